Background: an optimization exercise with open tools, aiming at small area. Do not read the settings as production practice.
Function was checked by simulation only, so behaviour that the tests miss may differ from the original.
Runs are listed by start time; runs that overlapped did not see each other's results, and the first one shown may already differ from the original design.
The series may have gaps, and a smaller design here may also do less where the tests do not look.
No activity file was given, so power comes from the tool's default toggle rates.

==> flow/design.v <==
module ProgramCounter(
    outPCNext,
    PCNext,
    reset,
    clock
);
    output reg[31:0] outPCNext;  
    input[31:0] PCNext;          
    input reset;                 
    input clock;                 
    always @(posedge clock)
        begin
            if (reset)  
                begin
                    outPCNext <= 32'b0;
                end
            else
                begin
                    outPCNext <= PCNext;
                end
        end
endmodule
module PCAdder(
    outPCAdder,
    outPCNext
);
    output [31:0] outPCAdder;     
    input[31:0] outPCNext;        
    assign outPCAdder = outPCNext + 32'd4;
endmodule
module PCAdderShift(
    PCAddShift,
    outPCNext,
    immediate
);
    output [31:0] PCAddShift;     
    input[31:0] outPCNext;        
    input[31:0] immediate;        
    assign PCAddShift = outPCNext + {immediate[30:0], 1'b0};
endmodule
module Controller(
    ALUOp,
    branch,
    rWrite,
    memoryToRegister,
    ALUSrc,
    memoryRead,
    memoryWrite,
    opcode
);
    output reg branch;               
    output reg rWrite;               
    output reg memoryToRegister;     
    output reg ALUSrc;               
    output reg memoryRead;           
    output reg memoryWrite;          
    output reg[1:0] ALUOp;           
    input[6:0] opcode;               
    always @(*)
        begin
            ALUSrc = 1'b0;
            memoryToRegister = 1'b0;
            rWrite = 1'b0;
            memoryRead = 1'b0;
            memoryWrite = 1'b0;
            branch = 1'b0;
            ALUOp = 2'b00;
            case (opcode)
                7'b0110011:  
                    begin
                        rWrite = 1'b1;
                        ALUOp = 2'b10;
                    end
                7'b0000011:  
                    begin
                        ALUSrc = 1'b1;
                        memoryToRegister = 1'b1;
                        rWrite = 1'b1;
                        memoryRead = 1'b1;
                        ALUOp = 2'b00;
                    end
                7'b0100011:  
                    begin
                        ALUSrc = 1'b1;
                        memoryWrite = 1'b1;
                        ALUOp = 2'b00;
                    end
                7'b1100011:  
                    begin
                        branch = 1'b1;
                        ALUOp = 2'b01;
                    end
                default: ;
            endcase
        end
endmodule
module ImmediateGenerator(
    outImmediate,
    immediate
);
    output reg[31:0] outImmediate;   
    input[31:0] immediate;           
    always @(*)
        begin
            case (immediate[6:0])
                7'b0100011: outImmediate = {{20{immediate[31]}}, immediate[31:25], immediate[11:7]};              
                7'b0000011: outImmediate = {{20{immediate[31]}}, immediate[31:20]};                               
                7'b1100011: outImmediate = {{21{immediate[31]}}, immediate[7], immediate[30:25], immediate[11:8]};  
                default:    outImmediate = 32'b0;
            endcase
        end
endmodule
module ALUControl(
    outALUControl,
    funct7,
    funct3,
    ALUOp
);
    output reg[3:0] outALUControl;   
    input[6:0] funct7;           
    input[2:0] funct3;           
    input[1:0] ALUOp;            
    always @(*)
        begin
            if (ALUOp == 2'b00)       
                outALUControl = 4'b0010;
            else if (ALUOp == 2'b01)  
                outALUControl = 4'b0110;
            else if (ALUOp == 2'b10 && funct7 == 7'b0000000 && funct3 == 3'b000)  
                outALUControl = 4'b0010;
            else if (ALUOp == 2'b10 && funct7 == 7'b0100000 && funct3 == 3'b000)  
                outALUControl = 4'b0110;
            else if (ALUOp == 2'b10 && funct7 == 7'b0000000 && funct3 == 3'b111)  
                outALUControl = 4'b0000;
            else if (ALUOp == 2'b10 && funct7 == 7'b0000000 && funct3 == 3'b110)  
                outALUControl = 4'b0001;
            else
                outALUControl = 4'b1111;  
        end
endmodule
module ALU(
    ALUOut,
    zero,
    ALUControl,
    input1,
    input2
);
    output reg[31:0] ALUOut;     
    output zero;                 
    input[31:0] input1;          
    input[31:0] input2;          
    input[3:0] ALUControl;       
    always @(*)
        begin
            case (ALUControl)
                4'b0000: ALUOut = input1 & input2;    
                4'b0001: ALUOut = input1 | input2;    
                4'b0010: ALUOut = input1 + input2;    
                4'b0110: ALUOut = input1 - input2;    
                4'b0111: ALUOut = input1 & input2;
                4'b1100: ALUOut = ~(input1 | input2);
                default: ALUOut = 32'b0;              
            endcase
        end
    assign zero = (ALUOut == 32'b0);
endmodule
module MUX_32_2_1(
    out,
    input1,
    input2,
    selector
);
    output [31:0] out;       
    input[31:0] input1;      
    input[31:0] input2;      
    input selector;          
    assign out = selector ? input2 : input1;
endmodule
module MUX_32_2_1_2(
    out,
    input1,
    input2,
    selector
);
    output [31:0] out;       
    input[31:0] input1;      
    input[31:0] input2;      
    input selector;          
    assign out = selector ? input2/4 : input1;
endmodule
module MUX32_2_1_and(
    PCNext,
    addPC,
    addPCShift,
    zero,
    branch
);
    output [31:0] PCNext;        
    input[31:0] addPC;           
    input[31:0] addPCShift;      
    input zero;                  
    input branch;                
    assign PCNext = (zero && branch) ? addPCShift : addPC;
endmodule
module RegisterMemory(
    outRS1,
    outRS2,
    rs1,
    rs2,
    rsWrite,
    dataWrite,
    rWrite,
    clock,
    reset
);
    output [31:0] outRS1;                    
    output [31:0] outRS2;                    
    reg[31:0] registerArray[31:0];
    input[4:0] rs1;                          
    input[4:0] rs2;                          
    input[4:0] rsWrite;                      
    input[31:0] dataWrite;                   
    input rWrite;                            
    input reset;                             
    input clock;                             
    integer i;
    assign outRS1 = registerArray[rs1];
    assign outRS2 = registerArray[rs2];
    always @(posedge clock)
        begin
            if (reset)
                begin
                    for (i = 0; i < 32; i = i + 1)
                        registerArray[i] <= (i == 29) ? 32'd252 : i;
                end
            else if (rWrite == 1'b1 && rsWrite != 5'd0)
                begin
                    registerArray[rsWrite] <= dataWrite;
                end
        end
endmodule
module DataMemory(
    readData,
    position,
    writeData,
    memWrite,
    memRead,
    clock,
    reset
);
    output [31:0] readData;      
    input[4:0] position;         
    input[31:0] writeData;       
    input reset;                 
    input clock;                 
    input memWrite;              
    input memRead;               
    reg[31:0] dataArray[31:0];   
    integer i;
    assign readData = dataArray[position];
    always @(posedge clock)
        begin
            if (reset)
                begin
                    for (i = 0; i < 32; i = i + 1)
                        dataArray[i] <= i;
                end
            else if (memWrite)
                begin
                    dataArray[position] <= writeData;
                end
        end
endmodule
module Datapath(
    clock,
    reset,
    instr,
    pc,
    rf_we,
    rf_waddr,
    rf_wdata,
    dm_we,
    dm_addr,
    dm_wdata
);
    input reset, clock;
    input [31:0] instr;          
    output [31:0] pc;            
    output rf_we;                
    output [4:0] rf_waddr;
    output [31:0] rf_wdata;
    output dm_we;                
    output [4:0] dm_addr;        
    output [31:0] dm_wdata;
    wire[31:0] PCSel,
               instruction,
               PCpsadd,
               writeData,
               data1,
               data2,
               PCNext,
               ALUout,
               immediate,
               auxiliarData,
               PCshift,
               readData;
    wire branch,
         memRead,
         memtoReg,
         memWrite,
         ALUSrc,
         zero,
         rWrite;  
    wire[1:0] ALUOp;  
    wire[3:0] ALUCrt;
    assign instruction = instr;
    assign pc = PCNext;
    assign rf_we = rWrite;
    assign rf_waddr = instruction[11:7];
    assign rf_wdata = writeData;
    assign dm_we = memWrite;
    assign dm_addr = ALUout[4:0];
    assign dm_wdata = data2;
    ProgramCounter programCounter(
        .outPCNext(PCNext),
        .PCNext(PCSel),
        .reset(reset),
        .clock(clock)
    );
    PCAdder pcAdd(
        .outPCAdder(PCpsadd),
        .outPCNext(PCNext)
    );
    Controller control(
        .ALUOp(ALUOp),
        .branch(branch),
        .rWrite(rWrite),
        .memoryToRegister(memtoReg),
        .ALUSrc(ALUSrc),
        .memoryRead(memRead),
        .memoryWrite(memWrite),
        .opcode(instruction[6:0])
    );
    ImmediateGenerator immGen(
        .outImmediate(immediate),
        .immediate(instruction)
    );
    RegisterMemory registerMem(
        .outRS1(data1),
        .outRS2(data2),
        .rs1(instruction[19:15]),
        .rs2(instruction[24:20]),
        .rsWrite(instruction[11:7]),
        .dataWrite(writeData),
        .rWrite(rWrite),
        .clock(clock),
        .reset(reset)
    );
    ALUControl aluCrt(
        .outALUControl(ALUCrt),
        .funct7(instruction[31:25]),
        .funct3(instruction[14:12]),
        .ALUOp(ALUOp)
    );
    MUX_32_2_1_2 mux1(
        .out(auxiliarData),
        .input1(data2),
        .input2(immediate),
        .selector(ALUSrc)
    );
    ALU alu(
        .ALUOut(ALUout),
        .zero(zero),
        .ALUControl(ALUCrt),
        .input1(data1),
        .input2(auxiliarData)
    );
    DataMemory dataMem(
        .readData(readData),
        .position(ALUout[4:0]),
        .writeData(data2),
        .memWrite(memWrite),
        .memRead(memRead),
        .clock(clock),
        .reset(reset)
    );
    MUX_32_2_1 mux2(
        .out(writeData),
        .input1(ALUout),
        .input2(readData),
        .selector(memtoReg)
    );
    MUX32_2_1_and mux32And(
        .PCNext(PCSel),
        .addPC(PCpsadd),
        .addPCShift(PCshift),
        .zero(zero),
        .branch(branch)
    );
    PCAdderShift pcAdderShift(
        .PCAddShift(PCshift),
        .outPCNext(PCNext),
        .immediate(immediate)
    );
endmodule
==> flow/run.sh <==
#!/bin/bash
# synth_recipe.tcl (not shown) runs the flow's synth.tcl, then flattens the netlist and writes it again
# the make line also repeats each setting of config.mk as NAME=value (left out here)
make -C /OpenROAD-flow-scripts/flow DESIGN_CONFIG=/design/flow/config.mk WORK_HOME=/design/flow/orfs CLKGATE_MAP_FILE= SYNTH_SCRIPT=/design/flow/synth_recipe.tcl finish
==> flow/config.mk <==
export PLATFORM = sky130hd
export DESIGN_NAME = Datapath
export DESIGN_NICKNAME = Datapath
export VERILOG_FILES = /design/flow/design.v
export SDC_FILE = /design/flow/constraint.sdc
export NUM_CORES = 4
export LEC_CHECK = 0
export CAP_MARGIN = 20
export CORE_MARGIN = 2
export CORE_UTILIZATION = 40
export SLEW_MARGIN = 20
==> flow/constraint.sdc <==
create_clock -name core_clock -period 12.0 [get_ports {clock}]
set_input_delay 2.4000 -clock core_clock [delete_from_list [all_inputs] [get_ports {clock}]]
set_output_delay 2.4000 -clock core_clock [all_outputs]
set_load 0.01 [all_outputs]
==> results of run 1 <==
[worst paths after layout]
| path | from | slack [ns] | cells past startpoint | end |
|---|---|---|---|---|
| setup / recovery | instr[23] | 0.28 | 24 | rf_wdata[22] |
| hold reg to reg | programCounter.outPCNext[1]$_SDFFE_PP0P_ | 0.55 | 2 | programCounter.outPCNext[1]$_SDFFE_PP0P_ |
| setup reg to reg | registerMem.registerArray[23][0]$_SDFFCE_PN1P_ | 3.89 | 29 | programCounter.outPCNext[31]$_SDFF_PP0_ |
| hold / removal | programCounter.outPCNext[1]$_SDFFE_PP0P_ | 0.55 | 2 | programCounter.outPCNext[1]$_SDFFE_PP0P_ |
[metal layers]
metal,vias to the layer above,share of wire
li1,33382,-
met3,1446,0.13
met2,6429,0.44
met4,20,0.072
met1,41612,0.35
met5,-,0.00029
[flip-flops by register name (all words and copies together) (netlist names)]
| register | cells |
|---|---|
| dataMem.dataArray | 1024 |
| registerMem.registerArray | 1024 |
| programCounter.outPCNext | 31 |
[cell usage after synthesis, types with 67 or more instances]
master and n:
a21oi_1 111, a22oi_1 193, a31oi_1 129, and3_1 155
buf_1 86, buf_2 124, clkbuf_1 632, edfxtp_1 2048
inv_1 87, mux2i_1 364, mux4_2 372, nand2_1 1388
nand2b_1 79, nand3_1 461, nor2_1 2040, xnor2_1 67
[per-stage QoR]
step / setup slack [ns] / hold WS [ns] / util / setup TNS [ns]
finish: 0.284 / 0.547 / 0.453 / 0
global route: 0.0182 / 0.586 / 0.453 / 0
CTS: 0.00431 / 0.541 / 0.453 / 0
detailed placement: -0.0182 / 0.527 / 0.427 / -0.0182
global placement: -0.0602 / 0.522 / 0.427 / -0.0602
floorplan: 0.582 / 0.540 / - / 0
[power groups by stage]
stage | Combinational (mW) | Sequential [mW] | Clock, mW
2_1_floorplan | 3.17 | 8.40 | 0
3_3_place_gp | 6.29 | 8.42 | 0
3_5_place_dp | 6.31 | 8.43 | 0
4_1_cts | 6.34 | 8.28 | 6.59
5_1_grt | 6.74 | 8.30 | 6.85
6_report | 6.55 | 8.28 | 6.59
[kinds of logic after synthesis]
kind of cell               Yosys count
other                                1
DFF                               2079
adders and majority gates           87
and+or+nand+nor                   4370
muxes                              753
buffers and inverters              985
AOI/OAI and AO/OA                  894
xor gates and xnor gates           105
[critical path, stage by stage]
cell and delay [ns]:
buf_2 0.26, buf_4 0.45, buf_4 0.34, or2_2 0.16, nor2_1 0.19, a22oi_1 0.31
and4_2 0.43, buf_4 0.34, buf_4 0.53, a21oi_1 0.19, xor2_1 0.20, ha_1 0.42
a21o_1 0.22, a31o_2 0.21, a21oi_1 0.11, o31ai_1 0.19, o21a_1 0.29, or3_1 0.40
xor2_1 0.16, a22o_1 0.24, nor2_1 0.13, a41o_1 0.50, inv_1 0.09, clkdlybuf4s50_1 0.50
[timing repair]
action / CTS / global route
endpoints found under the setup margin: 1 / 10
pin swaps: 0 / 4
resized for setup: 1 / 15
setup buffers: 0 / 0
[placed cells by master (no fill, tap or decap), types with 43 or more instances in the layout]
master	netlist	final
nand2_1	1388	1354
nor2_1	2040	2033
clkbuf_1	632	50
ha_1	66	66
a211oi_1	50	48
xnor2_1	67	67
a22oi_1	193	191
nand3_1	461	461
and3_1	155	152
nand4_1	49	49
a21oi_1	111	110
o21ai_0	65	65
inv_1	87	86
mux4_2	372	372
mux2i_1	364	363
nand2b_2	0	43
buf_4	35	416
clkbuf_16	0	217
clkinv_1	1	56
clkdlybuf4s50_1	0	127
a31oi_1	129	128
edfxtp_1	2048	2048
a32oi_1	65	65
[final cells by class]
cell class / instances / area, µm² / area share
clock buffers: 267 / 5620 / 0.0473
flip-flops and latches: 2079 / 62100 / 0.523
inverters: 99 / 387 / 0.00326
multi-input cells: 6242 / 39800 / 0.336
diodes: 12 / 30.0 / 0.000253
well taps: 3515 / 4400 / 0.0371
clock inverters: 127 / 1080 / 0.00913
repair buffers: 589 / 5220 / 0.0439
==> summary.txt, run 1 <==
Place
  • # port buffers: 140
  • Final GP Congestion: 0.956
  • DP Wirelength: 268000 µm
  • DP Area: 112000 µm²
  • Cells after DPL: 12523

Clock network
  • CTS max path bufs: 3
  • Clock Latency Late Sink: 0.91 ns
  • Clock Sinks: 2079
  • Worst-path clk slew: 0.06 ns
  • Hold-fix buffers, CTS: 0
  • CTS tree: yes
  • Root buffer cell: clkbuf_16
  • TritonCTS buffer count: 214
  • H-Tree Depth: 4

Floorplanning
  • Initial Util: 0.401
  • Die area: 267000 µm²
  • Die Y: 516 µm
  • Die width: 516 µm
  • Core Region: 262000 µm²
  • Number of I/O pins: 142
  • Row cnt: 188

Final layout
  • Layout cell share with drive strength beyond 1: 0.145
  • Non-Filler Instances: 12930
  • # fillers: 23907
  • NumNets Final: 9327
  • Area grow syn2layout: 13.0%
  • Design area: 119000 µm²

Drt
  • Initial DRC Count: 13284
  • Pre-antenna DRT Iters: 9
  • Drt via density: 6.41
  • Final WL: 438000 µm
  • Wirelength per Cell: 33.9 µm
  • Drc violations: 0
  • ANT nets after route: 0
  • Routed vias: 82889

Yosys
  • Most area-consuming cells after synthesis: edfxtp_1 (59%), mux4_2 (8.0%), nor2_1 (7.3%)
  • Ys flop type: edfxtp_1
  • Yosys reg bits: 2079
  • Dominant cell type by area after synthesis: edfxtp_1
  • Post-synth EDFFs: 2048
  • Mapped Area: 105000 µm²
  • Synth Area in Compound Gates: 0.0607
  • Async S/R FF share, synth: 0
  • Synth top area share: 0.586
  • Adder-cell share of the synthesized area: 0.0101
  • Multiplexer area fraction after synthesis: 0.116
  • Syn Area/Cell: 11.3 µm²
  • Synth Warn #: 7
  • Largest family of logic cells by synthesized area: simple AND/OR/NAND/NOR gates
  • Post-synthesis sequential area ratio: 0.592
  • Post-Synth Simple-Gate Area: 0.174
  • Synth unique cells: 89
  • Synth Area in XOR/XNOR: 0.00876
  • Post-Syn Instances: 9274

Status
  • Status: finished clean

STA
  • Max Fclk: 85.4 MHz
  • Fin crit period: 11.72 ns
  • Fin. max-slew vios: 0
  • Fin crit share: 0.976
  • Slew HR: 0.156
  • Final hold vios: 0
  • Clock skew: 0.0386 ns
  • Final setup violating endpoints: 0
  • RSZ-0062 raised after global routing: no
  • Slew @ Worst Pin: 1.26 ns

Worst hold path
  • HP Class: reg -> reg

Global route
  • Global-route wire length before repair: 608000 µm
  • Busiest layer in global routing: met2
  • Vias in the first global route: 78685
  • Antenna violations before repair: 19
  • Congestion Overflow GR: 0
  • M1 GR Usage: 0.404
  • GR Util met2: 0.493
  • GRT met3 Usage: 0.0961
  • Global Route Usage Sum: 0.322
  • Pin count of the biggest net entering global routing: 141

Pwr
  • Overall power: 21.4 mW
  • Sequential Power Share: 0.387
  • P_sw: 7.85 mW
  • Gate power share: 0.306
  • Leakage power: 43.7 nW
  • Sw Share: 0.366
  • Clk network pwr share: 0.308
  • Cell Pwr Density: 181 nW/µm²
  • Internal power: 13.6 mW
  • Worst IR Drop VDD: 0.175 mV

Worst setup path
  • Crit path max fanout: 27
  • Data arrival, critical path: 9.32 ns
  • Crit Path Class: in -> out
  • WP data required: 9.60 ns
  • Crit path launch type: input pin
  • Crit. End Element: primary output

Job
  • Max-cap viol count: 0
==> run 2: changes to the inputs <==
==> flow/design.v (replaced) <==
module Datapath(
    clock,
    reset,
    instr,
    pc,
    rf_we,
    rf_waddr,
    rf_wdata,
    dm_we,
    dm_addr,
    dm_wdata
);
    input reset, clock;
    input [31:0] instr;
    output [31:0] pc;
    output rf_we;
    output [4:0] rf_waddr;
    output [31:0] rf_wdata;
    output dm_we;
    output [4:0] dm_addr;
    output [31:0] dm_wdata;
    wire [6:0] op = instr[6:0];
    wire [4:0] rd = instr[11:7];
    wire [4:0] rs1 = instr[19:15];
    wire [4:0] rs2 = instr[24:20];
    wire [2:0] f3 = instr[14:12];
    wire [6:0] f7 = instr[31:25];
    wire is_r  = (op == 7'b0110011);
    wire is_ld = (op == 7'b0000011);
    wire is_st = (op == 7'b0100011);
    wire is_br = (op == 7'b1100011);
    reg [31:1] pcq;
    assign pc = {pcq, 1'b0};
    reg [31:0] rf [1:31];
    reg [31:0] dm [0:31];
    reg [31:0] a, b;
    integer k;
    always @(*) begin
        a = 32'd0;
        b = 32'd0;
        for (k = 1; k < 32; k = k + 1) begin
            a = a | ({32{rs1 == k}} & rf[k]);
            b = b | ({32{rs2 == k}} & rf[k]);
        end
    end
    wire f7z = (f7 == 7'b0000000);
    wire f7s = (f7 == 7'b0100000);
    wire op_as  = (f7z | f7s) & (f3 == 3'b000);
    wire op_and = f7z & (f3 == 3'b111);
    wire op_or  = f7z & (f3 == 3'b110);
    wire inv = instr[30] | ~instr[4];        
    wire [31:0] bb = b ^ {32{inv}};
    wire [31:0] p = a ^ bb;
    wire [31:0] g = a & bb;
    wire [32:0] s2 = {a, 1'b1} + {bb, inv};
    wire [31:0] sum = s2[32:1];
    genvar n;
    wire [31:0] alu = ({32{op_as}} & sum) |
                      ({32{op_and}} & g) |
                      ({32{op_or}} & (p | g));
    wire [4:0] ioff = is_st ? {instr[26:25], instr[11:9]} : instr[26:22];
    wire [4:0] ip = a[4:0] ^ ioff;
    wire [4:0] ig = a[4:0] & ioff;
    wire [5:0] ic;
    assign ic[0] = 1'b0;
    generate
        for (n = 0; n < 5; n = n + 1) begin : g_idx
            assign ic[n+1] = ig[n] | (ip[n] & ic[n]);
        end
    endgenerate
    wire [4:0] idx = ip ^ ic[4:0];
    reg [31:0] mrd;
    always @(*) begin
        mrd = 32'd0;
        for (k = 0; k < 32; k = k + 1)
            mrd = mrd | ({32{idx == k}} & dm[k]);
    end
    wire [31:0] wd = is_ld ? mrd : alu;
    assign rf_we = is_r | is_ld;
    assign rf_waddr = rd;
    assign rf_wdata = wd;
    assign dm_we = is_st;
    assign dm_addr = idx;
    assign dm_wdata = b;
    wire taken = is_br & (&p);
    wire [10:0] boff = taken ? {instr[7], instr[30:25], instr[11:8]} : 11'd2;
    wire bs = taken & instr[31];
    wire [30:0] pa = {{20{bs}}, boff};
    wire [31:1] pcn = pcq + pa;
    always @(posedge clock)
        if (reset) pcq <= 31'd0;
        else pcq <= pcn;
    wire [31:0] wd0 = wd & {32{~reset}};
    wire [31:0] wd1 = wd | {32{reset}};
    wire [31:0] bd0 = b & {32{~reset}};
    wire [31:0] bd1 = b | {32{reset}};
    genvar i, j;
    generate
        for (i = 1; i < 32; i = i + 1) begin : g_rf
            wire en = reset | (rf_we & (rd == i));
            wire [31:0] rv = (i == 29) ? 32'd252 : i;
            wire [31:0] d;
            for (j = 0; j < 32; j = j + 1) begin : g_b
                assign d[j] = rv[j] ? wd1[j] : wd0[j];
            end
            always @(posedge clock)
                if (en) rf[i] <= d;
        end
        for (i = 0; i < 32; i = i + 1) begin : g_dm
            wire en = reset | (is_st & (idx == i));
            wire [31:0] d;
            for (j = 0; j < 32; j = j + 1) begin : g_b
                assign d[j] = (i >> j) & 1 ? bd1[j] : bd0[j];
            end
            always @(posedge clock)
                if (en) dm[i] <= d;
        end
    endgenerate
endmodule
--- a/flow/config.mk
+++ b/flow/config.mk
@@ -8,4 +8,5 @@
 export CAP_MARGIN = 20
 export CORE_MARGIN = 2
-export CORE_UTILIZATION = 40
+export CORE_UTILIZATION = 60
+export CTS_BUF_LIST = sky130_fd_sc_hd__clkbuf_4
 export SLEW_MARGIN = 20
==> summary.txt, run 2 <==
Final layout
  • Most common cell after layout, fill and taps aside: edfxtp_1 (unchanged)
  • NumNets Final: 6517 (was 9327)
  • Reg with most FFs: dm
  • Regs by FF count: dm: 1024 flops, rf: 992 flops, pcq: 31 flops (was dataMem.dataArray: 1024 flops, registerMem.registerArray: 1024 flops, programCounter.outPCNext: 31 flops)
  • Area grow syn2layout: 16.3% (was 13.0%)
  • Max reg flops: 1024
  • Most frequent cells in the layout: edfxtp_1 (2016), clkbuf_4 (739), a22oi_1 (729) (was edfxtp_1 (2048), nor2_1 (2033), nand2_1 (1354))
  • Layout cell share with drive strength beyond 1: 0.218 (was 0.145)
  • Final core utilization: 0.703 (was 0.453)

Floorplanning
  • Number of I/O pins: 142 (unchanged)
  • Row cnt: 138 (was 188)
  • Initial Util: 0.604 (was 0.401)
  • Die area: 145000 µm² (was 267000 µm²)
  • Core Region: 141000 µm² (was 262000 µm²)
  • Die Y: 381 µm (was 516 µm)
  • Die width: 381 µm (was 516 µm)

Global route
  • Global Route Usage Sum: 0.498 (was 0.322)
  • Antenna violations before repair: 18 (was 19)
  • Pin count of the biggest net entering global routing: 81 (was 141)
  • Global-route wire length before repair: 497000 µm (was 608000 µm)
  • Congestion Overflow GR: 0 (unchanged)
  • Vias in the first global route: 64469 (was 78685)

Place
  • DP Wirelength: 213000 µm (was 268000 µm)
  • Final GP Congestion: 0.986 (was 0.956)
  • # port buffers: 140 (unchanged)

Clock network
  • CTS max path bufs: 4 (was 3)
  • Clock Sinks: 2047 (was 2079)
  • CTS tree: yes (unchanged)
  • Worst-path clk slew: 0.06 ns (about the same)
  • H-Tree Depth: 6 (was 4)
  • Post_cts resized: 0 (was 1)
  • Clock Latency Late Sink: 1.38 ns (was 0.91 ns)
  • TritonCTS buffer count: 531 (was 214)
  • Root buffer cell: clkbuf_4 (was clkbuf_16)
  • Hold-fix buffers, CTS: 0 (unchanged)
  • Setup bufs post-CTS: 0 (unchanged)

STA
  • Clock skew: 0.0880 ns (was 0.0386 ns)
  • Slew @ Worst Pin: 1.28 ns (was 1.26 ns)
  • Fin crit period: 12.01 ns (was 11.72 ns)
  • RSZ-0062 raised after global routing: no (unchanged)
  • Slew HR: 0.144 (was 0.156)
  • Max Fclk: 83.3 MHz (was 85.4 MHz)
  • Final hold vios: 0 (unchanged)
  • Fin. max-slew vios: 0 (unchanged)
  • Hold slack: 0.641 ns (was 0.547 ns)
  • Final worst setup slack: -0.00556 ns (was 0.284 ns)
  • Fin Setup TNS: -0.00556 ns (was 0 ns)
  • Fin crit share: 1.00 (was 0.976)
  • Final setup violating endpoints: 1 (was 0)

Pwr
  • Worst IR Drop VDD: 0.128 mV (was 0.175 mV)
  • Leakage power: 35.8 nW (was 43.7 nW)
  • Overall power: 17.0 mW (was 21.4 mW)
  • Cell Pwr Density: 171 nW/µm² (was 181 nW/µm²)

Yosys
  • Post-synthesis sequential area ratio: 0.716 (was 0.592)
  • Async S/R FF share, synth: 0 (unchanged)
  • Yosys reg bits: 2047 (was 2079)
  • Most area-consuming cells after synthesis: edfxtp_1 (71%), a22oi_1 (6.4%), a221oi_1 (3.0%) (was edfxtp_1 (59%), mux4_2 (8.0%), nor2_1 (7.3%))
  • Post-Syn Instances: 5653 (was 9274)
  • Mapped Area: 85400 µm² (was 105000 µm²)
  • Syn Area/Cell: 15.1 µm² (was 11.3 µm²)
  • Synth top area share: 0.709 (was 0.586)
  • Cell with the most instances after synthesis: edfxtp_1 (unchanged)
  • Synth Warn #: 3 (was 7)
  • Ys flop type: edfxtp_1 (unchanged)
  • Post-synth EDFFs: 2016 (was 2048)
  • Synth unique cells: 91 (was 89)
  • Commonest cells in the netlist: edfxtp_1 (2016), a22oi_1 (729), clkbuf_1 (298), a221oi_1 (294), a22o_1 (280) (was edfxtp_1 (2048), nor2_1 (2040), nand2_1 (1388), clkbuf_1 (632), nand3_1 (461))
  • Dominant cell type by area after synthesis: edfxtp_1 (unchanged)

Worst setup path
  • Worst reg2reg setup slack: 4.75 ns (was 3.89 ns)
  • Slowest stage cell, crit path: nor3_2 (was buf_4)
  • Data arrival, critical path: 9.61 ns (was 9.32 ns)
  • CP Cell Sequence: clkdlybuf4s50_1, buf_4, nand2_1, buf_4, nor2_4, buf_4, a22o_1, a221oi_1, nand3_1, or4_1, fa_1, inv_1, fa_1, buf_4, nor3_2, buf_12, a22oi_1, and3_1, nand4_1, o311ai_1, buf_4, o41a_1, nand2_1, clkdlybuf4s50_1 (was buf_2, buf_4, buf_4, or2_2, nor2_1, a22oi_1, and4_2, buf_4, buf_4, a21oi_1, xor2_1, ha_1, a21o_1, a31o_2, a21oi_1, o31ai_1, o21a_1, or3_1, xor2_1, a22o_1, nor2_1, a41o_1, inv_1, clkdlybuf4s50_1)
  • WP data required: 9.60 ns (about the same)
  • Crit path launch type: input pin (unchanged)
  • CP most frequent cell: buf_4 (unchanged)
  • Crit-path max cell delay: 0.83 ns (was 0.53 ns)
  • Crit path max fanout: 29 (was 27)
  • Crit. End Element: primary output (unchanged)
  • Crit Path Class: in -> out (unchanged)

Drt
  • Highest metal used: met5 (unchanged)
  • Drc violations: 0 (unchanged)
  • Wl on met1: 115000 µm (was 153000 µm)
  • Final WL: 369000 µm (was 438000 µm)
  • ANT nets after route: 0 (unchanged)
  • Wirelength per Cell: 42.8 µm (was 33.9 µm)
  • Pre-antenna DRT Iters: 12 (was 9)
  • Routed length on met2: 155000 µm (was 195000 µm)
  • Drt via density: 7.85 (was 6.41)
  • Routed vias: 67737 (was 82889)
  • Initial DRC Count: 14112 (was 13284)
  • Met3 wire len: 65600 µm (was 58800 µm)

Status
  • Layout check failures: setup timing
  • Status: complete, but fails checks (was finished clean)

Worst hold path
  • HP Class: reg -> reg (unchanged)

Job
  • Max-cap viol count: 0 (unchanged)
[run 2: changes by cell type after synthesis, moves of 96 or more]
cell      previous run  this run
mux4_2             372         1
a22o_1              16       280
a221oi_1            21       294
clkbuf_1           632       298
buf_2              124        22
mux2i_1            364        51
nor2_1            2040       174
a31oi_1            129        33
nand3_1            461       188
nand2_1           1388       183
nand4_1             49       154
and3_1             155        36
a22oi_1            193       729
[run 2: cell type report]
| class | instances | area (µm²) |
|---|---|---|
| Clock buffer | 739 | 5550 |
| Inverter | 103 | 389 |
| Tap cell | 1890 | 2360 |
| Clock inverter | 127 | 669 |
| Multi-Input combinational cell | 3119 | 23800 |
| Antenna cell | 19 | 47.5 |
| Timing Repair Buffer | 582 | 5420 |
| Sequential cell | 2047 | 61200 |
| Fill cell | 9571 | 42000 |
[run 2: logic make-up after synthesis]
| group | Yosys count | synth area share |
|---|---|---|
| simple gates | 1044 | 0.0643 |
| buf+inv | 487 | 0.0225 |
| mux | 59 | 0.00716 |
| fa+ha+maj | 99 | 0.0148 |
| flops | 2047 | 0.716 |
| compound gates | 1841 | 0.168 |
| xor+xnor | 75 | 0.00769 |
| other cells | 1 | 0.0000439 |
[run 2: stage by stage]
step	cells	worst slack [ns]	instance area, µm²
floorplan	5653	1.98	85400
global placement	7737	0.00366	92900
detailed placement	7740	0.0538	93000
CTS	8606	0.0228	99200
global route	8613	0.0120	99400
finish	8626	-0.00556	99400
[run 2: per-layer routing]
metal	GRT usage	vias to the layer above
met5	0.00231	-
met4	0.338	33
met3	0.216	2119
met2	0.721	7611
met1	0.605	32554
li1	-	25420
[run 2: final timing paths]
check,startpoint,endpoint,cells after the start
max,instr[16],rf_wdata[21],24
min reg2reg,pcq[31]$_SDFF_PP0_,pcq[31]$_SDFF_PP0_,3
max reg2reg,rf[18][0]$_DFFE_PP_,rf[23][22]$_DFFE_PP_,23
min,pcq[31]$_SDFF_PP0_,pcq[31]$_SDFF_PP0_,3
[run 2: where the power goes]
part	total, mW	switching, mW	leakage [nW]	internal [mW]
registers	8.54	0.175	20.8	8.36
logic	2.63	1.85	11.2	0.781
clock network	5.79	2.84	3.76	2.96
[run 2: worst max-delay path: cells and delay by family]
kind	cells	cell delay (ns)
AOI/OAI and AO/OA	5	1.03
buffers and inverters	9	2.83
adders and majority gates	2	0.88
and+or+nand+nor	8	2.39
==> run 3: changes to the inputs <==
==> flow/flow/run.sh (new file) <==
#!/bin/bash
# Layout flow: the standard ORFS flow (standard synthesis unchanged),
# with a leaner clock tree (larger sink clusters, no dummy loads) and
# plain buf_2 port buffers. Each tool's output goes to a log in this folder.
set -euo pipefail
CTS="-sink_clustering_enable -repair_clock_nets -dont_use_dummy_load"
CTS="$CTS -sink_clustering_size 24 -sink_clustering_max_diameter 80"
CTS="$CTS -buf_list {sky130_fd_sc_hd__clkbuf_8 sky130_fd_sc_hd__clkbuf_16}"
bash standard.sh "CTS_ARGS=$CTS" \
    "BUFFER_PORTS_ARGS=-buffer_cell sky130_fd_sc_hd__buf_2" \
    finish > standard_flow.log 2>&1
==> flow/standard.sh (new file) <==
#!/bin/bash
# synth_recipe.tcl (not shown) runs the flow's synth.tcl, then flattens the netlist and writes it again
# the make line also repeats each setting of config.mk as NAME=value (left out here)
make -C /OpenROAD-flow-scripts/flow DESIGN_CONFIG=/design/flow/config.mk WORK_HOME=/design/flow/orfs CLKGATE_MAP_FILE= SYNTH_SCRIPT=/design/flow/synth_recipe.tcl "${@:-finish}"
--- a/flow/config.mk
+++ b/flow/config.mk
@@ -8,5 +8,4 @@
 export CAP_MARGIN = 20
 export CORE_MARGIN = 2
-export CORE_UTILIZATION = 60
-export CTS_BUF_LIST = sky130_fd_sc_hd__clkbuf_4
+export CORE_UTILIZATION = 40
 export SLEW_MARGIN = 20
removed: flow/run.sh
==> summary.txt, run 3 <==
Drt
  • Final WL: 374000 µm (was 369000 µm)
  • ANT nets after route: 0 (unchanged)
  • Routed vias: 63599 (was 67737)
  • Drt via density: 7.29 (was 7.85)
  • Pre-antenna DRT Iters: 13 (was 12)
  • Initial DRC Count: 14036 (was 14112)
  • Drc violations: 0 (unchanged)
  • Wirelength per Cell: 42.9 µm (was 42.8 µm)

STA
  • Fin crit share: 0.970 (was 1.00)
  • Fin. max-slew vios: 0 (unchanged)
  • Fin crit period: 11.64 ns (was 12.01 ns)
  • Final hold vios: 0 (unchanged)
  • Max Fclk: 85.9 MHz (was 83.3 MHz)
  • Slew HR: 0.176 (was 0.144)
  • Clock skew: 0.120 ns (was 0.0880 ns)
  • Slew @ Worst Pin: 1.22 ns (was 1.28 ns)
  • Fin Setup TNS: 0 ns (was -0.00556 ns)
  • RSZ-0062 raised after global routing: no (unchanged)
  • Final worst setup slack: 0.361 ns (was -0.00556 ns)
  • Final setup violating endpoints: 0 (was 1)

Worst hold path
  • Hold path cells: 2 (was 3)
  • HP Class: reg -> reg (unchanged)
  • WHS Endpoint: pcq[1]$_SDFF_PP0_ (was pcq[31]$_SDFF_PP0_)
  • Hold path start: pcq[1]$_SDFF_PP0_ (was pcq[31]$_SDFF_PP0_)

Worst setup path
  • WP data required: 9.60 ns (about the same)
  • Reg2reg start: rf[13][0]$_DFFE_PP_ (was rf[18][0]$_DFFE_PP_)
  • Slowest stage cell, crit path: fa_1 (was nor3_2)
  • Crit. End Element: primary output (unchanged)
  • Data arrival, critical path: 9.24 ns (was 9.61 ns)
  • CP Cell Sequence: buf_2, nand3b_1, nor2_4, buf_4, a22oi_1, nand4_1, or4_1, inv_1, fa_1, buf_4, nor3_2, buf_4, buf_4, a22o_1, a221oi_1, and3_1, nand4_1, a21oi_1, a21oi_1, buf_2 (was clkdlybuf4s50_1, buf_4, nand2_1, buf_4, nor2_4, buf_4, a22o_1, a221oi_1, nand3_1, or4_1, fa_1, inv_1, fa_1, buf_4, nor3_2, buf_12, a22oi_1, and3_1, nand4_1, o311ai_1, buf_4, o41a_1, nand2_1, clkdlybuf4s50_1)
  • Crit-path max cell delay: 0.84 ns (was 0.83 ns)
  • RR Endpoint: rf[15][12]$_DFFE_PP_ (was rf[23][22]$_DFFE_PP_)
  • Worst reg2reg setup slack: 4.49 ns (was 4.75 ns)
  • Crit path max fanout: 21 (was 29)
  • Crit Path Class: in -> out (unchanged)
  • CP most frequent cell: buf_4 (unchanged)
  • R2r worst-path depth: 24 (was 23)
  • Crit path launch type: input pin (unchanged)

Pwr
  • Leakage power: 33.1 nW (was 35.8 nW)
  • Overall power: 14.8 mW (was 17.0 mW)
  • Cell Pwr Density: 155 nW/µm² (was 171 nW/µm²)
  • Worst IR Drop VDD: 0.142 mV (was 0.128 mV)

Global route
  • Congestion Overflow GR: 0 (unchanged)
  • Vias in the first global route: 58916 (was 64469)
  • Global-route wire length before repair: 499000 µm (was 497000 µm)
  • Pin count of the biggest net entering global routing: 75 (was 81)
  • Antenna violations before repair: 25 (was 18)
  • Global Route Usage Sum: 0.332 (was 0.498)

Floorplanning
  • Row cnt: 169 (was 138)
  • Die Y: 466 µm (was 381 µm)
  • Die area: 217000 µm² (was 145000 µm²)
  • Die width: 466 µm (was 381 µm)
  • Number of I/O pins: 142 (unchanged)
  • Initial Util: 0.402 (was 0.604)
  • Core Region: 212000 µm² (was 141000 µm²)

Clock network
  • Clock Latency Late Sink: 0.84 ns (was 1.38 ns)
  • Worst-path clk slew: 0.04 ns (was 0.06 ns)
  • CTS tree: yes (unchanged)
  • Root buffer cell: clkbuf_16 (was clkbuf_4)
  • CTS max path bufs: 3 (was 4)
  • Setup bufs post-CTS: 0 (unchanged)
  • Hold-fix buffers, CTS: 0 (unchanged)
  • TritonCTS buffer count: 106 (was 531)
  • H-Tree Depth: 3 (was 6)
  • Post_cts resized: 0 (unchanged)
  • Clock Sinks: 2047 (unchanged)

Yosys
  • Post-synth EDFFs: 2016 (unchanged)
  • Synth top area share: 0.709 (unchanged)
  • Mapped Area: 85400 µm² (unchanged)
  • Ys flop type: edfxtp_1 (unchanged)
  • Multiplexer area fraction after synthesis: 0.00716 (unchanged)
  • Cell with the most instances after synthesis: edfxtp_1 (unchanged)
  • Synth Area in XOR/XNOR: 0.00769 (unchanged)
  • Post-Synth Simple-Gate Area: 0.0643 (unchanged)
  • Commonest cells in the netlist: edfxtp_1 (2016), a22oi_1 (729), clkbuf_1 (298), a221oi_1 (294), a22o_1 (280) (unchanged)
  • Synth Area in Compound Gates: 0.168 (unchanged)
  • Synth unique cells: 91 (unchanged)
  • Adder-cell share of the synthesized area: 0.0148 (unchanged)
  • Async S/R FF share, synth: 0 (unchanged)
  • Most area-consuming cells after synthesis: edfxtp_1 (71%), a22oi_1 (6.4%), a221oi_1 (3.0%) (unchanged)
  • Largest family of logic cells by synthesized area: compound AO/OA/AOI/OAI gates (unchanged)
  • Synth Warn #: 3 (unchanged)
  • Yosys reg bits: 2047 (unchanged)
  • Dominant cell type by area after synthesis: edfxtp_1 (unchanged)
  • Post-Syn Instances: 5653 (unchanged)
  • Post-synthesis sequential area ratio: 0.716 (unchanged)
  • Syn Area/Cell: 15.1 µm² (unchanged)

Final layout
  • Max reg flops: 1024 (unchanged)
  • Layout cell share with drive strength beyond 1: 0.147 (was 0.218)
  • Most frequent cells in the layout: edfxtp_1 (2016), a22oi_1 (729), buf_4 (343) (was edfxtp_1 (2016), clkbuf_4 (739), a22oi_1 (729))
  • Area grow syn2layout: 11.9% (was 16.3%)
  • # fillers: 18551 (was 9571)
  • Most common cell after layout, fill and taps aside: edfxtp_1 (unchanged)
  • Multi-input gate area in the final layout: 23900 µm² (was 23800 µm²)
  • Regs by FF count: dm: 1024 flops, rf: 992 flops, pcq: 31 flops (unchanged)
  • NumNets Final: 6025 (was 6517)
  • Register area: 61200 µm² (unchanged)
  • Non-Filler Instances: 8722 (was 8626)
  • Reg with most FFs: dm (unchanged)

Place
  • Pre-CTS setup slack: 0.448 ns (was 0.0538 ns)
  • # port buffers: 140 (unchanged)
  • Cells after DPL: 8601 (was 7740)
  • Final GP Congestion: 0.975 (was 0.986)
  • DP Wirelength: 221000 µm (was 213000 µm)

Status
  • Status: finished clean (was complete, but fails checks)

Job
  • Max-cap viol count: 0 (unchanged)
-- run 3: layout make-up --
cell class                 count  area share
sequential                  2047       0.640
multi-input combinational   3119       0.250
timing repair buffer         515      0.0414
tap                         2821      0.0369
clock buffer                 106      0.0278
inverter                     103     0.00407
antenna                       11    0.000288
-- run 3: critical path, delay by kind of cell --
family,cells,cell delay (ns)
AND/OR/NAND/NOR,7,1.93
buffers and inverters,7,2.14
AO/OA/AOI/OAI,5,1.86
adder cells (fa/ha/maj),1,0.84
-- run 3: kinds of logic (layout without fill, tap and decap cells) --
| logic type | after synthesis | after routing |
|---|---|---|
| other cells | 1 | 12 |
| flops | 2047 | 2047 |
| fa+ha+maj | 99 | 99 |
| mux | 59 | 59 |
| compound gates | 1841 | 1841 |
| xor+xnor | 75 | 75 |
| simple gates | 1044 | 1044 |
| buf+inv | 487 | 724 |
-- run 3: routing by layer --
metal / GRT usage / vias to the layer above / part of all wire
met4: 0.186 / 30 / 0.076
met1: 0.416 / 31564 / 0.34
met2: 0.501 / 6422 / 0.43
met5: 0.00110 / - / 0.00061
met3: 0.118 / 1686 / 0.15
li1: - / 23897 / -
-- run 3: how the worst max path moves through the flow --
stage               startpoint      endpoint  slack [ns]  cells after the start
floorplan            instr[18]  rf_wdata[25]        1.98                     26
global placement     instr[18]  rf_wdata[12]        0.50                     25
detailed placement   instr[18]  rf_wdata[12]        0.45                     25
CTS                  instr[18]  rf_wdata[12]        0.44                     25
global route         instr[18]  rf_wdata[12]        0.18                     25
finish               instr[17]  rf_wdata[12]        0.36                     20
-- run 3: through the flow --
| step | hold slack (ns) | util | area [µm²] |
|---|---|---|---|
| floorplan | 0.629 | - | 85400 |
| global placement | 0.618 | 0.436 | 92600 |
| detailed placement | 0.627 | 0.437 | 92700 |
| CTS | 0.642 | 0.449 | 95300 |
| global route | 0.676 | 0.450 | 95500 |
| finish | 0.648 | 0.450 | 95600 |
-- run 3: power breakdown --
group | leakage, nW | total [mW] | switching [mW] | internal (mW)
Sequential | 20.8 | 8.52 | 0.174 | 8.35
Combinational | 11.0 | 2.54 | 1.84 | 0.700
Clock | 1.31 | 3.78 | 2.21 | 1.57
Total | 33.1 | 14.8 | 4.23 | 10.6
==> run 4: changes to the inputs <==
--- a/flow/design.v
+++ b/flow/design.v
@@ -60,14 +60,5 @@
                       ({32{op_or}} & (p | g));
     wire [4:0] ioff = is_st ? {instr[26:25], instr[11:9]} : instr[26:22];
-    wire [4:0] ip = a[4:0] ^ ioff;
-    wire [4:0] ig = a[4:0] & ioff;
-    wire [5:0] ic;
-    assign ic[0] = 1'b0;
-    generate
-        for (n = 0; n < 5; n = n + 1) begin : g_idx
-            assign ic[n+1] = ig[n] | (ip[n] & ic[n]);
-        end
-    endgenerate
-    wire [4:0] idx = ip ^ ic[4:0];
+    wire [4:0] idx = a[4:0] + ioff;
     reg [31:0] mrd;
     always @(*) begin
==> summary.txt, run 4 <==
Status
  • Status: finished clean (unchanged)

Final layout
  • Most frequent cells in the layout: edfxtp_1 (2016), a22oi_1 (715), buf_4 (370) (was edfxtp_1 (2016), a22oi_1 (729), buf_4 (343))
  • Most common cell after layout, fill and taps aside: edfxtp_1 (unchanged)
  • Layout cell share with drive strength beyond 1: 0.144 (was 0.147)
  • Design area: 96900 µm² (was 95600 µm²)
  • Reg with most FFs: dm (unchanged)
  • Area grow syn2layout: 11.8% (was 11.9%)
  • # fillers: 18722 (was 18551)
  • Regs by FF count: dm: 1024 flops, rf: 992 flops, pcq: 31 flops (unchanged)
  • Multi-input gate area in the final layout: 24900 µm² (was 23900 µm²)
  • NumNets Final: 6333 (was 6025)
  • Max reg flops: 1024 (unchanged)
  • Register area: 61200 µm² (unchanged)

Drt
  • ANT nets after route: 0 (unchanged)
  • Final WL: 401000 µm (was 374000 µm)
  • Drt via density: 7.38 (was 7.29)
  • Drc violations: 0 (unchanged)
  • Wirelength per Cell: 44.3 µm (was 42.9 µm)
  • Routed vias: 66854 (was 63599)
  • Pre-antenna DRT Iters: 12 (was 13)
  • Initial DRC Count: 15014 (was 14036)

Yosys
  • Ys flop type: edfxtp_1 (unchanged)
  • Mapped Area: 86700 µm² (was 85400 µm²)
  • Synth top area share: 0.698 (was 0.709)
  • Most area-consuming cells after synthesis: edfxtp_1 (70%), a22oi_1 (6.2%), a221oi_1 (2.1%) (was edfxtp_1 (71%), a22oi_1 (6.4%), a221oi_1 (3.0%))
  • Async S/R FF share, synth: 0 (unchanged)
  • Cell with the most instances after synthesis: edfxtp_1 (unchanged)
  • Synth Warn #: 3 (unchanged)
  • Synth unique cells: 91 (unchanged)
  • Yosys reg bits: 2047 (unchanged)
  • Dominant cell type by area after synthesis: edfxtp_1 (unchanged)
  • Post-synth EDFFs: 2016 (unchanged)
  • Syn Area/Cell: 14.6 µm² (was 15.1 µm²)
  • Post-Syn Instances: 5952 (was 5653)
  • Commonest cells in the netlist: edfxtp_1 (2016), a22oi_1 (715), nand2_1 (337), clkbuf_1 (297), nand3_1 (231) (was edfxtp_1 (2016), a22oi_1 (729), clkbuf_1 (298), a221oi_1 (294), a22o_1 (280))
  • Post-synthesis sequential area ratio: 0.706 (was 0.716)

Place
  • DP Area: 94100 µm² (was 92700 µm²)
  • # port buffers: 140 (unchanged)
  • Pre-CTS setup slack: 0.412 ns (was 0.448 ns)
  • DP Wirelength: 241000 µm (was 221000 µm)
  • Final GP Congestion: 0.989 (was 0.975)

Clock network
  • Clock Latency Late Sink: 0.84 ns (about the same)
  • CTS tree: yes (unchanged)
  • Clock Sinks: 2047 (unchanged)
  • Setup bufs post-CTS: 0 (unchanged)
  • Hold-fix buffers, CTS: 0 (unchanged)
  • Worst-path clk slew: 0.06 ns (was 0.04 ns)
  • Root buffer cell: clkbuf_16 (unchanged)
  • CTS max path bufs: 3 (unchanged)
  • TritonCTS buffer count: 107 (was 106)
  • H-Tree Depth: 3 (unchanged)

Pwr
  • Gate power share: 0.191 (was 0.171)
  • Sequential Power Share: 0.558 (was 0.574)
  • Sw Share: 0.299 (was 0.285)
  • P_sw: 4.56 mW (was 4.23 mW)
  • Overall power: 15.2 mW (was 14.8 mW)
  • Clk network pwr share: 0.250 (was 0.255)
  • Internal power: 10.7 mW (was 10.6 mW)
  • Worst IR Drop VDD: 0.139 mV (was 0.142 mV)
  • Leakage power: 33.8 nW (was 33.1 nW)
  • Cell Pwr Density: 157 nW/µm² (was 155 nW/µm²)

Worst setup path
  • Data arrival, critical path: 9.43 ns (was 9.24 ns)
  • Reg2reg start: rf[11][24]$_DFFE_PP_ (was rf[13][0]$_DFFE_PP_)
  • RR Endpoint: pcq[30]$_SDFF_PP0_ (was rf[15][12]$_DFFE_PP_)
  • Worst reg2reg setup slack: 4.13 ns (was 4.49 ns)
  • R2r worst-path depth: 22 (was 24)
  • Crit path max fanout: 19 (was 21)
  • Crit path launch type: input pin (unchanged)
  • Crit Path Class: in -> out (unchanged)
  • Crit. End Element: primary output (unchanged)
  • WP data required: 9.60 ns (about the same)

Global route
  • GR Util met2: 0.521 (was 0.501)
  • Global-route wire length before repair: 534000 µm (was 499000 µm)
  • Vias in the first global route: 62104 (was 58916)
  • M1 GR Usage: 0.436 (was 0.416)
  • Antenna violations before repair: 17 (was 25)
  • Busiest layer in global routing: met2 (unchanged)
  • GRT met3 Usage: 0.128 (was 0.118)
  • Pin count of the biggest net entering global routing: 77 (was 75)
  • Global Route Usage Sum: 0.351 (was 0.332)
  • Congestion Overflow GR: 0 (unchanged)

STA
  • Final hold vios: 0 (unchanged)
  • Final setup violating endpoints: 0 (unchanged)
  • Slew @ Worst Pin: 1.23 ns (was 1.22 ns)
  • Fin. max-slew vios: 0 (unchanged)
  • Hold slack: 0.590 ns (was 0.648 ns)
  • Max Fclk: 84.6 MHz (was 85.9 MHz)
  • Fin crit period: 11.83 ns (was 11.64 ns)
  • RSZ-0062 raised after global routing: no (unchanged)
  • Clock skew: 0.106 ns (was 0.120 ns)
  • Fin Setup TNS: 0 ns (unchanged)
  • Slew HR: 0.176 (about the same)
  • Fin crit share: 0.986 (was 0.970)
  • Final worst setup slack: 0.173 ns (was 0.361 ns)

Floorplanning
  • Initial Util: 0.403 (was 0.402)
  • Number of I/O pins: 142 (unchanged)
  • Die area: 220000 µm² (was 217000 µm²)
  • Die Y: 470 µm (was 466 µm)
  • Die width: 470 µm (was 466 µm)
  • Core Region: 215000 µm² (was 212000 µm²)
  • Row cnt: 170 (was 169)

Worst hold path
  • HP Class: reg -> reg (unchanged)
  • Hold path cells: 2 (unchanged)
  • Hold path start: pcq[1]$_SDFF_PP0_ (unchanged)
  • WHS Endpoint: pcq[1]$_SDFF_PP0_ (unchanged)

Job
  • Max-cap viol count: 0 (unchanged)
[run 4: through the flow]
step / std cells / util
2_1_floorplan: 5952 / -
3_3_place_gp: 8923 / 0.437
3_5_place_dp: 8925 / 0.437
4_1_cts: 9032 / 0.450
5_1_grt: 9039 / 0.450
6_report: 9055 / 0.451
[run 4: logic make-up (layout without fill, tap and decap cells)]
family	count (synthesis)	in the layout	share of synthesized area
compound gates	1855	1855	0.164
flops	2047	2047	0.706
mux	91	91	0.0109
buf+inv	493	738	0.0227
simple gates	1295	1295	0.0756
xor+xnor	70	70	0.00707
other cells	1	21	0.0000433
fa+ha+maj	100	100	0.0146
[run 4: power by group through the flow]
stage / Clock (mW) / Sequential [mW] / Combinational (mW)
final: 3.82 / 8.52 / 2.91
after global routing: 4.02 / 8.55 / 2.96
after CTS: 3.80 / 8.51 / 2.79
after detailed placement: 0 / 8.67 / 2.78
after global placement: 0 / 8.66 / 2.77
after floorplan: 0 / 8.61 / 1.40
[run 4: layout make-up]
class | count | share of cell area
multi-input combinational | 3412 | 0.257
inverter | 88 | 0.00351
tap | 2838 | 0.0367
antenna | 20 | 0.000517
timing repair buffer | 543 | 0.0429
sequential | 2047 | 0.631
clock buffer | 107 | 0.0276
[run 4: worst max-delay path by stage]
stage,startpoint,end,slack [ns],cells after the start
2_1_floorplan,instr[18],rf_wdata[19],2.10,23
3_3_place_gp,instr[24],rf_wdata[28],0.40,19
3_5_place_dp,instr[24],rf_wdata[28],0.41,19
4_1_cts,instr[24],rf_wdata[28],0.38,19
5_1_grt,instr[16],rf_wdata[5],0.08,21
6_report,instr[24],rf_wdata[28],0.17,19
[run 4: critical path, stage by stage]
cell	delay, ns
buf_2	0.15
nand2b_1	0.60
nor2_4	1.12
buf_4	0.40
buf_4	0.21
a22oi_1	0.08
nand3_1	0.11
or3_1	0.60
xnor2_1	0.18
ha_1	0.40
a21oi_1	0.31
o31ai_1	0.22
o311ai_0	0.39
buf_4	0.21
nand3_1	0.15
a211oi_1	0.37
mux2i_1	0.24
a22oi_1	0.92
buf_2	0.28
[run 4: what timing repair did]
item | in CTS | in global routing
resized for setup | 0 | 1
setup endpoints to repair | 0 | 1
endpoints found under the hold margin | 0 | 0
[run 4: metal layers]
metal  vias up  wire length [µm]
li1      24946                 -
met1     33072            134000
met2      7033            171000
met3      1781             64100
met4        22             31900
met5         -               233
==> run 5: changes to the inputs <==
--- a/flow/design.v
+++ b/flow/design.v
@@ -34,14 +34,24 @@
     reg [31:0] rf [1:31];
     reg [31:0] dm [0:31];
-    reg [31:0] a, b;
-    integer k;
-    always @(*) begin
-        a = 32'd0;
-        b = 32'd0;
-        for (k = 1; k < 32; k = k + 1) begin
-            a = a | ({32{rs1 == k}} & rf[k]);
-            b = b | ({32{rs2 == k}} & rf[k]);
+    wire [31:1] sa, sb;
+    genvar n;
+    generate
+        for (n = 1; n < 32; n = n + 1) begin : g_sel
+            assign sa[n] = (rs1 == n);
+            assign sb[n] = (rs2 == n);
         end
-    end
+    endgenerate
+    wire [31:0] a, b;
+    generate
+        for (n = 0; n < 32; n = n + 1) begin : g_rd
+            wire [31:1] col;
+            genvar m;
+            for (m = 1; m < 32; m = m + 1) begin : g_c
+                assign col[m] = rf[m][n];
+            end
+            OneHotMux31 mux_a(.sel(sa), .d(col), .o(a[n]));
+            OneHotMux31 mux_b(.sel(sb), .d(col), .o(b[n]));
+        end
+    endgenerate
     wire f7z = (f7 == 7'b0000000);
     wire f7s = (f7 == 7'b0100000);
@@ -55,16 +65,34 @@
     wire [32:0] s2 = {a, 1'b1} + {bb, inv};
     wire [31:0] sum = s2[32:1];
-    genvar n;
     wire [31:0] alu = ({32{op_as}} & sum) |
                       ({32{op_and}} & g) |
                       ({32{op_or}} & (p | g));
     wire [4:0] ioff = is_st ? {instr[26:25], instr[11:9]} : instr[26:22];
-    wire [4:0] idx = a[4:0] + ioff;
-    reg [31:0] mrd;
-    always @(*) begin
-        mrd = 32'd0;
-        for (k = 0; k < 32; k = k + 1)
-            mrd = mrd | ({32{idx == k}} & dm[k]);
-    end
+    wire [4:0] ip = a[4:0] ^ ioff;
+    wire [4:0] ig = a[4:0] & ioff;
+    wire [4:1] ic;
+    assign ic[1] = ig[0];
+    assign ic[2] = ig[1] | (ip[1] & ig[0]);
+    assign ic[3] = ig[2] | (ip[2] & ig[1]) | (ip[2] & ip[1] & ig[0]);
+    assign ic[4] = ig[3] | (ip[3] & ig[2]) | (ip[3] & ip[2] & ig[1]) |
+                   (ip[3] & ip[2] & ip[1] & ig[0]);
+    wire [4:0] idx = ip ^ {ic, 1'b0};
+    wire [31:0] sm;
+    generate
+        for (n = 0; n < 32; n = n + 1) begin : g_msel
+            assign sm[n] = (idx == n);
+        end
+    endgenerate
+    wire [31:0] mrd;
+    generate
+        for (n = 0; n < 32; n = n + 1) begin : g_mrd
+            wire [31:0] col;
+            genvar m;
+            for (m = 0; m < 32; m = m + 1) begin : g_c
+                assign col[m] = dm[m][n];
+            end
+            OneHotMux32 mux_m(.sel(sm), .d(col), .o(mrd[n]));
+        end
+    endgenerate
     wire [31:0] wd = is_ld ? mrd : alu;
     assign rf_we = is_r | is_ld;
@@ -109,2 +137,37 @@
     endgenerate
 endmodule
+module OneHotMux31(sel, d, o);
+    input [31:1] sel;
+    input [31:1] d;
+    output o;
+    wire [10:0] t;
+    genvar g;
+    generate
+        for (g = 0; g < 10; g = g + 1) begin : g_t
+            AOI222 u(.a0(sel[3*g+1]), .b0(d[3*g+1]), .a1(sel[3*g+2]), .b1(d[3*g+2]),
+                     .a2(sel[3*g+3]), .b2(d[3*g+3]), .y(t[g]));
+        end
+    endgenerate
+    assign t[10] = ~(sel[31] & d[31]);
+    assign o = ~&t;
+endmodule
+module OneHotMux32(sel, d, o);
+    input [31:0] sel;
+    input [31:0] d;
+    output o;
+    wire [10:0] t;
+    genvar g;
+    generate
+        for (g = 0; g < 10; g = g + 1) begin : g_t
+            AOI222 u(.a0(sel[3*g]), .b0(d[3*g]), .a1(sel[3*g+1]), .b1(d[3*g+1]),
+                     .a2(sel[3*g+2]), .b2(d[3*g+2]), .y(t[g]));
+        end
+    endgenerate
+    assign t[10] = ~((sel[30] & d[30]) | (sel[31] & d[31]));
+    assign o = ~&t;
+endmodule
+module AOI222(a0, b0, a1, b1, a2, b2, y);
+    input a0, b0, a1, b1, a2, b2;
+    output y;
+    assign y = ~((a0 & b0) | (a1 & b1) | (a2 & b2));
+endmodule
==> flow/flow/run.sh (replaced) <==
#!/bin/bash
# Layout flow: the standard ORFS flow (standard synthesis unchanged),
# with a leaner clock tree (clkbuf_8 leaves over clusters of up to 16
# sinks, no dummy loads) and plain buf_2 port buffers.
# Each tool's output goes to a log in this folder.
set -euo pipefail
CTS="-sink_clustering_enable -repair_clock_nets -dont_use_dummy_load"
CTS="$CTS -sink_clustering_size 16 -sink_clustering_max_diameter 60"
CTS="$CTS -buf_list {sky130_fd_sc_hd__clkbuf_8}"
bash standard.sh "CTS_ARGS=$CTS" \
    "BUFFER_PORTS_ARGS=-buffer_cell sky130_fd_sc_hd__buf_2" \
    finish > standard_flow.log 2>&1
--- a/flow/config.mk
+++ b/flow/config.mk
@@ -10,2 +10,3 @@
 export CORE_UTILIZATION = 40
 export SLEW_MARGIN = 20
+export SYNTH_HIERARCHICAL = 1
==> summary.txt, run 5 <==
Floorplanning
  • Core Region: 201000 µm² (was 215000 µm²)
  • Die Y: 454 µm (was 470 µm)
  • Row cnt: 165 (was 170)
  • Initial Util: 0.401 (was 0.403)
  • Die width: 454 µm (was 470 µm)
  • Die area: 206000 µm² (was 220000 µm²)
  • Number of I/O pins: 142 (unchanged)

Pwr
  • Cell Pwr Density: 155 nW/µm² (was 157 nW/µm²)
  • Worst IR Drop VDD: 0.114 mV (was 0.139 mV)
  • Leakage power: 31.1 nW (was 33.8 nW)
  • Overall power: 14.1 mW (was 15.2 mW)

Worst setup path
  • WP buf/inv: 7 (was 5)
  • Crit-path max cell delay: 0.80 ns (was 1.12 ns)
  • RR Endpoint: pcq[30]$_SDFF_PP0_ (unchanged)
  • R2r worst-path depth: 22 (unchanged)
  • Reg2reg start: rf[19][22]$_DFFE_PP_ (was rf[11][24]$_DFFE_PP_)
  • Slowest stage cell, crit path: a222oi_1 (was nor2_4)
  • WP data required: 9.60 ns (about the same)
  • CP Cell Sequence: buf_2, nand2_1, nor2_4, buf_4, a222oi_1, nand4_1, a2111o_1, ha_1, a21oi_1, inv_1, a21oi_1, xnor2_2, buf_4, nor2_4, buf_4, a222oi_1, nand4_1, or4_4, a222oi_1, inv_1, buf_2 (was buf_2, nand2b_1, nor2_4, buf_4, buf_4, a22oi_1, nand3_1, or3_1, xnor2_1, ha_1, a21oi_1, o31ai_1, o311ai_0, buf_4, nand3_1, a211oi_1, mux2i_1, a22oi_1, buf_2)
  • Worst reg2reg setup slack: 4.88 ns (was 4.13 ns)
  • Crit Path Class: in -> out (unchanged)
  • Crit path launch type: input pin (unchanged)
  • Crit path max fanout: 23 (was 19)
  • Family with the most delay on the worst path: compound AO/OA/AOI/OAI gates (was simple AND/OR/NAND/NOR gates)
  • Data arrival, critical path: 9.04 ns (was 9.43 ns)
  • Crit. End Element: primary output (unchanged)

Clock network
  • Setup bufs post-CTS: 0 (unchanged)
  • Clock Sinks: 2047 (unchanged)
  • H-Tree Depth: 4 (was 3)
  • TritonCTS buffer count: 162 (was 107)
  • CTS tree: yes (unchanged)
  • Hold-fix buffers, CTS: 0 (unchanged)
  • CTS max path bufs: 3 (unchanged)
  • Root buffer cell: clkbuf_8 (was clkbuf_16)
  • Worst-path clk slew: 0.06 ns (about the same)
  • Clock Latency Late Sink: 1.00 ns (was 0.84 ns)
  • Post_cts resized: 0 (unchanged)

STA
  • Slew @ Worst Pin: 1.16 ns (was 1.23 ns)
  • Fin. max-slew vios: 0 (unchanged)
  • Max Fclk: 87.4 MHz (was 84.6 MHz)
  • Fin crit share: 0.953 (was 0.986)
  • Final setup violating endpoints: 0 (unchanged)
  • Hold slack: 0.524 ns (was 0.590 ns)
  • Fin crit period: 11.44 ns (was 11.83 ns)
  • Clock skew: 0.123 ns (was 0.106 ns)
  • RSZ-0062 raised after global routing: no (unchanged)
  • Fin Setup TNS: 0 ns (unchanged)
  • Final hold vios: 0 (unchanged)
  • Slew HR: 0.224 (was 0.176)

Global route
  • Pin count of the biggest net entering global routing: 140 (was 77)
  • Global-route wire length before repair: 388000 µm (was 534000 µm)
  • Congestion Overflow GR: 0 (unchanged)
  • Antenna violations before repair: 20 (was 17)
  • Global Route Usage Sum: 0.263 (was 0.351)
  • Vias in the first global route: 51717 (was 62104)

Worst hold path
  • HP Class: reg -> reg (unchanged)
  • Hold path cells: 2 (unchanged)
  • Hold path start: pcq[31]$_SDFF_PP0_ (was pcq[1]$_SDFF_PP0_)
  • WHS Endpoint: pcq[31]$_SDFF_PP0_ (was pcq[1]$_SDFF_PP0_)

Yosys
  • Post-synth EDFFs: 2016 (unchanged)
  • Ys flop type: edfxtp_1 (unchanged)
  • Synth Warn #: 9 (was 3)
  • Yosys reg bits: 2047 (unchanged)
  • Synth top area share: 0.749 (was 0.698)
  • Commonest cells in the netlist: edfxtp_1 (2016), a222oi_1 (965), nand4_1 (202), nor2_1 (193), nand2_1 (190) (was edfxtp_1 (2016), a22oi_1 (715), nand2_1 (337), clkbuf_1 (297), nand3_1 (231))
  • Most area-consuming cells after synthesis: edfxtp_1 (75%), a222oi_1 (12%), nand4_1 (1.6%) (was edfxtp_1 (70%), a22oi_1 (6.2%), a221oi_1 (2.1%))
  • Post-synthesis sequential area ratio: 0.756 (was 0.706)
  • Async S/R FF share, synth: 0 (unchanged)
  • Cell with the most instances after synthesis: edfxtp_1 (unchanged)
  • Syn Area/Cell: 17.6 µm² (was 14.6 µm²)
  • Mapped Area: 80900 µm² (was 86700 µm²)
  • Dominant cell type by area after synthesis: edfxtp_1 (unchanged)
  • Synth unique cells: 77 (was 91)
  • Post-Syn Instances: 4605 (was 5952)

Drt
  • Wirelength per Cell: 35.7 µm (was 44.3 µm)
  • Initial DRC Count: 11986 (was 15014)
  • Pre-antenna DRT Iters: 17 (was 12)
  • Routed vias: 54019 (was 66854)
  • Final WL: 278000 µm (was 401000 µm)
  • Drt via density: 6.93 (was 7.38)
  • ANT nets after route: 0 (unchanged)
  • Drc violations: 0 (unchanged)

Final layout
  • Area grow syn2layout: 12.2% (was 11.8%)
  • Regs by FF count: dm: 1024 flops, rf: 992 flops, pcq: 31 flops (unchanged)
  • NumNets Final: 5229 (was 6333)
  • Most common cell after layout, fill and taps aside: edfxtp_1 (unchanged)
  • Reg with most FFs: dm (unchanged)
  • Most frequent cells in the layout: edfxtp_1 (2016), a222oi_1 (965), buf_4 (264) (was edfxtp_1 (2016), a22oi_1 (715), buf_4 (370))
  • # fillers: 17409 (was 18722)
  • Max reg flops: 1024 (unchanged)
  • Layout cell share with drive strength beyond 1: 0.168 (was 0.144)

Status
  • Status: finished clean (unchanged)

Job
  • Max-cap viol count: 0 (unchanged)

Place
  • DP Wirelength: 181000 µm (was 241000 µm)
  • Final GP Congestion: 0.944 (was 0.989)
  • # port buffers: 140 (unchanged)
## run 5: cell types whose count changed after synthesis, sizes merged, moves of 83 or more
cell    previous run  this run
a22oi            715         9
nand3            231        21
a21oi            162        64
buf              108        14
a222oi           130       965
a22o             180        33
o21ai            146        63
nand2            338       191
a221oi           212         3
clkbuf           297        62
## run 5: worst max-delay path by stage
| stage | slack, ns | from | cells past startpoint | endpoint |
|---|---|---|---|---|
| 2_1_floorplan | 0.95 | instr[19] | 20 | rf_wdata[28] |
| 3_3_place_gp | 0.72 | instr[18] | 23 | rf_wdata[21] |
| 3_5_place_dp | 0.69 | instr[15] | 21 | rf_wdata[21] |
| 4_1_cts | 0.67 | instr[15] | 21 | rf_wdata[21] |
| 5_1_grt | 0.39 | instr[17] | 22 | rf_wdata[21] |
| 6_report | 0.56 | instr[15] | 21 | rf_wdata[21] |
## run 5: worst register-to-register path, delay by kind of cell (launching register included)
kind	cells	cell delay, ns
and+or+nand+nor	7	2.74
AOI/OAI and AO/OA	7	2.05
adders and majority gates	2	0.69
buffers and inverters	3	0.48
DFF	1	0.43
xor gates and xnor gates	2	0.36
muxes	1	0.23
## run 5: stage by stage
| step | instance area (µm²) | setup WS [ns] | cells | util |
|---|---|---|---|---|
| 6_report | 90700 | 0.560 | 7794 | 0.450 |
| 5_1_grt | 90700 | 0.388 | 7790 | 0.450 |
| 4_1_cts | 90600 | 0.673 | 7784 | 0.450 |
| 3_5_place_dp | 88400 | 0.690 | 7622 | 0.439 |
| 3_3_place_gp | 88200 | 0.719 | 7614 | 0.438 |
| 2_1_floorplan | 80900 | 0.952 | 4605 | - |
## run 5: report_power, final
group | internal (mW) | switching (mW) | leakage, nW
Combinational | 0.684 | 1.52 | 9.04
Clock | 1.21 | 2.16 | 1.16
Sequential | 8.34 | 0.151 | 20.9
Total | 10.2 | 3.83 | 31.1
## run 5: cell type report
type                            count  area [µm²]  area share
Antenna cell                       10        25.0    0.000276
Tap cell                         2672        3340      0.0369
Inverter                          101         379     0.00418
Clock buffer                      162        2230      0.0246
Sequential cell                  2047       61200       0.674
Timing Repair Buffer              421        3060      0.0337
Multi-Input combinational cell   2381       20500       0.226
## run 5: metal layers
| layer | routed length (µm) | global-route usage |
|---|---|---|
| met5 | 97 | 0 |
| met4 | 14400 | 0.115 |
| met3 | 31900 | 0.0536 |
| met2 | 130000 | 0.423 |
| met1 | 102000 | 0.345 |
## run 5: Yosys stat by module, one instance, submodules excluded
module	copies in the design	flops+latches	cells	cell area, µm²
Datapath	1	2047	3229	68300
AOI222	960	0	1	10.0
OneHotMux31	64	0	4	27.5
OneHotMux32	32	0	5	36.3
## run 5: cells by family (layout without fill, tap and decap cells)
group                    Yosys count  in the layout  share of synthesized area
multiplexers                      11             11                    0.00141
AO/OA/AOI/OAI                   1350           1350                      0.156
flip-flops                      2047           2047                      0.756
buffers and inverters            177            684                    0.00856
XOR/XNOR                          88             88                    0.00953
AND/OR/NAND/NOR                  850            850                     0.0557
other                              1             11                  0.0000464
adder cells (fa/ha/maj)           81             81                     0.0127
==> run 6: changes to the inputs <==
==> flow/flow/run.sh (replaced) <==
#!/bin/bash
# Layout flow: the standard ORFS flow (standard synthesis unchanged),
# with a leaner clock tree (clkbuf_8 leaves over clusters of up to 16
# sinks, no dummy loads) and plain buf_1 port buffers.
# Each tool's output goes to a log in this folder.
set -euo pipefail
CTS="-sink_clustering_enable -repair_clock_nets -dont_use_dummy_load"
CTS="$CTS -sink_clustering_size 16 -sink_clustering_max_diameter 60"
CTS="$CTS -buf_list {sky130_fd_sc_hd__clkbuf_8}"
bash standard.sh "CTS_ARGS=$CTS" \
    "BUFFER_PORTS_ARGS=-buffer_cell sky130_fd_sc_hd__buf_1" \
    finish > standard_flow.log 2>&1
--- a/flow/config.mk
+++ b/flow/config.mk
@@ -6,7 +6,7 @@
 export NUM_CORES = 4
 export LEC_CHECK = 0
-export CAP_MARGIN = 20
+export CAP_MARGIN = 10
 export CORE_MARGIN = 2
-export CORE_UTILIZATION = 40
-export SLEW_MARGIN = 20
+export CORE_UTILIZATION = 50
+export SLEW_MARGIN = 10
 export SYNTH_HIERARCHICAL = 1
==> summary.txt, run 6 <==
Drt
  • Final WL: 292000 µm (was 278000 µm)
  • Wirelength per Cell: 40.2 µm (was 35.7 µm)
  • Routed vias: 54688 (was 54019)
  • Drt via density: 7.52 (was 6.93)
  • Drc violations: 0 (unchanged)
  • Initial DRC Count: 12408 (was 11986)
  • Pre-antenna DRT Iters: 15 (was 17)
  • ANT nets after route: 0 (unchanged)

Clock network
  • Post_cts resized: 0 (unchanged)
  • Setup bufs post-CTS: 0 (unchanged)
  • H-Tree Depth: 4 (unchanged)
  • CTS tree: yes (unchanged)
  • Clock Latency Late Sink: 0.98 ns (was 1.00 ns)
  • CTS max path bufs: 3 (unchanged)
  • Root buffer cell: clkbuf_8 (unchanged)
  • Hold-fix buffers, CTS: 0 (unchanged)
  • Worst-path clk slew: 0.06 ns (about the same)
  • Clock Sinks: 2047 (unchanged)
  • TritonCTS buffer count: 161 (was 162)

Yosys
  • Largest family of logic cells by synthesized area: compound AO/OA/AOI/OAI gates (unchanged)
  • Commonest cells in the netlist: edfxtp_1 (2016), a222oi_1 (965), nand4_1 (202), nor2_1 (193), nand2_1 (190) (unchanged)
  • Post-Syn Instances: 4605 (unchanged)
  • Dominant cell type by area after synthesis: edfxtp_1 (unchanged)
  • Post-synth EDFFs: 2016 (unchanged)
  • Async S/R FF share, synth: 0 (unchanged)
  • Synth unique cells: 77 (unchanged)
  • Synth top area share: 0.749 (unchanged)
  • Adder-cell share of the synthesized area: 0.0127 (unchanged)
  • Yosys reg bits: 2047 (unchanged)
  • Post-Synth Simple-Gate Area: 0.0557 (unchanged)
  • Synth Warn #: 9 (unchanged)
  • Multiplexer area fraction after synthesis: 0.00141 (unchanged)
  • Most area-consuming cells after synthesis: edfxtp_1 (75%), a222oi_1 (12%), nand4_1 (1.6%) (unchanged)
  • Synth Area in XOR/XNOR: 0.00953 (unchanged)
  • Ys flop type: edfxtp_1 (unchanged)
  • Mapped Area: 80900 µm² (unchanged)
  • Post-synthesis sequential area ratio: 0.756 (unchanged)
  • Synth Area in Compound Gates: 0.156 (unchanged)
  • Cell with the most instances after synthesis: edfxtp_1 (unchanged)
  • Syn Area/Cell: 17.6 µm² (unchanged)

STA
  • RSZ-0062 raised after global routing: no (unchanged)
  • Final hold vios: 0 (unchanged)
  • Fin. max-slew vios: 0 (unchanged)
  • Fin crit period: 12.01 ns (was 11.44 ns)
  • Fin Setup TNS: -0.00760 ns (was 0 ns)
  • Slew HR: 0.143 (was 0.224)
  • Final setup violating endpoints: 1 (was 0)
  • Fin crit share: 1.00 (was 0.953)
  • Clock skew: 0.119 ns (was 0.123 ns)
  • Max Fclk: 83.3 MHz (was 87.4 MHz)
  • Slew @ Worst Pin: 1.28 ns (was 1.16 ns)
  • Final worst setup slack: -0.00760 ns (was 0.560 ns)

Floorplanning
  • Die Y: 406 µm (was 454 µm)
  • Initial Util: 0.504 (was 0.401)
  • Row cnt: 147 (was 165)
  • Number of I/O pins: 142 (unchanged)
  • Die area: 165000 µm² (was 206000 µm²)
  • Core Region: 161000 µm² (was 201000 µm²)
  • Die width: 406 µm (was 454 µm)

Final layout
  • Register area: 61200 µm² (unchanged)
  • Design area: 89600 µm² (was 90700 µm²)
  • Max reg flops: 1024 (unchanged)
  • Area grow syn2layout: 10.8% (was 12.2%)
  • Multi-input gate area in the final layout: 20600 µm² (was 20500 µm²)
  • Most frequent cells in the layout: edfxtp_1 (2016), a222oi_1 (965), buf_4 (264) (unchanged)
  • Layout cell share with drive strength beyond 1: 0.139 (was 0.168)
  • Regs by FF count: dm: 1024 flops, rf: 992 flops, pcq: 31 flops (unchanged)
  • Most common cell after layout, fill and taps aside: edfxtp_1 (unchanged)
  • Reg with most FFs: dm (unchanged)
  • Non-Filler Instances: 7271 (was 7794)
  • NumNets Final: 5214 (was 5229)
  • # fillers: 12717 (was 17409)

Worst setup path
  • Family with the most delay on the worst path: simple AND/OR/NAND/NOR gates (was compound AO/OA/AOI/OAI gates)
  • Crit-path max cell delay: 0.89 ns (was 0.80 ns)
  • Crit Path Class: in -> out (unchanged)
  • Crit. End Element: primary output (unchanged)
  • CP Cell Sequence: buf_1, nand3b_1, nor2_4, a222oi_1, nand4_1, a2111o_1, ha_1, inv_1, fa_1, xor2_1, inv_1, nor2_1, nand3_1, nor2_4, buf_4, a222oi_1, nand4_1, or4_4, nor2_1, nor3_1, buf_1 (was buf_2, nand2_1, nor2_4, buf_4, a222oi_1, nand4_1, a2111o_1, ha_1, a21oi_1, inv_1, a21oi_1, xnor2_2, buf_4, nor2_4, buf_4, a222oi_1, nand4_1, or4_4, a222oi_1, inv_1, buf_2)
  • Crit path max fanout: 21 (was 23)
  • WP buf/inv: 5 (was 7)
  • Data arrival, critical path: 9.61 ns (was 9.04 ns)
  • Crit path launch type: input pin (unchanged)
  • Slowest stage cell, crit path: nor3_1 (was a222oi_1)
  • WP data required: 9.60 ns (about the same)

Place
  • Final GP Congestion: 1.01 (was 0.944)
  • DP Wirelength: 185000 µm (was 181000 µm)
  • Cells after DPL: 7094 (was 7622)
  • DP Area: 87300 µm² (was 88400 µm²)
  • # port buffers: 140 (unchanged)

Status
  • Layout check failures: setup timing
  • Status: complete, but fails checks (was finished clean)

Global route
  • Antenna violations before repair: 10 (was 20)
  • Vias in the first global route: 51946 (was 51717)
  • Congestion Overflow GR: 0 (unchanged)
  • Global Route Usage Sum: 0.349 (was 0.263)
  • Global-route wire length before repair: 401000 µm (was 388000 µm)
  • Pin count of the biggest net entering global routing: 65 (was 140)

Job
  • Max-cap viol count: 0 (unchanged)

Pwr
  • Worst IR Drop VDD: 0.125 mV (was 0.114 mV)
  • Cell Pwr Density: 158 nW/µm² (was 155 nW/µm²)
  • Leakage power: 30.4 nW (was 31.1 nW)

Worst hold path
  • HP Class: reg -> reg (unchanged)
[run 6: cell types whose count changed in the layout (fill, tap and decap cells not counted), sizes merged]
cell | previous run | this run
diode | 10 | 14
nor2 | 193 | 194
inv | 100 | 101
clkinv | 1 | 0
buf | 421 | 404
clkbuf | 162 | 163
[run 6: per-layer routing]
layer  share of wire  global-route usage  wire, µm
met1            0.35               0.448    102000
met2            0.45               0.528    130000
met3            0.13              0.0980     39000
met4           0.072               0.216     21200
met5         0.00014                   0        41
[run 6: worst paths after layout]
check	startpoint	end	slack (ns)	cells past startpoint
max	instr[15]	rf_wdata[28]	-0.008	21
min	pcq[31]$_SDFF_PP0_	pcq[31]$_SDFF_PP0_	0.51	2
max reg2reg	rf[28][16]$_DFFE_PP_	pcq[30]$_SDFF_PP0_	4.81	21
min reg2reg	pcq[31]$_SDFF_PP0_	pcq[31]$_SDFF_PP0_	0.51	2
[run 6: power breakdown]
part	internal (mW)	total, mW	switching (mW)
Combinational	0.660	2.30	1.64
Clock	1.20	3.35	2.15
Sequential	8.34	8.49	0.147
Total	10.2	14.1	3.93
[run 6: stage by stage]
step,setup WS [ns],power [mW],hold slack [ns],utilization
detailed placement,0.360,10.9,0.503,0.544
floorplan,0.952,9.73,0.525,-
global route,0.00131,14.5,0.553,0.558
global placement,0.449,10.8,0.492,0.544
CTS,0.357,14.1,0.519,0.557
finish,-0.00760,14.1,0.508,0.558
[run 6: per-module statistics from Yosys, one instance, submodules excluded]
module / cell area, µm² / cells inside / flip-flops and latches / copies in the design
Datapath: 68300 / 3229 / 2047 / 1
OneHotMux32: 36.3 / 5 / 0 / 32
OneHotMux31: 27.5 / 4 / 0 / 64
AOI222: 10.0 / 1 / 0 / 960
[run 6: layout make-up]
type / count / share of cell area
multi-input combinational: 2382 / 0.229
clock buffer: 161 / 0.0247
inverter: 101 / 0.00423
timing repair buffer: 406 / 0.0286
antenna: 14 / 0.000391
tap: 2160 / 0.0302
sequential: 2047 / 0.682
[run 6: logic make-up (layout without fill, tap and decap cells)]
group	after synthesis	after routing
AOI/OAI and AO/OA	1350	1350
DFF	2047	2047
adders and majority gates	81	81
other	1	15
buffers and inverters	177	668
and+or+nand+nor	850	851
muxes	11	11
xor gates and xnor gates	88	88
[run 6: worst min-delay path: cells and delay by family (launching register included)]
kind                      cells  cell delay, ns
DFF                           1            0.34
xor gates and xnor gates      1            0.07
and+or+nand+nor               1            0.07
==> run 7: changes to the inputs <==
==> flow/flow/run.sh (replaced) <==
#!/bin/bash
# Layout flow: the standard ORFS flow (standard synthesis unchanged),
# with a leaner clock tree (clkbuf_8 leaves over clusters of up to 16
# sinks, no dummy loads) and plain buf_2 port buffers.
# Each tool's output goes to a log in this folder.
set -euo pipefail
CTS="-sink_clustering_enable -repair_clock_nets -dont_use_dummy_load"
CTS="$CTS -sink_clustering_size 16 -sink_clustering_max_diameter 60"
CTS="$CTS -buf_list {sky130_fd_sc_hd__clkbuf_8}"
bash standard.sh "CTS_ARGS=$CTS" \
    "BUFFER_PORTS_ARGS=-buffer_cell sky130_fd_sc_hd__buf_2" \
    finish > standard_flow.log 2>&1
--- a/flow/config.mk
+++ b/flow/config.mk
@@ -6,7 +6,7 @@
 export NUM_CORES = 4
 export LEC_CHECK = 0
-export CAP_MARGIN = 10
+export CAP_MARGIN = 20
 export CORE_MARGIN = 2
-export CORE_UTILIZATION = 50
-export SLEW_MARGIN = 10
+export CORE_UTILIZATION = 60
+export SLEW_MARGIN = 20
 export SYNTH_HIERARCHICAL = 1
==> summary.txt, run 7 <==
Final layout
  • Area grow syn2layout: 10.4% (was 10.8%)
  • Reg with most FFs: dm (unchanged)
  • Most common cell after layout, fill and taps aside: edfxtp_1 (unchanged)
  • Regs by FF count: dm: 1024 flops, rf: 992 flops, pcq: 31 flops (unchanged)
  • Layout cell share with drive strength beyond 1: 0.163 (was 0.139)
  • Most frequent cells in the layout: edfxtp_1 (2016), a222oi_1 (965), buf_4 (251) (was edfxtp_1 (2016), a222oi_1 (965), buf_4 (264))
  • NumNets Final: 5204 (was 5214)
  • Max reg flops: 1024 (unchanged)
  • Final core utilization: 0.668 (was 0.558)

Floorplanning
  • Die width: 371 µm (was 406 µm)
  • Core Region: 134000 µm² (was 161000 µm²)
  • Die Y: 371 µm (was 406 µm)
  • Die area: 138000 µm² (was 165000 µm²)
  • Number of I/O pins: 142 (unchanged)
  • Initial Util: 0.605 (was 0.504)
  • Row cnt: 134 (was 147)

Yosys
  • Post-Syn Instances: 4605 (unchanged)
  • Mapped Area: 80900 µm² (unchanged)
  • Synth unique cells: 77 (unchanged)
  • Yosys reg bits: 2047 (unchanged)
  • Async S/R FF share, synth: 0 (unchanged)
  • Commonest cells in the netlist: edfxtp_1 (2016), a222oi_1 (965), nand4_1 (202), nor2_1 (193), nand2_1 (190) (unchanged)
  • Post-synthesis sequential area ratio: 0.756 (unchanged)
  • Most area-consuming cells after synthesis: edfxtp_1 (75%), a222oi_1 (12%), nand4_1 (1.6%) (unchanged)
  • Ys flop type: edfxtp_1 (unchanged)
  • Dominant cell type by area after synthesis: edfxtp_1 (unchanged)
  • Synth top area share: 0.749 (unchanged)
  • Cell with the most instances after synthesis: edfxtp_1 (unchanged)
  • Synth Warn #: 9 (unchanged)
  • Syn Area/Cell: 17.6 µm² (unchanged)
  • Post-synth EDFFs: 2016 (unchanged)

Pwr
  • Leakage power: 30.9 nW (was 30.4 nW)
  • Cell Pwr Density: 157 nW/µm² (was 158 nW/µm²)
  • Internal power: 10.2 mW (about the same)
  • Sw Share: 0.274 (was 0.278)
  • Worst IR Drop VDD: 0.113 mV (was 0.125 mV)
  • Gate power share: 0.161 (was 0.162)
  • Clk network pwr share: 0.233 (was 0.237)
  • Sequential Power Share: 0.606 (was 0.601)
  • P_sw: 3.85 mW (was 3.93 mW)

STA
  • RSZ-0062 raised after global routing: no (unchanged)
  • Final hold vios: 0 (unchanged)
  • Slew @ Worst Pin: 1.16 ns (was 1.28 ns)
  • Fin crit share: 0.957 (was 1.00)
  • Hold slack: 0.525 ns (was 0.508 ns)
  • Slew HR: 0.223 (was 0.143)
  • Final worst setup slack: 0.521 ns (was -0.00760 ns)
  • Fin crit period: 11.48 ns (was 12.01 ns)
  • Max Fclk: 87.1 MHz (was 83.3 MHz)
  • Fin. max-slew vios: 0 (unchanged)
  • Clock skew: 0.0846 ns (was 0.119 ns)
  • Final setup violating endpoints: 0 (was 1)
  • Fin Setup TNS: 0 ns (was -0.00760 ns)

Worst setup path
  • Crit Path Class: in -> out (unchanged)
  • Crit-path max cell delay: 0.74 ns (was 0.89 ns)
  • WP data required: 9.60 ns (about the same)
  • Crit. End Element: primary output (unchanged)
  • CP Cell Sequence: buf_2, nand2b_1, buf_4, nor3_2, a222oi_1, nand4_1, a2111o_1, ha_1, a21o_1, a21oi_1, inv_1, a21oi_1, xnor2_2, buf_4, nor2_4, buf_4, a222oi_1, nand4_1, or4_4, a222oi_1, inv_1, buf_2 (was buf_1, nand3b_1, nor2_4, a222oi_1, nand4_1, a2111o_1, ha_1, inv_1, fa_1, xor2_1, inv_1, nor2_1, nand3_1, nor2_4, buf_4, a222oi_1, nand4_1, or4_4, nor2_1, nor3_1, buf_1)
  • Slowest stage cell, crit path: a222oi_1 (was nor3_1)
  • Crit path max fanout: 18 (was 21)
  • Data arrival, critical path: 9.08 ns (was 9.61 ns)
  • Crit path launch type: input pin (unchanged)

Place
  • # port buffers: 140 (unchanged)
  • DP Wirelength: 178000 µm (was 185000 µm)
  • Pre-CTS setup slack: 0.697 ns (was 0.360 ns)
  • Final GP Congestion: 0.939 (was 1.01)

Clock network
  • TritonCTS buffer count: 156 (was 161)
  • Clock Latency Late Sink: 0.92 ns (was 0.98 ns)
  • CTS tree: yes (unchanged)
  • Post_cts resized: 0 (unchanged)
  • Root buffer cell: clkbuf_8 (unchanged)
  • Clock Sinks: 2047 (unchanged)
  • Worst-path clk slew: 0.09 ns (was 0.06 ns)
  • Setup bufs post-CTS: 0 (unchanged)
  • CTS max path bufs: 3 (unchanged)
  • Hold-fix buffers, CTS: 0 (unchanged)
  • H-Tree Depth: 4 (unchanged)

Global route
  • Congestion Overflow GR: 0 (unchanged)
  • Global-route wire length before repair: 393000 µm (was 401000 µm)
  • Antenna violations before repair: 21 (was 10)
  • Global Route Usage Sum: 0.410 (was 0.349)
  • Vias in the first global route: 52915 (was 51946)
  • Pin count of the biggest net entering global routing: 78 (was 65)

Drt
  • Routed vias: 55785 (was 54688)
  • Final WL: 286000 µm (was 292000 µm)
  • Pre-antenna DRT Iters: 15 (unchanged)
  • ANT nets after route: 0 (unchanged)
  • Wirelength per Cell: 41.6 µm (was 40.2 µm)
  • Drc violations: 0 (unchanged)
  • Initial DRC Count: 12843 (was 12408)
  • Drt via density: 8.12 (was 7.52)

Status
  • Status: finished clean (was complete, but fails checks)

Worst hold path
  • HP Class: reg -> reg (unchanged)

Job
  • Max-cap viol count: 0 (unchanged)
==> run 7: cell count changes in the layout (fill, tap and decap cells not counted), moves of 5 or more <==
cell | previous run | this run
buf_1 | 138 | 0
buf_16 | 1 | 6
buf_2 | 0 | 139
buf_4 | 264 | 251
clkbuf_8 | 161 | 156
==> run 7: final cells by class <==
cell class / count / area [µm²]
flip-flops and latches: 2047 / 61200
fillers: 9081 / 44300
inverters: 101 / 379
clock buffers: 156 / 2150
multi-input cells: 2381 / 20500
repair buffers: 402 / 2860
well taps: 1768 / 2210
diodes: 12 / 30.0
==> run 7: per-module statistics from Yosys (local to each module, per instance) <==
module / copies in the design / area (µm²) / cells / flops+latches
Datapath: 1 / 68300 / 3229 / 2047
OneHotMux32: 32 / 36.3 / 5 / 0
OneHotMux31: 64 / 27.5 / 4 / 0
AOI222: 960 / 10.0 / 1 / 0
==> run 7: worst max-delay path: cells and delay by family <==
kind / cells / cell delay, ns
compound gates: 7 / 2.72
buf+inv: 7 / 1.39
simple gates: 6 / 2.07
xor+xnor: 1 / 0.19
fa+ha+maj: 1 / 0.29
==> run 7: worst paths after layout <==
kind                        start                 end  slack [ns]  depth (start not counted)
min reg2reg    pcq[31]$_SDFF_PP0_  pcq[31]$_SDFF_PP0_        0.52                          2
max reg2reg  rf[28][26]$_DFFE_PP_  pcq[30]$_SDFF_PP0_        5.03                         20
max                     instr[17]        rf_wdata[15]        0.52                         22
min            pcq[31]$_SDFF_PP0_  pcq[31]$_SDFF_PP0_        0.52                          2
==> run 7: kinds of logic (layout without fill, tap and decap cells) <==
family | count (synthesis) | after routing | synth area share
buf+inv | 177 | 659 | 0.00856
flops | 2047 | 2047 | 0.756
xor+xnor | 88 | 88 | 0.00953
simple gates | 850 | 850 | 0.0557
compound gates | 1350 | 1350 | 0.156
mux | 11 | 11 | 0.00141
other cells | 1 | 13 | 0.0000464
fa+ha+maj | 81 | 81 | 0.0127
==> run 7: power by group through the flow <==
stage / logic, mW / clock network (mW) / registers, mW
after floorplan: 1.13 / 0 / 8.61
after global placement: 2.17 / 0 / 8.63
after detailed placement: 2.19 / 0 / 8.65
after CTS: 2.20 / 3.28 / 8.49
after global routing: 2.32 / 3.52 / 8.53
final: 2.26 / 3.27 / 8.49
==> run 7: layer usage <==
| metal | up-vias | track usage | part of all wire |
|---|---|---|---|
| met5 | - | 0.0154 | 0.0013 |
| met4 | 16 | 0.209 | 0.063 |
| met3 | 1077 | 0.132 | 0.16 |
| met2 | 5122 | 0.634 | 0.45 |
| met1 | 27654 | 0.522 | 0.33 |
| li1 | 21916 | - | - |
==> run 7: stage by stage <==
| step | total power, mW | cell area, µm² | std cells |
|---|---|---|---|
| CTS | 14.0 | 89200 | 6853 |
| finish | 14.0 | 89300 | 6867 |
| floorplan | 9.73 | 80900 | 4605 |
| detailed placement | 10.8 | 87100 | 6697 |
| global placement | 10.8 | 86800 | 6689 |
| global route | 14.4 | 89300 | 6859 |
==> run 8: changes to the inputs <==
--- a/flow/config.mk
+++ b/flow/config.mk
@@ -8,5 +8,5 @@
 export CAP_MARGIN = 20
 export CORE_MARGIN = 2
-export CORE_UTILIZATION = 60
+export CORE_UTILIZATION = 50
 export SLEW_MARGIN = 20
 export SYNTH_HIERARCHICAL = 1
==> summary.txt, run 8 <==
Worst setup path
  • WP data required: 9.60 ns (about the same)
  • CP Cell Sequence: buf_2, nand2b_1, nor3_2, buf_4, a222oi_1, nand4_1, a2111o_1, ha_1, a21o_1, a21oi_1, xor2_1, buf_4, inv_1, nor2_1, nand2_1, nor2_4, buf_4, a222oi_1, nand4_1, or4_4, o21ai_0, buf_4, inv_1, buf_2 (was buf_2, nand2b_1, buf_4, nor3_2, a222oi_1, nand4_1, a2111o_1, ha_1, a21o_1, a21oi_1, inv_1, a21oi_1, xnor2_2, buf_4, nor2_4, buf_4, a222oi_1, nand4_1, or4_4, a222oi_1, inv_1, buf_2)
  • WP buf/inv: 8 (was 7)
  • Reg2reg start: rf[28][25]$_DFFE_PP_ (was rf[28][26]$_DFFE_PP_)
  • CP most frequent cell: buf_4
  • Crit-path max cell delay: 0.61 ns (was 0.74 ns)
  • Crit. End Element: primary output (unchanged)
  • Crit path launch type: input pin (unchanged)
  • Family with the most delay on the worst path: simple AND/OR/NAND/NOR gates (was compound AO/OA/AOI/OAI gates)
  • Crit path max fanout: 18 (unchanged)
  • Crit path from: instr[16] (was instr[17])
  • Data arrival, critical path: 9.13 ns (was 9.08 ns)
  • Slowest stage cell, crit path: o21ai_0 (was a222oi_1)
  • Crit Path Class: in -> out (unchanged)

STA
  • Clock skew: 0.133 ns (was 0.0846 ns)
  • Fin. max-slew vios: 0 (unchanged)
  • Final setup violating endpoints: 0 (unchanged)
  • Final hold vios: 0 (unchanged)
  • Fin crit period: 11.53 ns (was 11.48 ns)
  • Slew HR: 0.168 (was 0.223)
  • Slew @ Worst Pin: 1.24 ns (was 1.16 ns)
  • Fin crit share: 0.960 (was 0.957)
  • Fin Setup TNS: 0 ns (unchanged)
  • Max Fclk: 86.8 MHz (was 87.1 MHz)
  • Hold slack: 0.528 ns (was 0.525 ns)
  • RSZ-0062 raised after global routing: no (unchanged)

Yosys
  • Cell with the most instances after synthesis: edfxtp_1 (unchanged)
  • Async S/R FF share, synth: 0 (unchanged)
  • Synth unique cells: 77 (unchanged)
  • Post-synthesis sequential area ratio: 0.756 (unchanged)
  • Commonest cells in the netlist: edfxtp_1 (2016), a222oi_1 (965), nand4_1 (202), nor2_1 (193), nand2_1 (190) (unchanged)
  • Syn Area/Cell: 17.6 µm² (unchanged)
  • Mapped Area: 80900 µm² (unchanged)
  • Synth top area share: 0.749 (unchanged)
  • Post-synth EDFFs: 2016 (unchanged)
  • Most area-consuming cells after synthesis: edfxtp_1 (75%), a222oi_1 (12%), nand4_1 (1.6%) (unchanged)
  • Dominant cell type by area after synthesis: edfxtp_1 (unchanged)
  • Ys flop type: edfxtp_1 (unchanged)
  • Yosys reg bits: 2047 (unchanged)
  • Post-Syn Instances: 4605 (unchanged)
  • Synth Warn #: 9 (unchanged)

Place
  • DP Wirelength: 189000 µm (was 178000 µm)
  • Final GP Congestion: 0.972 (was 0.939)
  • DP Area: 87800 µm² (was 87100 µm²)
  • # port buffers: 140 (unchanged)

Global route
  • M1 GR Usage: 0.459 (was 0.522)
  • Global-route wire length before repair: 410000 µm (was 393000 µm)
  • Busiest layer in global routing: met2 (unchanged)
  • Pin count of the biggest net entering global routing: 70 (was 78)
  • Congestion Overflow GR: 0 (unchanged)
  • Vias in the first global route: 52543 (was 52915)
  • Antenna violations before repair: 22 (was 21)
  • GRT met3 Usage: 0.115 (was 0.132)
  • GR Util met2: 0.551 (was 0.634)
  • Global Route Usage Sum: 0.360 (was 0.410)

Worst hold path
  • Hold path start: pcq[31]$_SDFF_PP0_ (unchanged)
  • HP Class: reg -> reg (unchanged)

Job
  • Max-cap viol count: 0 (unchanged)

Clock network
  • Post_cts resized: 0 (unchanged)
  • Clock Latency Late Sink: 0.99 ns (was 0.92 ns)
  • Worst-path clk slew: 0.08 ns (was 0.09 ns)
  • H-Tree Depth: 4 (unchanged)
  • TritonCTS buffer count: 161 (was 156)
  • CTS tree: yes (unchanged)
  • Clock Sinks: 2047 (unchanged)
  • Setup bufs post-CTS: 0 (unchanged)
  • Root buffer cell: clkbuf_8 (unchanged)
  • Hold-fix buffers, CTS: 0 (unchanged)
  • CTS max path bufs: 3 (unchanged)

Drt
  • Routed vias: 55837 (was 55785)
  • Final WL: 302000 µm (was 286000 µm)
  • Drt via density: 7.67 (was 8.12)
  • ANT nets after route: 0 (unchanged)
  • Initial DRC Count: 13271 (was 12843)
  • Wirelength per Cell: 41.5 µm (was 41.6 µm)
  • Drc violations: 0 (unchanged)
  • Pre-antenna DRT Iters: 19 (was 15)

Final layout
  • Layout cell share with drive strength beyond 1: 0.169 (was 0.163)
  • Area grow syn2layout: 11.4% (was 10.4%)
  • Most common cell after layout, fill and taps aside: edfxtp_1 (unchanged)
  • Design area: 90100 µm² (was 89300 µm²)
  • NumNets Final: 5231 (was 5204)
  • Most frequent cells in the layout: edfxtp_1 (2016), a222oi_1 (965), buf_4 (269) (was edfxtp_1 (2016), a222oi_1 (965), buf_4 (251))
  • Regs by FF count: dm: 1024 flops, rf: 992 flops, pcq: 31 flops (unchanged)
  • Reg with most FFs: dm (unchanged)
  • Max reg flops: 1024 (unchanged)

Floorplanning
  • Die area: 165000 µm² (was 138000 µm²)
  • Initial Util: 0.504 (was 0.605)
  • Core Region: 161000 µm² (was 134000 µm²)
  • Number of I/O pins: 142 (unchanged)
  • Row cnt: 147 (was 134)
  • Die width: 406 µm (was 371 µm)
  • Die Y: 406 µm (was 371 µm)

Status
  • Status: finished clean (unchanged)

Pwr
  • Worst IR Drop VDD: 0.122 mV (was 0.113 mV)
  • Cell Pwr Density: 157 nW/µm² (about the same)
  • Leakage power: 31.1 nW (was 30.9 nW)
-- run 8: cell counts after synthesis --
Identical to the previous run, type by type.
-- run 8: where the power goes --
part,total (mW),switching [mW],internal [mW]
logic,2.32,1.65,0.677
clock network,3.35,2.15,1.20
registers,8.49,0.147,8.34
total,14.2,3.94,10.2
-- run 8: logic make-up (layout without fill, tap and decap cells) --
group / count (synthesis) / count (layout) / synth area share
compound gates: 1350 / 1350 / 0.156
xor+xnor: 88 / 88 / 0.00953
mux: 11 / 11 / 0.00141
buf+inv: 177 / 686 / 0.00856
fa+ha+maj: 81 / 81 / 0.0127
simple gates: 850 / 850 / 0.0557
flops: 2047 / 2047 / 0.756
other cells: 1 / 9 / 0.0000464
-- run 8: worst paths after layout --
kind                             end  slack (ns)  depth (start not counted)
setup / recovery         rf_wdata[6]        0.47                         24
hold / removal    pcq[31]$_SDFF_PP0_        0.53                          2
setup reg to reg  pcq[30]$_SDFF_PP0_        4.67                         21
hold reg to reg   pcq[31]$_SDFF_PP0_        0.53                          2
-- run 8: metal layers --
| metal | share of wire | vias to the layer above |
|---|---|---|
| met3 | 0.15 | 894 |
| met2 | 0.45 | 4760 |
| met1 | 0.34 | 28218 |
| met5 | 0.00068 | - |
| li1 | - | 21945 |
| met4 | 0.064 | 20 |
-- run 8: layout make-up --
type                            instances  area, µm²
Fill cell                           12417      70500
Sequential cell                      2047      61200
Multi-Input combinational cell       2381      20500
Timing Repair Buffer                  424       3060
Tap cell                             2160       2700
Clock buffer                          161       2220
Inverter                              101        379
Antenna cell                            8       20.0
-- run 8: modules after synthesis (local to each module, per instance) --
module	flops+latches	area [µm²]
OneHotMux31	0	27.5
AOI222	0	10.0
OneHotMux32	0	36.3
Datapath	2047	68300
-- run 8: worst register-to-register path: stages (launching register included) --
cell,delay (ns)
edfxtp_1,0.40
a222oi_1,0.40
nand4_1,0.67
a2111o_1,0.85
xnor2_1,0.32
inv_1,0.07
ha_1,0.43
nand4_2,0.21
nor4_1,0.62
and4b_2,0.61
or2b_1,0.30
ha_1,0.29
a211oi_1,0.31
o21bai_1,0.15
o2111ai_1,0.32
a21oi_1,0.11
buf_4,0.19
nor3_1,0.34
a2bb2oi_1,0.17
mux2i_1,0.20
xnor2_1,0.14
nor2_1,0.05
-- run 8: stage by stage --
stage	cells	setup slack (ns)	total power [mW]	utilization
after floorplan	4605	0.952	9.73	-
after global placement	7105	0.670	10.9	0.546
after detailed placement	7112	0.664	10.9	0.547
after CTS	7273	0.619	14.1	0.561
after global routing	7277	0.348	14.5	0.561
final	7282	0.474	14.2	0.561
==> run 9: changes to the inputs <==
--- a/flow/design.v
+++ b/flow/design.v
@@ -81,8 +81,8 @@
     generate
         for (n = 0; n < 32; n = n + 1) begin : g_msel
-            assign sm[n] = (idx == n);
+            assign sm[n] = is_ld & (idx == n);
         end
     endgenerate
-    wire [31:0] mrd;
+    wire [31:0] wd;
     generate
         for (n = 0; n < 32; n = n + 1) begin : g_mrd
@@ -92,8 +92,7 @@
                 assign col[m] = dm[m][n];
             end
-            OneHotMux32 mux_m(.sel(sm), .d(col), .o(mrd[n]));
+            OneHotMux33 mux_m(.sel(sm), .d(col), .sx(~is_ld), .dx(alu[n]), .o(wd[n]));
         end
     endgenerate
-    wire [31:0] wd = is_ld ? mrd : alu;
     assign rf_we = is_r | is_ld;
     assign rf_waddr = rd;
@@ -152,7 +151,8 @@
     assign o = ~&t;
 endmodule
-module OneHotMux32(sel, d, o);
+module OneHotMux33(sel, d, sx, dx, o);
     input [31:0] sel;
     input [31:0] d;
+    input sx, dx;
     output o;
     wire [10:0] t;
@@ -164,5 +164,5 @@
         end
     endgenerate
-    assign t[10] = ~((sel[30] & d[30]) | (sel[31] & d[31]));
+    AOI222 u_x(.a0(sel[30]), .b0(d[30]), .a1(sel[31]), .b1(d[31]), .a2(sx), .b2(dx), .y(t[10]));
     assign o = ~&t;
 endmodule
--- a/flow/config.mk
+++ b/flow/config.mk
@@ -8,5 +8,5 @@
 export CAP_MARGIN = 20
 export CORE_MARGIN = 2
-export CORE_UTILIZATION = 50
+export CORE_UTILIZATION = 60
 export SLEW_MARGIN = 20
 export SYNTH_HIERARCHICAL = 1
==> summary.txt, run 9 <==
Status
  • Status: finished clean (unchanged)

Floorplanning
  • Number of I/O pins: 142 (unchanged)
  • Row cnt: 134 (was 147)
  • Die width: 371 µm (was 406 µm)
  • Initial Util: 0.605 (was 0.504)
  • Die area: 138000 µm² (was 165000 µm²)
  • Die Y: 371 µm (was 406 µm)
  • Core Region: 134000 µm² (was 161000 µm²)

Job
  • Max-cap viol count: 0 (unchanged)

Yosys
  • Commonest cells in the netlist: edfxtp_1 (2016), a222oi_1 (992), nand4_1 (208), nor2_1 (189), nand2_1 (134) (was edfxtp_1 (2016), a222oi_1 (965), nand4_1 (202), nor2_1 (193), nand2_1 (190))
  • Post-synthesis sequential area ratio: 0.757 (was 0.756)
  • Ys flop type: edfxtp_1 (unchanged)
  • Dominant cell type by area after synthesis: edfxtp_1 (unchanged)
  • Cell with the most instances after synthesis: edfxtp_1 (unchanged)
  • Async S/R FF share, synth: 0 (unchanged)
  • Most area-consuming cells after synthesis: edfxtp_1 (75%), a222oi_1 (12%), nand4_1 (1.6%) (unchanged)
  • Post-synth EDFFs: 2016 (unchanged)
  • Synth Warn #: 9 (unchanged)
  • Syn Area/Cell: 17.6 µm² (about the same)
  • Mapped Area: 80800 µm² (was 80900 µm²)
  • Synth unique cells: 80 (was 77)
  • Post-Syn Instances: 4595 (was 4605)
  • Yosys reg bits: 2047 (unchanged)
  • Synth top area share: 0.749 (about the same)

Drt
  • ANT nets after route: 0 (unchanged)
  • Drc violations: 0 (unchanged)
  • Drt via density: 8.00 (was 7.67)
  • Pre-antenna DRT Iters: 14 (was 19)
  • Initial DRC Count: 12145 (was 13271)
  • Wirelength per Cell: 40.3 µm (was 41.5 µm)
  • Routed vias: 54783 (was 55837)
  • Final WL: 276000 µm (was 302000 µm)

STA
  • Hold slack: 0.534 ns (was 0.528 ns)
  • Slew HR: 0.210 (was 0.168)
  • Fin. max-slew vios: 0 (unchanged)
  • Fin Setup TNS: 0 ns (unchanged)
  • Final setup violating endpoints: 0 (unchanged)
  • Fin crit share: 0.953 (was 0.960)
  • Final hold vios: 0 (unchanged)
  • Max Fclk: 87.5 MHz (was 86.8 MHz)
  • Clock skew: 0.122 ns (was 0.133 ns)
  • Slew @ Worst Pin: 1.18 ns (was 1.24 ns)
  • Final worst setup slack: 0.567 ns (was 0.474 ns)
  • Fin crit period: 11.43 ns (was 11.53 ns)
  • RSZ-0062 raised after global routing: no (unchanged)

Clock network
  • Worst-path clk slew: 0.07 ns (was 0.08 ns)
  • Clock Latency Late Sink: 0.92 ns (was 0.99 ns)
  • Hold-fix buffers, CTS: 0 (unchanged)
  • TritonCTS buffer count: 156 (was 161)
  • Setup bufs post-CTS: 0 (unchanged)
  • CTS max path bufs: 3 (unchanged)
  • Clock Sinks: 2047 (unchanged)
  • Root buffer cell: clkbuf_8 (unchanged)
  • Post_cts resized: 0 (unchanged)
  • H-Tree Depth: 4 (unchanged)
  • CTS tree: yes (unchanged)

Pwr
  • Leakage power: 30.8 nW (was 31.1 nW)
  • Overall power: 13.1 mW (was 14.2 mW)
  • Worst IR Drop VDD: 0.143 mV (was 0.122 mV)
  • Cell Pwr Density: 147 nW/µm² (was 157 nW/µm²)

Place
  • # port buffers: 140 (unchanged)
  • Pre-CTS setup slack: 0.768 ns (was 0.664 ns)
  • Final GP Congestion: 0.970 (was 0.972)
  • DP Wirelength: 175000 µm (was 189000 µm)
  • DP Area: 86700 µm² (was 87800 µm²)

Global route
  • Antenna violations before repair: 20 (was 22)
  • Global Route Usage Sum: 0.397 (was 0.360)
  • Global-route wire length before repair: 383000 µm (was 410000 µm)
  • Congestion Overflow GR: 0 (unchanged)
  • Pin count of the biggest net entering global routing: 114 (was 70)
  • Vias in the first global route: 51546 (was 52543)

Final layout
  • Most frequent cells in the layout: edfxtp_1 (2016), a222oi_1 (992), buf_4 (247) (was edfxtp_1 (2016), a222oi_1 (965), buf_4 (269))
  • Max reg flops: 1024 (unchanged)
  • Design area: 89000 µm² (was 90100 µm²)
  • Regs by FF count: dm: 1024 flops, rf: 992 flops, pcq: 31 flops (unchanged)
  • Reg with most FFs: dm (unchanged)
  • Area grow syn2layout: 10.2% (was 11.4%)
  • Layout cell share with drive strength beyond 1: 0.160 (was 0.169)
  • NumNets Final: 5181 (was 5231)
  • Most common cell after layout, fill and taps aside: edfxtp_1 (unchanged)

Worst setup path
  • WP data required: 9.60 ns (about the same)
  • Worst reg2reg setup slack: 4.90 ns (was 4.67 ns)
  • Crit path launch type: input pin (unchanged)
  • Slowest stage cell, crit path: a2111o_1 (was o21ai_0)
  • Crit Path Class: in -> out (unchanged)
  • Crit-path max cell delay: 0.75 ns (was 0.61 ns)
  • Crit path max fanout: 32 (was 18)
  • CP Cell Sequence: buf_2, nand2b_1, nor3_2, buf_4, a222oi_1, nand4_1, a2111o_1, xnor2_1, inv_1, ha_1, a21oi_1, o21ai_0, nand4_1, nand3_1, o211ai_1, a41oi_1, o21a_1, o32ai_1, a222oi_1, nand3_1, or3_1, buf_2 (was buf_2, nand2b_1, nor3_2, buf_4, a222oi_1, nand4_1, a2111o_1, ha_1, a21o_1, a21oi_1, xor2_1, buf_4, inv_1, nor2_1, nand2_1, nor2_4, buf_4, a222oi_1, nand4_1, or4_4, o21ai_0, buf_4, inv_1, buf_2)
  • Data arrival, critical path: 9.03 ns (was 9.13 ns)
  • Crit. End Element: primary output (unchanged)

Worst hold path
  • HP Class: reg -> reg (unchanged)
-- run 9: changes by cell type in the layout (fill, tap and decap cells not counted), moves of 15 or more --
cell      change
nand3_1      +40
or4_4        -32
o22ai_1      +27
nor2_2       +15
nor2_4       -27
buf_4        -22
a222oi_1     +27
o21ai_0      -30
nand2_1      -56
or3_1        +26
a21oi_1      +18
a22o_1       -33
-- run 9: report_power, final --
part           internal (mW)  switching [mW]  total, mW
combinational          0.357           0.987       1.34
sequential              8.34           0.142       8.48
clock                   1.16            2.08       3.24
total                   9.86            3.21       13.1
-- run 9: per-module statistics from Yosys, one instance, submodules excluded --
| module | flops+latches | cell area (µm²) |
|---|---|---|
| Datapath | 2047 | 68400 |
| AOI222 | 0 | 10.0 |
| OneHotMux31 | 0 | 27.5 |
| OneHotMux33 | 0 | 23.8 |
-- run 9: cell families (layout without fill, tap and decap cells) --
| group | Yosys count | count (layout) | share of synthesized area |
|---|---|---|---|
| buffers and inverters | 178 | 647 | 0.00881 |
| multiplexers | 4 | 4 | 0.000542 |
| other | 1 | 15 | 0.0000464 |
| adder cells (fa/ha/maj) | 81 | 81 | 0.0127 |
| AO/OA/AOI/OAI | 1341 | 1341 | 0.155 |
| flip-flops | 2047 | 2047 | 0.757 |
| AND/OR/NAND/NOR | 858 | 858 | 0.0565 |
| XOR/XNOR | 85 | 85 | 0.00921 |
-- run 9: layer usage --
metal  share of wire  GRT usage
met1            0.34      0.518
met2            0.46      0.611
met3            0.13     0.0954
met4           0.070      0.233
met5         0.00016          0
-- run 9: worst paths after layout --
check | start | to | cells past startpoint
setup / recovery | instr[23] | rf_wdata[30] | 22
setup reg to reg | rf[19][17]$_DFFE_PP_ | pcq[19]$_SDFF_PP0_ | 21
hold reg to reg | pcq[30]$_SDFF_PP0_ | pcq[30]$_SDFF_PP0_ | 2
hold / removal | pcq[30]$_SDFF_PP0_ | pcq[30]$_SDFF_PP0_ | 2
-- run 9: through the flow --
step	cells	utilization
after floorplan	4595	-
after global placement	6673	0.648
after detailed placement	6675	0.649
after CTS	6831	0.665
after global routing	6839	0.666
final	6846	0.666
-- run 9: final cells by class --
class	count	area, µm²
inverter	93	349
timing repair buffer	398	2790
multi-input combinational	2370	20300
clock buffer	156	2150
tap	1768	2210
antenna	14	35.0
sequential	2047	61200
fill	9236	44600
-- run 9: worst max-delay path, delay by kind of cell --
family / cells / cell delay, ns
compound gates: 9 / 3.07
simple gates: 7 / 2.06
buf+inv: 4 / 0.69
fa+ha+maj: 1 / 0.44
xor+xnor: 1 / 0.32
==> run 10: changes to the inputs <==
--- a/flow/config.mk
+++ b/flow/config.mk
@@ -8,5 +8,5 @@
 export CAP_MARGIN = 20
 export CORE_MARGIN = 2
-export CORE_UTILIZATION = 60
+export CORE_UTILIZATION = 70
 export SLEW_MARGIN = 20
 export SYNTH_HIERARCHICAL = 1
==> summary.txt, run 10 <==
Clock network
  • Clock Latency Late Sink: 0.91 ns (was 0.92 ns)
  • H-Tree Depth: 4 (unchanged)
  • Post_cts resized: 0 (unchanged)
  • Hold-fix buffers, CTS: 0 (unchanged)
  • Worst-path clk slew: 0.10 ns (was 0.07 ns)
  • Root buffer cell: clkbuf_8 (unchanged)
  • Setup bufs post-CTS: 0 (unchanged)
  • CTS tree: yes (unchanged)
  • CTS max path bufs: 3 (unchanged)
  • TritonCTS buffer count: 153 (was 156)
  • Clock Sinks: 2047 (unchanged)

Place
  • DP Wirelength: 171000 µm (was 175000 µm)
  • Final GP Congestion: 1.02 (was 0.970)
  • # port buffers: 140 (unchanged)
  • Pre-CTS setup slack: 0.801 ns (was 0.768 ns)
  • Cells after DPL: 6407 (was 6675)

Final layout
  • Area grow syn2layout: 9.75% (was 10.2%)
  • Layout cell share with drive strength beyond 1: 0.157 (was 0.160)
  • Non-Filler Instances: 6577 (was 6846)
  • Regs by FF count: dm: 1024 flops, rf: 992 flops, pcq: 31 flops (unchanged)
  • Max reg flops: 1024 (unchanged)
  • Most frequent cells in the layout: edfxtp_1 (2016), a222oi_1 (992), buf_4 (229) (was edfxtp_1 (2016), a222oi_1 (992), buf_4 (247))
  • Most common cell after layout, fill and taps aside: edfxtp_1 (unchanged)
  • Reg with most FFs: dm (unchanged)
  • NumNets Final: 5170 (was 5181)

Job
  • Max-cap viol count: 0 (unchanged)

STA
  • RSZ-0062 raised after global routing: no (unchanged)
  • Fin. max-slew vios: 0 (unchanged)
  • Clock skew: 0.117 ns (was 0.122 ns)
  • Final setup violating endpoints: 0 (unchanged)
  • Fin crit period: 11.51 ns (was 11.43 ns)
  • Final worst setup slack: 0.493 ns (was 0.567 ns)
  • Slew HR: 0.180 (was 0.210)
  • Slew @ Worst Pin: 1.23 ns (was 1.18 ns)
  • Max Fclk: 86.9 MHz (was 87.5 MHz)
  • Final hold vios: 0 (unchanged)
  • Fin Setup TNS: 0 ns (unchanged)
  • Fin crit share: 0.959 (was 0.953)

Drt
  • Drc violations: 0 (unchanged)
  • Routed vias: 56127 (was 54783)
  • Drt via density: 8.53 (was 8.00)
  • Initial DRC Count: 14529 (was 12145)
  • Pre-antenna DRT Iters: 14 (unchanged)
  • Met3 wire len: 45900 µm (was 36500 µm)
  • Highest metal used: met5 (unchanged)
  • Wl on met1: 82000 µm (was 94500 µm)
  • Routed length on met2: 123000 µm (was 126000 µm)
  • Wirelength per Cell: 41.7 µm (was 40.3 µm)
  • ANT nets after route: 0 (unchanged)
  • Final WL: 274000 µm (was 276000 µm)

Floorplanning
  • Die area: 118000 µm² (was 138000 µm²)
  • Die Y: 344 µm (was 371 µm)
  • Die width: 344 µm (was 371 µm)
  • Row cnt: 124 (was 134)
  • Number of I/O pins: 142 (unchanged)
  • Initial Util: 0.707 (was 0.605)
  • Core Region: 114000 µm² (was 134000 µm²)

Yosys
  • Post-synthesis sequential area ratio: 0.757 (unchanged)
  • Mapped Area: 80800 µm² (unchanged)
  • Commonest cells in the netlist: edfxtp_1 (2016), a222oi_1 (992), nand4_1 (208), nor2_1 (189), nand2_1 (134) (unchanged)
  • Dominant cell type by area after synthesis: edfxtp_1 (unchanged)
  • Synth unique cells: 80 (unchanged)
  • Post-synth EDFFs: 2016 (unchanged)
  • Synth top area share: 0.749 (unchanged)
  • Yosys reg bits: 2047 (unchanged)
  • Synth Warn #: 9 (unchanged)
  • Cell with the most instances after synthesis: edfxtp_1 (unchanged)
  • Syn Area/Cell: 17.6 µm² (unchanged)
  • Most area-consuming cells after synthesis: edfxtp_1 (75%), a222oi_1 (12%), nand4_1 (1.6%) (unchanged)
  • Ys flop type: edfxtp_1 (unchanged)
  • Async S/R FF share, synth: 0 (unchanged)
  • Post-Syn Instances: 4595 (unchanged)

Worst hold path
  • HP Class: reg -> reg (unchanged)

Worst setup path
  • Crit path launch type: input pin (unchanged)
  • Crit path max fanout: 17 (was 32)
  • WP data required: 9.60 ns (about the same)
  • Crit Path Class: in -> out (unchanged)
  • Crit. End Element: primary output (unchanged)
  • Data arrival, critical path: 9.11 ns (was 9.03 ns)

Status
  • Status: finished clean (unchanged)

Global route
  • Pin count of the biggest net entering global routing: 120 (was 114)
  • Global Route Usage Sum: 0.461 (was 0.397)
  • Global-route wire length before repair: 381000 µm (was 383000 µm)
  • Vias in the first global route: 53693 (was 51546)
  • Antenna violations before repair: 22 (was 20)
  • Congestion Overflow GR: 0 (unchanged)

Pwr
  • Worst IR Drop VDD: 0.141 mV (was 0.143 mV)
  • Overall power: 13.0 mW (was 13.1 mW)
  • Leakage power: 30.8 nW (about the same)
  • Cell Pwr Density: 147 nW/µm² (about the same)
==> run 10: cell counts after synthesis <==
No cell type changed its count.
==> run 10: path summary, 6_finish.rpt <==
path / to / slack (ns) / startpoint / cells after the start
hold / removal: pcq[30]$_SDFF_PP0_ / 0.56 / pcq[30]$_SDFF_PP0_ / 2
setup reg to reg: pcq[19]$_SDFF_PP0_ / 4.61 / rf[25][27]$_DFFE_PP_ / 21
hold reg to reg: pcq[30]$_SDFF_PP0_ / 0.56 / pcq[30]$_SDFF_PP0_ / 2
setup / recovery: rf_wdata[7] / 0.49 / instr[15] / 20
==> run 10: routing by layer <==
| metal | track usage | up-vias |
|---|---|---|
| li1 | - | 21922 |
| met1 | 0.575 | 27108 |
| met2 | 0.696 | 5943 |
| met3 | 0.144 | 1148 |
| met4 | 0.320 | 6 |
| met5 | 0 | - |
==> run 10: modules after synthesis (local to each module, per instance) <==
module	flops+latches	area [µm²]	cells
AOI222	0	10.0	1
OneHotMux31	0	27.5	4
Datapath	2047	68400	3219
OneHotMux33	0	23.8	4
==> run 10: kinds of logic after synthesis <==
group                    count (synthesis)  synth area share
AO/OA/AOI/OAI                         1341             0.155
XOR/XNOR                                85           0.00921
adder cells (fa/ha/maj)                 81            0.0127
buffers and inverters                  178           0.00881
flip-flops                            2047             0.757
multiplexers                             4          0.000542
other                                    1         0.0000464
AND/OR/NAND/NOR                        858            0.0565
==> run 10: layout make-up <==
type                    instances  area, µm²
well taps                    1512       1890
repair buffers                390       2880
fillers                      6284      25700
multi-input cells            2370      20300
flip-flops and latches       2047      61200
diodes                         12       30.0
inverters                      93        349
clock buffers                 153       2110
==> run 10: report_power, final <==
group          leakage [nW]  switching (mW)  total (mW)  internal (mW)
Clock                  1.10            2.05        3.19           1.14
Combinational          8.70           0.991        1.35          0.359
Sequential             21.0           0.156        8.49           8.34
Total                  30.8            3.20        13.0           9.84
==> run 10: worst max-delay path: stages <==
cell and delay (ns):
buf_2 0.24, or3_1 0.44, nor2_2 0.77, buf_4 0.41
a222oi_1 0.16, nand4_1 0.15, a2111o_1 0.36, ha_1 0.26
inv_1 0.07, fa_1 0.40, xor2_1 0.35, inv_1 0.23
nor2_1 0.29, nand3_1 0.34, nor2_2 0.80, buf_4 0.41
a222oi_1 0.17, nand3_1 0.12, or3_1 0.49, buf_2 0.24
==> run 10: stage by stage <==
stage | instance area, µm² | hold slack [ns] | utilization
final | 88700 | 0.559 | 0.776
after global routing | 88700 | 0.596 | 0.775
after CTS | 88500 | 0.561 | 0.774
after detailed placement | 86300 | 0.548 | 0.755
after global placement | 86200 | 0.534 | 0.754
after floorplan | 80800 | 0.534 | -

[static timing again, ports no longer ideal]
The results above use ideal ports. As a check the final layouts listed here were re-extracted and re-timed, cells and wires unchanged.
Step 1 assumes that a clkbuf_16 drives the clock port and a buf_2 every other input.
Step 2, shift: input delay + t, output delay - t, t = (earliest + latest rising clock arrival at the registers) / 2. This alone moves slack from input paths to output paths.
Slacks: ideal / step 1 / step 2; pairs: ideal / step 1.
run	t, ns	setup WS [ns]	hold slack, ns	worst setup path at the end	worst register clock-pin slew, ns
run 1	0.992	0.284 / 0.123 / 0.123	0.547 / 0.547 / 0.547	input to output	0.07 / 0.07
run 2	1.416	-0.006 / -0.039 / -0.039	0.641 / 0.641 / 0.641	input to output	0.08 / 0.08
run 3	0.862	0.361 / 0.169 / 0.169	0.648 / 0.648 / 0.648	input to output	0.10 / 0.10
run 4	0.874	0.173 / 0.123 / 0.123	0.590 / 0.590 / 0.590	input to output	0.10 / 0.10
run 5	1.019	0.560 / 0.455 / 0.455	0.524 / 0.524 / 0.524	input to output	0.11 / 0.11
run 6	1.000	-0.008 / -0.032 / -0.032	0.508 / 0.508 / 0.508	input to output	0.12 / 0.12
run 7	0.952	0.521 / 0.490 / 0.490	0.525 / 0.525 / 0.525	input to output	0.10 / 0.10
run 8	1.004	0.474 / 0.440 / 0.440	0.528 / 0.528 / 0.528	input to output	0.11 / 0.11
run 9	0.942	0.567 / 0.273 / 0.273	0.534 / 0.534 / 0.534	input to output	0.11 / 0.11
run 10	0.938	0.493 / 0.297 / 0.297	0.559 / 0.559 / 0.559	input to output	0.11 / 0.11
For run 9, which loses most, drivers alone change the setup slack by -0.294 ns; drivers and shift together by -0.294 ns.
